Source: an optimization exercise on an open RTL-to-GDS flow (aim: small area). Production flows keep margins and buffers that such runs may drop. The RTL was checked by simulation tests, not by an equivalence proof against the original design. Order is by start time. A run may have started before the one above it ended, and the first run may already hold edits. Some runs may be left out. An edit can pass the tests and still lose a function that they never use. Power figures rest on the tool's default switching activity, not on a simulated workload.

### flow/run.sh
#!/bin/bash
# synth_recipe.tcl (not shown) runs the flow's synth.tcl, then flattens the netlist and writes it again
# the make line also repeats each setting of config.mk as NAME=value (left out here)
make -C /OpenROAD-flow-scripts/flow DESIGN_CONFIG=/design/flow/config.mk WORK_HOME=/design/flow/orfs CLKGATE_MAP_FILE= SYNTH_SCRIPT=/design/flow/synth_recipe.tcl finish
### flow/config.mk
export PLATFORM = sky130hd
export DESIGN_NAME = top
export DESIGN_NICKNAME = top
export VERILOG_FILES = /design/flow/design.v
export SDC_FILE = /design/flow/constraint.sdc
export NUM_CORES = 4
export LEC_CHECK = 0
export CAP_MARGIN = 20
export CORE_MARGIN = 2
export CORE_UTILIZATION = 40
export SLEW_MARGIN = 20
### flow/constraint.sdc
create_clock -name core_clock -period 8.0 [get_ports {clk}]
set_input_delay 1.6000 -clock core_clock [delete_from_list [all_inputs] [get_ports {clk}]]
set_output_delay 1.6000 -clock core_clock [all_outputs]
set_load 0.01 [all_outputs]
### flow/design.v
module PC_Reg #(
    parameter DATA_LENGTH = 32
) (
    input logic clk,
    input logic rst,
    input logic [DATA_LENGTH-1:0] next_PC,
    output logic [DATA_LENGTH-1:0] PC
);
always_ff @(posedge clk)begin
    if (rst) PC <= 0;
    else PC <= next_PC;
end
endmodule
module adder #(
    parameter DATA_LENGTH = 32
) (
   input logic [DATA_LENGTH-1:0] in,
   input logic [DATA_LENGTH-1:0] N,
   output logic [DATA_LENGTH-1:0] out 
);
assign out = in + N;
endmodule
module mux_2 #(
    parameter WIDTH = 32
) (
    input logic [WIDTH-1:0] d_0,
    input logic [WIDTH-1:0] d_1,
    input logic s,
    output logic [WIDTH-1:0] dout
);
assign dout = s ? d_1 : d_0;
endmodule
module  top_fetch #(
    parameter WIDTH = 32
) (
    input logic clk,
    input logic rst,
    input logic PCsrc_E,
    input logic [WIDTH-1:0] PCTarget_E,
    input logic [WIDTH-1:0] imem_rdata,  
    output logic [WIDTH-1:0] instr_F,
    output logic [WIDTH-1:0] PC_F,
    output logic [WIDTH-1:0] PCPlus4_F
);
logic [WIDTH-1:0] next_PC;
adder add_inc(
    .in(PC_F),
    .N(32'd4),
    .out(PCPlus4_F)
);
mux_2 mux(
    .d_0(PCPlus4_F),
    .d_1(PCTarget_E),
    .s(PCsrc_E),
    .dout(next_PC)
);
PC_Reg PC_Reg(
    .clk(clk),
    .rst(rst),
    .next_PC(next_PC),
    .PC(PC_F)
);
assign instr_F = imem_rdata;
endmodule
module ALU_decoder #(
) (
    input logic [1:0] ALUOp,
    input logic [2:0] funct3,
    input logic funct7_bit,
    output logic [3:0] ALUControlD
);
always_comb begin
    case(ALUOp)
        2'b00: ALUControlD = 4'b0;
        2'b01: ALUControlD = {1'b0, funct3};
        default: begin
            case(funct3)
                3'b000: ALUControlD = {ALUOp == 2'b10 ? funct7_bit : 1'b0, 3'b000};  
                3'b001: ALUControlD = {funct7_bit, 3'b001};  
                3'b010: ALUControlD = {funct7_bit, 3'b101};  
                3'b011: ALUControlD = {funct7_bit, 3'b111};  
                3'b100: ALUControlD = {funct7_bit, 3'b100};  
                3'b101: ALUControlD = {funct7_bit, 3'b110};  
                3'b110: ALUControlD = {funct7_bit, 3'b011};  
                3'b111: ALUControlD = {funct7_bit, 3'b010};  
                default: ALUControlD = 4'b0;  
            endcase
        end
    endcase
end    
endmodule
module main_decoder #(
) (
    input logic [14:12] funct3,
    input logic [6:0] opcode,
    output logic RegWriteD,
    output logic [1:0] ResultSrcD,
    output logic ALUsrcD,
    output logic [2:0] ImmSrcD,
    output logic BranchD,
    output logic JumpD,
    output logic [1:0] ALUOp,
    output logic [2:0] R_size,
    output logic [2:0] DMem_size,
    output logic jalr_o, lui_o,
    output logic load_extend_s
);
typedef enum {UNDEFINED, R_type, addi, slli, L_type, lui, S_type, B_type, jal, jalr} Instr;
Instr instr;
always_comb begin
    case (opcode)
        7'b0110011: instr = R_type;
        7'b0010011: if (funct3 == 3'b000) instr = addi;
                    else instr = slli;  
        7'b0000011: instr = L_type;
        7'b0110111: instr = lui;
        7'b0100011: instr = S_type;
        7'b1100011: instr = B_type;
        7'b1101111: instr = jal;
        7'b1100111: instr = jalr;
        default: instr = UNDEFINED;
    endcase
end
always_comb begin
    RegWriteD = instr == R_type || instr == addi || instr == slli || instr == L_type || instr == lui || instr == jal || instr == jalr;
    case(instr)
        L_type: ResultSrcD = 2'b01;
        jal: ResultSrcD = 2'b10;
        jalr: ResultSrcD = 2'b10;
        default: ResultSrcD = 2'b00;
    endcase
    ALUsrcD = instr == addi || instr == slli || instr == L_type || instr == lui || instr == S_type;
    case(instr)
        lui: ImmSrcD = 3'b001;
        S_type: ImmSrcD = 3'b010;
        B_type: ImmSrcD = 3'b011;
        jal: ImmSrcD = 3'b100;
        default: ImmSrcD = 3'b000;  
    endcase
    BranchD = instr == B_type;
    JumpD = instr == jal || instr == jalr;
    case(instr)
        L_type: ALUOp = 2'b00;
        S_type: ALUOp = 2'b00;
        B_type: ALUOp = 2'b01;
        R_type: ALUOp = 2'b10;
        default: ALUOp = 2'b11;  
    endcase
    if(instr == L_type) begin
        case(funct3)
            3'b010: DMem_size = 3'b100;
            3'b001: DMem_size = 3'b010;
            3'b101: DMem_size = 3'b010;
            3'b000: DMem_size = 3'b001;
            3'b100: DMem_size = 3'b001;
            default: DMem_size = 3'b000;
        endcase
        R_size = 3'b000;
    end else if(instr == S_type) begin
        case(funct3)
            3'b010: R_size = 3'b100;
            3'b001: R_size = 3'b010;
            3'b000: R_size = 3'b001;
            default: R_size = 3'b000;
        endcase
        DMem_size = 3'b000;
    end else begin
        R_size = 3'b000;
        DMem_size = 3'b000;
    end
    jalr_o = instr == jalr;
    lui_o = instr == lui;
    load_extend_s = 1'b0;
    if(instr == L_type)
    case(funct3)
        3'b001: load_extend_s = 1'b1;
        3'b000: load_extend_s = 1'b1;
        default: load_extend_s = 1'b0;
    endcase
end
endmodule
module control_unit #(
) (
    input logic [6:0] opcode,
    input logic [2:0] funct3,
    input logic [6:0] funct7,
    output logic RegWriteD,
    output logic [1:0] ResultSrcD,
    output logic ALUsrcD,
    output logic [2:0] ImmSrcD,
    output logic BranchD,
    output logic JumpD,
    output logic [2:0] R_size,
    output logic [2:0] DMem_size,
    output logic [3:0] ALUControlD,
    output logic jalr, lui,
    output logic load_extend_s
);
logic [1:0] instr_type;        
main_decoder main_control (
    .funct3(funct3),
    .opcode(opcode),
    .RegWriteD(RegWriteD),
    .ResultSrcD(ResultSrcD),
    .ALUsrcD(ALUsrcD),
    .ImmSrcD(ImmSrcD),
    .BranchD(BranchD),
    .JumpD(JumpD),
    .R_size(R_size),
    .DMem_size(DMem_size),
    .ALUOp(instr_type),
    .jalr_o(jalr),
    .lui_o(lui),
    .load_extend_s(load_extend_s)
);
ALU_decoder alu_control (
    .ALUOp(instr_type),
    .funct3(funct3),
    .funct7_bit(funct7[5]),
    .ALUControlD(ALUControlD)
);
endmodule
module register #(
    parameter ADDRESS_WIDTH = 5,
    parameter DATA_WIDTH = 32
) (
    input logic clk, rst,
    input logic [4:0] rs1, rs2, rd,
    input logic WE3,
    input logic [DATA_WIDTH-1:0] WD3,
    output logic [DATA_WIDTH-1:0] RD1,
    output logic [DATA_WIDTH-1:0] RD2,
    output logic [DATA_WIDTH-1:0] a0
);
logic [DATA_WIDTH-1:0] reg_array [2**ADDRESS_WIDTH-1:0];
logic wr_en;
assign wr_en = WE3 && rd != 0;
always_comb begin
    RD1 = rs1 == 0 ? 0 : (wr_en && rd == rs1) ? WD3 : reg_array[rs1];
    RD2 = rs2 == 0 ? 0 : (wr_en && rd == rs2) ? WD3 : reg_array[rs2];
    a0 = reg_array[10];  
end
integer i;
always_ff @(posedge clk) begin
    for (i = 1; i < 2**ADDRESS_WIDTH; i = i + 1) begin
        if (rst)
            reg_array[i] <= 0;
        else if (wr_en && rd == i)  
            reg_array[i] <= WD3;
    end
end
endmodule
module sign_extend #(
    parameter data_width = 32,
              imm_width1 = 12,
              imm_width2 = 20,
              imm_width3 = 20
) (
    input logic [data_width-1:0] InstrD,
    input logic [2:0] ImmSrcD,
    output logic [data_width-1:0] ImmExtD
);
logic [imm_width1-1:0] imm_type_1;
logic [imm_width2-1:0] imm_type_lui;
logic [imm_width3-1:0] imm_type_jal;
always_comb begin
    imm_type_1 = {imm_width1{1'b0}};
    imm_type_lui = {imm_width2{1'b0}};
    imm_type_jal = {imm_width3{1'b0}};
    case(ImmSrcD)
        3'b000: imm_type_1 = InstrD[31:20];
        3'b001: imm_type_lui = InstrD[31:12];
        3'b010: imm_type_1 = {InstrD[31:25], InstrD[11:7]};
        3'b011: imm_type_1 = {InstrD[31], InstrD[7], InstrD[30:25], InstrD[11:8]};
        3'b100: imm_type_jal = {InstrD[31], InstrD[19:12], InstrD[20], InstrD[30:21]};
        default: ;
    endcase
    case(ImmSrcD)
        3'b000: ImmExtD = {{data_width - imm_width1{imm_type_1[11]}}, imm_type_1};
        3'b010: ImmExtD = {{data_width - imm_width1{imm_type_1[11]}}, imm_type_1};
        3'b011: ImmExtD = {{data_width - imm_width1{imm_type_1[11]}}, imm_type_1};
        3'b100: ImmExtD = {{data_width - imm_width3{imm_type_jal[19]}}, imm_type_jal};
        3'b001: ImmExtD = {imm_type_lui, {data_width - imm_width2{1'b0}}};
        default: ImmExtD = {data_width{1'b0}};
    endcase
end
endmodule
module top_decode #(
    parameter WIDTH = 32
) (
    input logic clk,
    input logic rst,
    input logic [WIDTH-1:0] instr_D,
    input logic regWrite_W,
    input logic [4:0] Rd_W,
    input logic [WIDTH-1:0] result_W,
    output logic regWrite_D,
    output logic [1:0] resultSrc_D,
    output logic jump_D,
    output logic branch_D,  
    output logic [3:0] ALUctrl_D,
    output logic ALUsrc_D,
    output logic [4:0] Rd_D,
    output logic [WIDTH-1:0] RD1_D, RD2_D, ImmExt_D, a0,
    output logic [2:0] R_size_D, DMem_size_D,
    output logic jalr, lui, load_extend_s
);
assign Rd_D = instr_D[11:7];
logic [2:0] ImmSrc_D;
register register (
    .clk(clk),
    .rst(rst),
    .rs1(instr_D[19:15]),
    .rs2(instr_D[24:20]),
    .rd(Rd_W),
    .WE3(regWrite_W),
    .WD3(result_W),
    .RD1(RD1_D),
    .RD2(RD2_D),
    .a0(a0)
);
control_unit control_unit(
    .opcode(instr_D[6:0]),
    .funct3(instr_D[14:12]),
    .funct7(instr_D[31:25]),
    .RegWriteD(regWrite_D),
    .ResultSrcD(resultSrc_D),
    .ALUsrcD(ALUsrc_D),
    .ImmSrcD(ImmSrc_D),
    .BranchD(branch_D),
    .JumpD(jump_D),
    .R_size(R_size_D),
    .DMem_size(DMem_size_D),
    .ALUControlD(ALUctrl_D),
    .jalr(jalr),
    .lui(lui),
    .load_extend_s(load_extend_s)
);
sign_extend SignExtend (
    .InstrD(instr_D),
    .ImmSrcD(ImmSrc_D),
    .ImmExtD(ImmExt_D)
);
endmodule
module alu #(
    parameter DATA_WIDTH = 32
) (
    input logic [DATA_WIDTH-1:0] ALUop1,
    input logic [DATA_WIDTH-1:0] ALUop2,
    input logic [3:0] ALUctrl,
    output logic [DATA_WIDTH-1:0] SUM,
    output logic EQ
);
logic [4:0] shamt;
assign shamt = ALUop2[4:0];
always_comb begin
        EQ = 1'b0;
        case (ALUctrl[2:0])
            3'b000: begin
                    SUM = ALUctrl[3] ? ALUop1 - ALUop2 : ALUop1 + ALUop2;  
                    EQ = (ALUop1 == ALUop2);  
            end
            3'b001: begin
                    SUM = ALUop1 << shamt;  
                    EQ = (ALUop1 != ALUop2);  
            end
            3'b010: SUM = ALUop1 & ALUop2;  
            3'b011: SUM = ALUop1 | ALUop2;  
            3'b101: begin
                SUM = {31'b0, signed'(ALUop1) < signed'(ALUop2)};  
                EQ = (signed'(ALUop1) >= signed'(ALUop2));  
            end
            3'b100: begin
                SUM = ALUop1 ^ ALUop2;
                EQ = (signed'(ALUop1) < signed'(ALUop2));  
            end
            3'b110: begin
                SUM = ALUctrl[3] ? DATA_WIDTH'(signed'(ALUop1) >>> shamt) : ALUop1 >> shamt;  
                EQ =  ALUop1 < ALUop2;  
            end
            3'b111: begin 
                SUM = {31'b0, ALUop1 < ALUop2};  
                EQ =  ALUop1 >=  ALUop2;  
            end
            default: begin
                SUM = ALUop1;
                EQ = (ALUop1 == ALUop2);
            end
        endcase
end
endmodule
module pc_src #(
) (
    input logic JumpE,
    input logic BranchE,
    input logic ZeroE,
    output logic PCSrcE
);
logic and_result;
always_comb begin
    and_result = BranchE & ZeroE;
    PCSrcE = and_result | JumpE;
end
endmodule
module top_execute #(
    parameter DATA_WIDTH = 32
) (
    input logic ALUsrc,
    input logic [3:0] ALUctrl,
    input logic [DATA_WIDTH-1:0] RD1, RD2,
    input logic [DATA_WIDTH-1:0] ImmOp,
    input logic [DATA_WIDTH-1:0] PC_E,
    input logic jump_E,
    input logic branch_E,
    input logic jalr,
    input logic lui,
    output logic [DATA_WIDTH-1:0] ALUout2,
    output logic PCsrc_E,
    output logic [DATA_WIDTH-1:0] PCTarget_E, writeData_E
);
logic EQ;
logic [DATA_WIDTH-1:0] ALUop2, ALUout1;
assign ALUop2 = ALUsrc ? ImmOp : RD2;
assign PCTarget_E = jalr ? ALUout1 : (PC_E + (ImmOp << 1));
assign writeData_E = RD2;
assign ALUout2 = lui ? ImmOp : ALUout1;
alu ALU(
.ALUop1(RD1),
.ALUop2(ALUop2),
.ALUctrl(ALUctrl),
.SUM(ALUout1),
.EQ(EQ)
);
pc_src pc_src(
    .JumpE(jump_E),
    .BranchE(branch_E),
    .ZeroE(EQ),
    .PCSrcE(PCsrc_E)
);
endmodule
module byte_extend #(
    parameter WORD_LENGTH = 32,
    parameter BYTE_LEN = 8
) (
    input logic [BYTE_LEN-1:0] din,
    input logic s,
    output logic [WORD_LENGTH-1:0] dout
);
logic sign;
always_comb begin
    sign = din[7];
    if(s) begin
        case (sign)
            1: dout = {{24{1'b1}},din};
            0: dout = {{24{1'b0}},din};
            default: dout = {{24{1'b0}},din};
        endcase
    end
    else begin
        dout = {{24{1'b0}},din};
    end    
end
endmodule
module half_extend #(
    parameter WORD_LENGTH = 32,
    parameter HALF_LEN = 16
) (
    input logic [HALF_LEN-1:0] din,
    input logic s,
    output logic [WORD_LENGTH-1:0] dout
);
logic sign;
always_comb begin
    sign = din[HALF_LEN-1];
    if(s) begin
        case (sign)
            1: dout = {{16{1'b1}},din};
            0: dout = {{16{1'b0}},din};
            default: dout = {{16{1'b0}},din};
        endcase
    end
    else begin
        dout = {{16{1'b0}},din};
    end    
end
endmodule
module half_byte_word #(
    parameter CPU_WORD = 32,
    parameter HALF_LEN = 16,
    parameter BYTE_LEN = 8
) (
    input logic lw,  
    input logic lb,  
    input logic lh,  
    input logic s,
    input [CPU_WORD-1:0] data,
    output logic [CPU_WORD-1:0] dout
);
    logic [CPU_WORD-1:0] he;
    logic [CPU_WORD-1:0] be;
    logic [HALF_LEN-1:0] h;
    logic [BYTE_LEN-1:0] b;
    assign h = data[HALF_LEN-1:0];
    assign b = data[BYTE_LEN-1:0];
    half_extend h_e(h,s,he);
    byte_extend s_e(b,s,be);
    always_comb begin
        if(lh)  begin
            dout = he;
        end
        else if(lb) begin
            dout = be;
        end
        else if(lw) begin
            dout = data;
        end
        else begin
            dout = {CPU_WORD{1'b0}};
        end
    end
endmodule
/*verilator lint_off MODDUP*/
module top_memory #(
    parameter WIDTH = 32
) (
    input logic clk,
    input logic sw,
    input logic sh,
    input logic sb,
    input logic lw,
    input logic lh,
    input logic lb,
    input logic s,
    input logic [WIDTH-1:0] ALUResult_M,
    input logic [WIDTH-1:0] writeData_M,
    output logic [WIDTH-1:0] readData_M,
    output logic [WIDTH-1:0] dmem_addr,
    output logic [WIDTH-1:0] dmem_wdata,
    output logic [3:0] dmem_we,
    output logic dmem_re,
    input logic [WIDTH-1:0] dmem_rdata
);
logic [WIDTH-1:0] dout;
assign dmem_addr = ALUResult_M;
assign dmem_wdata = writeData_M;
assign dmem_we = sb ? 4'b0001 : sh ? 4'b0011 : sw ? 4'b1111 : 4'b0000;
assign dmem_re = lw | lh | lb;
assign dout = dmem_rdata;
half_byte_word hbw(
    .lw(lw),
    .lh(lh),
    .lb(lb),
    .s(s),
    .data(dout),
    .dout(readData_M)
);
endmodule
module fetch_decode_reg #(
    parameter WIDTH = 32
) (
    input logic clk, rst,
    input logic [WIDTH-1:0] instr_F, PC_F, PCPlus4_F,
    output logic [WIDTH-1:0] instr_D, PC_D, PCPlus4_D
);
always_ff @(posedge clk) begin
    if (rst) begin
        instr_D <= 0;
        PC_D <= 0;
        PCPlus4_D <= 0;
    end else begin
        instr_D <= instr_F;
        PC_D <= PC_F;
        PCPlus4_D <= PCPlus4_F;
    end
end
endmodule
module decode_execute_reg #(
    parameter WIDTH = 32
) (
    input logic clk, rst,
    input logic regWrite_D, jump_D, ALUsrc_D, branch_D, jalr_D, lui_D, load_extend_s_D,
    input logic [1:0] resultSrc_D,
    input logic [2:0] R_size_D, DMem_size_D,
    input logic [3:0] ALUctrl_D,
    input logic [4:0] Rd_D,
    input logic [WIDTH-1:0] RD1_D, RD2_D, PC_D, ImmExt_D, PCPlus4_D,
    output logic regWrite_E, jump_E, ALUsrc_E, branch_E, jalr_E, lui_E, load_extend_s_E,
    output logic [1:0] resultSrc_E,
    output logic [2:0] R_size_E, DMem_size_E,
    output logic [3:0] ALUctrl_E,
    output logic [4:0] Rd_E,
    output logic [WIDTH-1:0] RD1_E, RD2_E, PC_E, ImmExt_E, PCPlus4_E
);
always_ff @(posedge clk) begin
    if (rst) begin
        regWrite_E <= 0;
        resultSrc_E <= 0;
        jump_E <= 0;
        branch_E <= 0;
        ALUctrl_E <= 0;
        ALUsrc_E <= 0;
        RD1_E <= 0;
        RD2_E <= 0;
        PC_E <= 0;
        Rd_E <= 0;
        ImmExt_E <= 0;
        PCPlus4_E <= 0;
        R_size_E <= 0;
        DMem_size_E <= 0;
        jalr_E <= 0;
        lui_E <= 0;
        load_extend_s_E <= 0;
    end else begin
        regWrite_E <= regWrite_D;
        resultSrc_E <= resultSrc_D;
        jump_E <= jump_D;
        branch_E <= branch_D;
        ALUctrl_E <= ALUctrl_D;
        ALUsrc_E <= ALUsrc_D;
        RD1_E <= RD1_D;
        RD2_E <= RD2_D;
        PC_E <= PC_D;
        Rd_E <= Rd_D;
        ImmExt_E <= ImmExt_D;
        PCPlus4_E <= PCPlus4_D;
        R_size_E <= R_size_D;
        DMem_size_E <= DMem_size_D;
        jalr_E <= jalr_D;
        lui_E <= lui_D;
        load_extend_s_E <= load_extend_s_D;
    end
end
endmodule
module execute_memory_reg #(
    parameter WIDTH = 32
) (
    input logic clk, rst,
    input logic regWrite_E, load_extend_s_E,
    input logic [1:0] resultSrc_E,
    input logic [2:0] R_size_E, DMem_size_E,
    input logic [4:0] Rd_E,
    input logic [WIDTH-1:0] ALUResult_E, writeData_E, PCPlus4_E,
    output logic regWrite_M, load_extend_s_M,
    output logic [1:0] resultSrc_M,
    output logic [2:0] R_size_M, DMem_size_M,
    output logic [4:0] Rd_M,
    output logic [WIDTH-1:0] ALUResult_M, writeData_M, PCPlus4_M
);
always_ff @(posedge clk) begin
    if (rst) begin
        regWrite_M <= 0;
        resultSrc_M <= 0;
        ALUResult_M <= 0;
        writeData_M <= 0;
        Rd_M <= 0;
        PCPlus4_M <= 0;
        R_size_M <= 0;
        DMem_size_M <= 0;
        load_extend_s_M <= 0;
    end else begin
        regWrite_M <= regWrite_E;
        resultSrc_M <= resultSrc_E;
        ALUResult_M <= ALUResult_E;
        writeData_M <= writeData_E;
        Rd_M <= Rd_E;
        PCPlus4_M <= PCPlus4_E;
        R_size_M <= R_size_E;
        DMem_size_M <= DMem_size_E;
        load_extend_s_M <= load_extend_s_E;
    end
end
endmodule
module memory_writeback_reg #(
    parameter WIDTH = 32
) (
    input logic clk, rst,
    input logic regWrite_M,
    input logic [1:0] resultSrc_M,
    input logic [4:0] Rd_M,
    input logic [WIDTH-1:0] ALUResult_M, readData_M, PCPlus4_M,
    output logic regWrite_W,
    output logic [1:0] resultSrc_W,
    output logic [4:0] Rd_W,
    output logic [WIDTH-1:0] ALUResult_W, readData_W, PCPlus4_W
);
always_ff @(posedge clk) begin
    if (rst) begin
        regWrite_W <= 0;
        resultSrc_W <= 0;
        Rd_W <= 0;
        ALUResult_W <= 0;
        readData_W <= 0;
        PCPlus4_W <= 0;
    end else begin
        regWrite_W <= regWrite_M;
        resultSrc_W <= resultSrc_M;
        Rd_W <= Rd_M;
        ALUResult_W <= ALUResult_M;
        readData_W <= readData_M;
        PCPlus4_W <= PCPlus4_M;
    end
end
endmodule
module top_writeback #(
    parameter WIDTH = 32
) (
    input logic [WIDTH-1:0] ALUResult_W, readData_W, PCPlus4_W,
    input logic [1:0] resultSrc_W,
    output logic [WIDTH-1:0] result_W
);
always_comb begin
    case (resultSrc_W)
        2'b00: result_W = ALUResult_W;
        2'b01: result_W = readData_W;
        2'b10: result_W = PCPlus4_W;
        default: result_W = 0;
    endcase
end
endmodule
module top #(
    parameter WIDTH = 32
) (
    input logic clk, rst,
    output logic [31:0] imem_addr,
    input logic [31:0] imem_rdata,
    output logic [31:0] dmem_addr,
    output logic [31:0] dmem_wdata,
    output logic [3:0] dmem_we,
    output logic dmem_re,
    input logic [31:0] dmem_rdata,
    output logic [31:0] a0
);
logic [WIDTH-1:0] instr_F, PC_F, PCPlus4_F;
logic [WIDTH-1:0] instr_D, PC_D, PCPlus4_D;
logic [WIDTH-1:0] RD1_D, RD2_D, ImmExt_D;
logic regWrite_D, jump_D, ALUsrc_D, branch_D, jalr_D, lui_D, load_extend_s_D;
logic [1:0] resultSrc_D;
logic [2:0] R_size_D, DMem_size_D;
logic [3:0] ALUctrl_D;
logic [4:0] Rd_D;
logic [WIDTH-1:0] RD1_E, RD2_E, ImmExt_E, PCPlus4_E, PC_E;
logic regWrite_E, jump_E, ALUsrc_E, PCsrc_E, branch_E, jalr_E, lui_E, load_extend_s_E;
logic [1:0] resultSrc_E;
logic [2:0] R_size_E, DMem_size_E;
logic [3:0] ALUctrl_E;
logic [4:0] Rd_E;
logic [WIDTH-1:0] ALUResult_E, writeData_E, PCTarget_E;
logic [WIDTH-1:0] ALUResult_M, writeData_M, PCPlus4_M;
logic regWrite_M, load_extend_s_M;
logic [1:0] resultSrc_M;
logic [2:0] R_size_M, DMem_size_M;
logic [4:0] Rd_M;
logic [WIDTH-1:0] readData_M;
logic [WIDTH-1:0] ALUResult_W, readData_W, PCPlus4_W;
logic regWrite_W;
logic [1:0] resultSrc_W;
logic [4:0] Rd_W;
logic [WIDTH-1:0] result_W;
top_fetch top_fetch(
    .clk(clk),
    .rst(rst),
    .PCsrc_E(PCsrc_E),  
    .PCTarget_E(PCTarget_E),  
    .imem_rdata(imem_rdata),
    .instr_F(instr_F),
    .PC_F(PC_F),
    .PCPlus4_F(PCPlus4_F)
);
assign imem_addr = PC_F;
fetch_decode_reg fetch_decode_reg(
    .clk(clk),
    .rst(rst),
    .instr_F(instr_F),
    .PC_F(PC_F),
    .PCPlus4_F(PCPlus4_F),
    .instr_D(instr_D),
    .PC_D(PC_D),
    .PCPlus4_D(PCPlus4_D)
);
top_decode top_decode(
    .clk(clk),
    .rst(rst),
    .instr_D(instr_D),
    .regWrite_W(regWrite_W),  
    .Rd_W(Rd_W),  
    .result_W(result_W),  
    .regWrite_D(regWrite_D),
    .resultSrc_D(resultSrc_D),
    .jump_D(jump_D),
    .branch_D(branch_D),
    .ALUctrl_D(ALUctrl_D),
    .ALUsrc_D(ALUsrc_D),
    .RD1_D(RD1_D),
    .RD2_D(RD2_D),
    .Rd_D(Rd_D),
    .ImmExt_D(ImmExt_D),
    .a0(a0),
    .R_size_D(R_size_D),
    .DMem_size_D(DMem_size_D),
    .jalr(jalr_D),
    .lui(lui_D),
    .load_extend_s(load_extend_s_D)
);
decode_execute_reg decode_execute_reg(
    .clk(clk),
    .rst(rst),
    .regWrite_D(regWrite_D),
    .jump_D(jump_D),
    .branch_D(branch_D),
    .jalr_D(jalr_D),
    .lui_D(lui_D),
    .load_extend_s_D(load_extend_s_D),
    .ALUsrc_D(ALUsrc_D),
    .resultSrc_D(resultSrc_D),
    .ALUctrl_D(ALUctrl_D),
    .Rd_D(Rd_D),
    .RD1_D(RD1_D),
    .RD2_D(RD2_D),
    .PC_D(PC_D),
    .ImmExt_D(ImmExt_D),
    .PCPlus4_D(PCPlus4_D),
    .R_size_D(R_size_D),
    .DMem_size_D(DMem_size_D),
    .regWrite_E(regWrite_E),
    .jump_E(jump_E),
    .branch_E(branch_E),
    .jalr_E(jalr_E),
    .lui_E(lui_E),
    .load_extend_s_E(load_extend_s_E),
    .ALUsrc_E(ALUsrc_E),
    .resultSrc_E(resultSrc_E),
    .ALUctrl_E(ALUctrl_E),
    .Rd_E(Rd_E),
    .RD1_E(RD1_E),
    .RD2_E(RD2_E),
    .PC_E(PC_E),
    .ImmExt_E(ImmExt_E),
    .PCPlus4_E(PCPlus4_E),
    .R_size_E(R_size_E),
    .DMem_size_E(DMem_size_E)
);
top_execute top_execute(
    .ALUctrl(ALUctrl_E),
    .ALUsrc(ALUsrc_E),
    .RD1(RD1_E),
    .RD2(RD2_E),
    .ImmOp(ImmExt_E),
    .PC_E(PC_E),
    .jump_E(jump_E),
    .branch_E(branch_E),
    .ALUout2(ALUResult_E),
    .PCsrc_E(PCsrc_E),
    .PCTarget_E(PCTarget_E),
    .writeData_E(writeData_E),
    .jalr(jalr_E),  
    .lui(lui_E)
);
execute_memory_reg execute_memory_reg(
    .clk(clk),
    .rst(rst),
    .regWrite_E(regWrite_E),
    .load_extend_s_E(load_extend_s_E),
    .resultSrc_E(resultSrc_E),
    .R_size_E(R_size_E),
    .DMem_size_E(DMem_size_E),
    .Rd_E(Rd_E),
    .ALUResult_E(ALUResult_E),
    .writeData_E(writeData_E),
    .PCPlus4_E(PCPlus4_E),
    .regWrite_M(regWrite_M),
    .load_extend_s_M(load_extend_s_M),
    .resultSrc_M(resultSrc_M),
    .R_size_M(R_size_M),
    .DMem_size_M(DMem_size_M),
    .Rd_M(Rd_M),
    .ALUResult_M(ALUResult_M),
    .writeData_M(writeData_M),
    .PCPlus4_M(PCPlus4_M)
);
top_memory top_memory(
    .clk(clk),
    .sw(R_size_M[2]),
    .sh(R_size_M[1]),
    .sb(R_size_M[0]),
    .lw(DMem_size_M[2]),
    .lh(DMem_size_M[1]),
    .lb(DMem_size_M[0]),
    .s(load_extend_s_M),
    .ALUResult_M(ALUResult_M),
    .writeData_M(writeData_M),
    .readData_M(readData_M),
    .dmem_addr(dmem_addr),
    .dmem_wdata(dmem_wdata),
    .dmem_we(dmem_we),
    .dmem_re(dmem_re),
    .dmem_rdata(dmem_rdata)
);
memory_writeback_reg memory_writeback_reg(
    .clk(clk),
    .rst(rst),
    .regWrite_M(regWrite_M),
    .resultSrc_M(resultSrc_M),
    .Rd_M(Rd_M),
    .ALUResult_M(ALUResult_M),
    .readData_M(readData_M),
    .PCPlus4_M(PCPlus4_M),
    .regWrite_W(regWrite_W),
    .resultSrc_W(resultSrc_W),
    .Rd_W(Rd_W),
    .ALUResult_W(ALUResult_W),
    .readData_W(readData_W),
    .PCPlus4_W(PCPlus4_W)
);
top_writeback top_writeback(
    .ALUResult_W(ALUResult_W),
    .readData_W(readData_W),
    .PCPlus4_W(PCPlus4_W),
    .resultSrc_W(resultSrc_W),
    .result_W(result_W)
);
endmodule
==> flow_metrics.py, run 1 <==
metrics = {
    "status": {
        "status": "finished clean",
    },
    "routing": {
        "drt_iter0_markers": 14500,
        "wl_per_cell_um": 35.2,
        "ant_nets": 0,
        "drt_first_pass_iters": 11,
        "wirelength_um": 371000,
        "drc": 0,
        "vias": 72800,
        "via_per_inst": 6.90,
    },
    "synth": {
        "async_flop_share_pct": 0,
        "ys_warn_count": 48,
        "yosysMostFrequentCell": "dfxtp_1",
        "synth_area_leaders": "dfxtp_1 42%, a211oi_1 11%, nor2_1 7.3%",
        "synth-seq-cells": 1515,
        "synth_ff_type": "dfxtp_1",
        "ys_seq_area_share_pct": 42.1,
        "syn_area_per_cell_sq_um": 8.72,
        "synth_nets": 8475,
        "synth_cell_types": 101,
        "synth_top_area_cell": "dfxtp_1",
        "synth-edff-count": 0,
        "syn_inst": 8274,
        "synth_top_cell_area_share_pct": 42.1,
        "synthTopCellsByCount": "1515 x dfxtp_1, 1400 x nor2_1, 1035 x a211oi_1",
        "synthesis.area_sq_um": 72100,
    },
    "power_and_ir_drop": {
        "clock_power_share_pct": 44.8,
        "p_total_mw": 17.5,
        "ir_drop_mv": 0.169,
        "p_leak_nw": 27.6,
        "switching_power_mw": 4.78,
        "pwr-share-seq_pct": 44.4,
        "power.density_nw_per_um2": 212,
        "intPower_mw": 12.7,
        "p_sw_share_pct": 27.4,
        "comb_power_share_pct": 10.7,
    },
    "clock_network": {
        "cts_buffers": 161,
        "cts_resized": 0,
        "postCtsHoldBufs": 0,
        "htreeDepth": 4,
        "clk_pin_slew_ns": 0.06,
        "cts_root_buf": "clkbuf_16",
        "postCtsSetupBuffers": 0,
        "clk_path_buf_depth": 3,
        "cts.sinks": 1515,
        "clkLatencyLatePin_ns": 0.84,
        "cts_tree": "yes",
    },
    "worst_setup_path": {
        "cp_top_family": "compound AO/OA/AOI/OAI gates",
        "cpPeakStageDelay_ns": 0.72,
        "timing.rr.end": "top_fetch.PC_Reg.PC[30]",
        "cp-startpoint": "decode_execute_reg.ALUsrc_E",
        "critPathLaunchType": "register",
        "rrSetupSlack_ns": 2.49,
        "worst_ep_arrival_time_ns": 6.19,
        "cp.buffers_inverters": 2,
        "path_depth": 14,
        "crit_top_cell": "buf_4",
        "cpMaxStageDelayCell": "a311oi_4",
        "regToRegStartpoint": "decode_execute_reg.ALUsrc_E",
        "worstPathRequired_ns": 8.68,
        "endpoint": "top_fetch.PC_Reg.PC[30]",
        "r2r_cells": 14,
        "worstPathCellList": "buf_4 > mux2i_1 > ha_1 > nor4_4 > nand2_1 > a211oi_2 > o31ai_2 > a21boi_2 > o21ai_1 > and2_1 > a311oi_4 > buf_4 > and4b_1 > or3_1",
        "endpoint_kind": "register",
        "critPathMaxFanout": 23,
        "critPathKind": "register to register",
    },
    "layout": {
        "drive_gt1_share_pct": 9.40,
        "fin_cells": 10600,
        "final_cell_area_sq_um": 82300,
        "multi_input_area_sq_um": 39100,
        "area_growth_pct": 14.1,
        "utilization_pct": 46.0,
        "register_area_sq_um": 30300,
        "fill_cells": 17300,
        "final_nets": 8255,
    },
    "floorplan": {
        "core_region_area_sq_um": 179000,
        "num_rows": 155,
        "dieHeight_um": 429,
        "die_x_um": 429,
        "initial_core_util_pct": 40.3,
        "boundaryPins": 199,
        "die_area_sq_um": 184000,
    },
    "timing": {
        "final-hold-violation-count": 0,
        "setup_slack_ns": 2.49,
        "fin_skew_ns": 0.0375,
        "fin_tns_setup_ns": 0,
        "hold_slack_ns": 0.430,
        "slew_violations": 0,
        "fin_crit_sh_pct": 68.9,
        "rsz0062_at_grt": "false",
        "slew_headroom_pct": 9.45,
        "fmax_mhz": 181,
        "setup_violations": 0,
        "worstMarginPinSlew_ns": 1.36,
        "period_needed_ns": 5.51,
    },
    "placed_design": {
        "dpl-instance-area_sq_um": 76700,
        "port_buffers": 198,
        "post-place-ws_ns": 2.61,
        "globalplace.congestion": 1.01,
        "placed_cells": 10200,
        "dp_hpwl_um": 233000,
    },
    "grt": {
        "grt_pass1_wl_um": 511000,
        "grt_use_total_pct": 38.4,
        "grt.overflow.total": 0,
        "grt_pass1_vias": 66200,
        "grt_max_degree": 203,
        "antenna_found_initial": 28,
    },
    "worst_hold_path": {
        "holdCritStartpoint": "fetch_decode_reg.PC_D[23]",
        "hp-class": "register to register",
    },
    "run": {
        "cap_violations": 0,
    },
}
[cells in the final DEF, fill, tap and decap left out, types with 211 or more instances in the layout]
cell type | Yosys | layout
a211oi_1 | 1035 | 1035
a21oi_1 | 288 | 256
a221oi_1 | 409 | 409
a22o_1 | 347 | 347
buf_4 | 8 | 225
dfxtp_1 | 1515 | 1512
mux2i_1 | 213 | 211
nand2_1 | 343 | 343
nor2_1 | 1400 | 1324
nor2b_1 | 302 | 298
[worst reg2reg max path: cells and delay by family (launching register included)]
| family | cells | cell delay, ns |
|---|---|---|
| AO/OA/AOI/OAI | 5 | 1.71 |
| adder cells (fa/ha/maj) | 1 | 0.38 |
| buffers and inverters | 2 | 0.85 |
| flip-flops | 1 | 0.65 |
| multiplexers | 1 | 0.42 |
| AND/OR/NAND/NOR | 5 | 1.38 |
[registers in the layout, summed over array words and instances, names as in the netlist, 30 cells and up]
register                          cells
decode_execute_reg.PC_E              32
execute_memory_reg.ALUResult_M       32
fetch_decode_reg.instr_D             32
fetch_decode_reg.PCPlus4_D           32
top_fetch.PC_Reg.PC                  32
decode_execute_reg.RD2_E             32
memory_writeback_reg.ALUResult_W     32
memory_writeback_reg.PCPlus4_W       32
execute_memory_reg.PCPlus4_M         32
fetch_decode_reg.PC_D                30
decode_execute_reg.ImmExt_E          32
top_decode.register.reg_array       992
execute_memory_reg.writeData_M       32
decode_execute_reg.PCPlus4_E         30
decode_execute_reg.RD1_E             32
memory_writeback_reg.readData_W      32
[metal layers]
| layer | global-route usage [%] | share of wire, % |
|---|---|---|
| met5 | 0 | 0.028 |
| met4 | 25.7 | 8.5 |
| met3 | 13.4 | 13 |
| met2 | 56.4 | 41 |
| met1 | 47.1 | 37 |
[how the worst min path moves through the flow]
stage                                                endpoint  slack [ns]  cells after the start
after floorplan              decode_execute_reg.PCPlus4_E[10]        0.41                      1
after global placement            decode_execute_reg.PC_E[17]        0.42                      1
after detailed placement          decode_execute_reg.PC_E[17]        0.42                      1
after CTS                 memory_writeback_reg.resultSrc_W[1]        0.44                      1
after global routing      memory_writeback_reg.resultSrc_W[1]        0.44                      1
final                             decode_execute_reg.PC_E[23]        0.43                      1
[power groups by stage]
stage / Clock (mW) / Combinational [mW] / Sequential [mW]
2_1_floorplan: 0 / 1.02 / 7.84
6_report: 7.83 / 1.87 / 7.76
3_5_place_dp: 0 / 1.76 / 7.93
4_1_cts: 7.83 / 1.77 / 7.76
3_3_place_gp: 0 / 1.78 / 7.93
5_1_grt: 8.14 / 1.91 / 7.76
[final cells by class]
cell class / count / area share, %
Antenna cell: 20 / 0.0608
Clock buffer: 233 / 5.73
Clock inverter: 57 / 0.891
Inverter: 155 / 0.707
Multi-Input combinational cell: 5787 / 47.5
Sequential cell: 1515 / 36.8
Tap cell: 2355 / 3.58
Timing Repair Buffer: 434 / 4.73
[cells by family after synthesis]
logic type / after synthesis / share of synthesized area (%)
compound gates: 2739 / 28.7
xor+xnor: 100 / 1.21
buf+inv: 972 / 5.30
mux: 308 / 4.70
flops: 1515 / 42.1
fa+ha+maj: 135 / 2.37
simple gates: 2505 / 15.6
==> run 2, diff against run 1 <==
==> flow/design.v (replaced) <==
module g_ha (input logic a, b, output logic s, co);
assign {co, s} = {1'b0, a} + {1'b0, b};
endmodule
module pc_inc (input logic [31:0] a, output logic [31:0] y);
logic [32:3] c;
assign y[1:0] = a[1:0];
g_inv u_2 (.a(a[2]), .y(y[2]));
assign c[3] = a[2];
for (genvar i = 3; i < 32; i++) begin : g_b
    g_ha u (.a(a[i]), .b(c[i]), .s(y[i]), .co(c[i+1]));
end
endmodule
module pc_tadd (input logic [31:0] a, input logic [12:1] b, input logic sign,
                output logic [31:0] y);
assign y[0] = a[0];
logic [13:2] c;
g_xor2 u_s1 (.a(a[1]), .b(b[1]), .y(y[1]));
g_and2 u_c1 (.a(a[1]), .b(b[1]), .y(c[2]));
for (genvar i = 2; i <= 12; i++) begin : g_lo
    logic p, g;
    if (i % 2 == 0) begin : g_even
        g_xor2  u_p (.a(a[i]), .b(b[i]), .y(p));
        g_and2  u_g (.a(a[i]), .b(b[i]), .y(g));
        g_a21oi u_c (.a1(p), .a2(c[i]), .b1(g), .y(c[i+1]));
    end else begin : g_odd
        g_xnor2 u_p (.a(a[i]), .b(b[i]), .y(p));
        g_nand2 u_g (.a(a[i]), .b(b[i]), .y(g));
        g_o21ai u_c (.a1(p), .a2(c[i]), .b1(g), .y(c[i+1]));
    end
    g_xor2 u_s (.a(p), .b(c[i]), .y(y[i]));
end
logic [32:13] d;
g_xor2 u_d13 (.a(c[13]), .b(sign), .y(d[13]));
for (genvar i = 13; i < 32; i++) begin : g_hi
    logic x;
    if (i % 2 == 1) begin : g_odd
        g_xnor2 u_x (.a(a[i]), .b(sign), .y(x));           
        g_nor2  u_d (.a(x), .b(d[i]), .y(d[i+1]));
        g_xnor2 u_y (.a(a[i]), .b(d[i]), .y(y[i]));
    end else begin : g_even
        g_xor2  u_x (.a(a[i]), .b(sign), .y(x));
        g_nand2 u_d (.a(x), .b(d[i]), .y(d[i+1]));
        g_xor2  u_y (.a(a[i]), .b(d[i]), .y(y[i]));
    end
end
endmodule
module g_ao222n (input logic a, b, c, d, e, f, output logic y);
assign y = ~((a & b) | (c & d) | (e & f));
endmodule
module g_ao22n (input logic a, b, c, d, output logic y);
assign y = ~((a & b) | (c & d));
endmodule
module g_nand2 (input logic a, b, output logic y);
assign y = ~(a & b);
endmodule
module g_nand3 (input logic a, b, c, output logic y);
assign y = ~(a & b & c);
endmodule
module g_nand4 (input logic a, b, c, d, output logic y);
assign y = ~(a & b & c & d);
endmodule
module g_or3 (input logic a, b, c, output logic y);
assign y = a | b | c;
endmodule
module rf_hold (input logic wd, en, q, hold, output logic d);
assign d = (wd & en) | (q & hold);
endmodule
module rf_read32 (input logic [31:0] s, x, output logic y);
logic [10:0] p;
for (genvar k = 0; k < 10; k++) begin : g_p
    g_ao222n u (.a(s[3*k]), .b(x[3*k]), .c(s[3*k+1]), .d(x[3*k+1]),
                .e(s[3*k+2]), .f(x[3*k+2]), .y(p[k]));
end
g_ao22n u_last (.a(s[30]), .b(x[30]), .c(s[31]), .d(x[31]), .y(p[10]));
logic [2:0] o;
g_nand4 u_o0 (.a(p[0]), .b(p[1]), .c(p[2]), .d(p[3]), .y(o[0]));
g_nand4 u_o1 (.a(p[4]), .b(p[5]), .c(p[6]), .d(p[7]), .y(o[1]));
g_nand3 u_o2 (.a(p[8]), .b(p[9]), .c(p[10]), .y(o[2]));
g_or3 u_y (.a(o[0]), .b(o[1]), .c(o[2]), .y(y));
endmodule
module rf_read31 (input logic [30:0] s, x, output logic y);
logic [10:0] p;
for (genvar k = 0; k < 10; k++) begin : g_p
    g_ao222n u (.a(s[3*k]), .b(x[3*k]), .c(s[3*k+1]), .d(x[3*k+1]),
                .e(s[3*k+2]), .f(x[3*k+2]), .y(p[k]));
end
g_nand2 u_last (.a(s[30]), .b(x[30]), .y(p[10]));
logic [2:0] o;
g_nand4 u_o0 (.a(p[0]), .b(p[1]), .c(p[2]), .d(p[3]), .y(o[0]));
g_nand4 u_o1 (.a(p[4]), .b(p[5]), .c(p[6]), .d(p[7]), .y(o[1]));
g_nand3 u_o2 (.a(p[8]), .b(p[9]), .c(p[10]), .y(o[2]));
g_or3 u_y (.a(o[0]), .b(o[1]), .c(o[2]), .y(y));
endmodule
module g_xor2 (input logic a, b, output logic y);
assign y = a ^ b;
endmodule
module g_xnor2 (input logic a, b, output logic y);
assign y = ~(a ^ b);
endmodule
module g_and2 (input logic a, b, output logic y);
assign y = a & b;
endmodule
module g_nor2 (input logic a, b, output logic y);
assign y = ~(a | b);
endmodule
module g_inv (input logic a, output logic y);
assign y = ~a;
endmodule
module g_a21oi (input logic a1, a2, b1, output logic y);
assign y = ~((a1 & a2) | b1);
endmodule
module g_o21ai (input logic a1, a2, b1, output logic y);
assign y = ~((a1 | a2) & b1);
endmodule
module g_a22oi (input logic a, b, c, d, output logic y);
assign y = ~((a & b) | (c & d));
endmodule
module g_o22ai (input logic a, b, c, d, output logic y);
assign y = ~((a | b) & (c | d));
endmodule
module g_ornot (input logic t, u, output logic y);
assign y = t | ~u;
endmodule
module g_mux2i (input logic s, d0, d1, output logic y);
assign y = ~(s ? d1 : d0);
endmodule
module g_mux2 (input logic s, d0, d1, output logic y);
assign y = s ? d1 : d0;
endmodule
module g_nor4 (input logic a, b, c, d, output logic y);
assign y = ~(a | b | c | d);
endmodule
module g_and4 (input logic a, b, c, d, output logic y);
assign y = a & b & c & d;
endmodule
module alu_core (
    input  logic [31:0] a, b,
    input  logic        sub,
    input  logic        ss, sxo, sao, ssr, ssl,
    input  logic        sh_left, fill,
    output logic [31:0] r,
    output logic        cout,
    output logic        eq
);
logic [31:0] bx;       
logic [31:0] pp;       
logic [31:0] gg;       
logic [31:0] s;
for (genvar i = 0; i < 32; i++) begin : g_pg
    g_xor2 u_bx (.a(b[i]), .b(sub), .y(bx[i]));
    if (i % 2 == 0) begin : g_even
        g_xor2  u_p (.a(a[i]), .b(bx[i]), .y(pp[i]));
        g_and2  u_g (.a(a[i]), .b(bx[i]), .y(gg[i]));
    end else begin : g_odd
        g_xnor2 u_p (.a(a[i]), .b(bx[i]), .y(pp[i]));
        g_nand2 u_g (.a(a[i]), .b(bx[i]), .y(gg[i]));
    end
end
logic [4:0] cb;        
assign cb[0] = sub;
logic [8:0] c0;
assign c0[0] = sub;
for (genvar i = 0; i < 8; i++) begin : g_b0
    if (i % 2 == 0) begin : g_even
        g_a21oi u_c (.a1(pp[i]), .a2(c0[i]), .b1(gg[i]), .y(c0[i+1]));
    end else begin : g_odd
        g_o21ai u_c (.a1(pp[i]), .a2(c0[i]), .b1(gg[i]), .y(c0[i+1]));
    end
    g_xor2 u_s (.a(pp[i]), .b(c0[i]), .y(s[i]));
end
assign cb[1] = c0[8];
for (genvar k = 1; k < 4; k++) begin : g_blk
    logic [8:1] z, o;      
    g_nand2 u_z1 (.a(a[8*k]), .b(bx[8*k]), .y(z[1]));
    g_nor2  u_o1 (.a(pp[8*k]), .b(gg[8*k]), .y(o[1]));
    g_xor2  u_s0 (.a(pp[8*k]), .b(cb[k]), .y(s[8*k]));
    for (genvar j = 1; j < 8; j++) begin : g_bit
        localparam int I = 8 * k + j;
        if (j < 7) begin : g_c
            if (j % 2 == 0) begin : g_even
                g_a21oi u_cz (.a1(pp[I]), .a2(z[j]), .b1(gg[I]), .y(z[j+1]));
                g_a21oi u_co (.a1(pp[I]), .a2(o[j]), .b1(gg[I]), .y(o[j+1]));
            end else begin : g_odd
                g_o21ai u_cz (.a1(pp[I]), .a2(z[j]), .b1(gg[I]), .y(z[j+1]));
                g_o21ai u_co (.a1(pp[I]), .a2(o[j]), .b1(gg[I]), .y(o[j+1]));
            end
        end else begin : g_last
            g_o21ai u_cz (.a1(pp[I]), .a2(z[j]), .b1(gg[I]), .y(z[j+1]));
            g_o21ai u_co (.a1(pp[I]), .a2(o[j]), .b1(gg[I]), .y(o[j+1]));
        end
        logic cn;    
        g_mux2i u_m (.s(cb[k]), .d0(z[j]), .d1(o[j]), .y(cn));
        g_xnor2 u_s (.a(pp[I]), .b(cn), .y(s[I]));
    end
    g_mux2 u_cb (.s(cb[k]), .d0(z[8]), .d1(o[8]), .y(cb[k+1]));
end
assign cout = cb[4];
logic [7:0] eqp;
for (genvar k = 0; k < 8; k++) begin : g_eq
    logic x0, x1;
    g_nor2 u_n0 (.a(pp[4*k+1]), .b(pp[4*k+3]), .y(x0));
    g_and2 u_n1 (.a(pp[4*k]), .b(pp[4*k+2]), .y(x1));
    g_and2 u_n2 (.a(x0), .b(x1), .y(eqp[k]));
end
logic eq0, eq1;
g_and4 u_eq0 (.a(eqp[0]), .b(eqp[1]), .c(eqp[2]), .d(eqp[3]), .y(eq0));
g_and4 u_eq1 (.a(eqp[4]), .b(eqp[5]), .c(eqp[6]), .d(eqp[7]), .y(eq1));
g_and2 u_eq (.a(eq0), .b(eq1), .y(eq));
logic [31:0] lv [0:5];
logic fill_n;
g_inv u_fn (.a(fill), .y(fill_n));
for (genvar k = 0; k < 32; k++) begin : g_rev
    g_mux2i u (.s(sh_left), .d0(a[k]), .d1(a[31-k]), .y(lv[0][k]));    
end
for (genvar l = 0; l < 5; l++) begin : g_lvl
    for (genvar k = 0; k < 32; k++) begin : g_bit
        if (k + (1 << l) < 32) begin : g_in
            g_mux2i u (.s(b[l]), .d0(lv[l][k]), .d1(lv[l][k + (1 << l)]), .y(lv[l+1][k]));
        end else begin : g_fill
            g_mux2i u (.s(b[l]), .d0(lv[l][k]), .d1(l % 2 == 0 ? fill_n : fill), .y(lv[l+1][k]));
        end
    end
end
logic sxo_n, sao_n;
g_inv u_i0 (.a(sxo), .y(sxo_n));
g_inv u_i1 (.a(sao), .y(sao_n));
for (genvar k = 0; k < 32; k++) begin : g_res
    if (k % 2 == 0) begin : g_even
        logic y1, y2;
        g_ao222n u1 (.a(s[k]), .b(ss), .c(pp[k]), .d(sxo), .e(gg[k]), .f(sao), .y(y1));
        g_a22oi  u2 (.a(lv[5][k]), .b(ssr), .c(lv[5][31-k]), .d(ssl), .y(y2));
        g_nand2  u3 (.a(y1), .b(y2), .y(r[k]));
    end else begin : g_odd
        logic t, u;
        g_o22ai  u1 (.a(pp[k]), .b(sxo_n), .c(gg[k]), .d(sao_n), .y(t));
        g_ao222n u2 (.a(s[k]), .b(ss), .c(lv[5][k]), .d(ssr), .e(lv[5][31-k]), .f(ssl), .y(u));
        g_ornot  u3 (.t(t), .u(u), .y(r[k]));
    end
end
endmodule
module top #(
    parameter WIDTH = 32
) (
    input logic clk, rst,
    output logic [31:0] imem_addr,
    input logic [31:0] imem_rdata,
    output logic [31:0] dmem_addr,
    output logic [31:0] dmem_wdata,
    output logic [3:0] dmem_we,
    output logic dmem_re,
    input logic [31:0] dmem_rdata,
    output logic [31:0] a0
);
logic [31:0] pc_F;
logic [31:0] instr_D, pc_D;
logic [31:0] instr_E, pc_E;
logic [31:0] res_M, sd_M;
logic [4:0]  rd_M;
logic        ld_M, st_M;
logic [2:0]  f3_M;
logic [31:0] wb_W;
logic [4:0]  rd_W;
logic [31:0] rf [1:31];
logic        taken_E;
logic [31:0] target_E;
assign imem_addr = pc_F;
logic [31:0] pc_inc4;
pc_inc u_inc (.a(pc_F), .y(pc_inc4));
always_ff @(posedge clk) begin
    if (rst) pc_F <= 32'd0;
    else     pc_F <= taken_E ? target_E : pc_inc4;
end
always_ff @(posedge clk) begin
    instr_D <= {imem_rdata[31:1], imem_rdata[0] & ~rst};
    pc_D    <= pc_F;
    instr_E <= {instr_D[31:1], instr_D[0] & ~rst};
    pc_E    <= pc_D;
    h1_E    <= h1_D;
    l1_E    <= l1_D;
    h2_E    <= h2_D;
    l2_E    <= l2_D;
end
logic [3:0] h1_D, h2_D, h1_E, h2_E;
logic [7:0] l1_D, l2_D, l1_E, l2_E;
logic       en1_D;
assign en1_D = !(instr_D[6:0] == 7'b0110111 || instr_D[6:0] == 7'b1101111);
always_comb begin
    for (int k = 0; k < 4; k++) begin
        h1_D[k] = instr_D[19:18] == k && en1_D;
        h2_D[k] = instr_D[24:23] == k;
    end
    for (int k = 0; k < 8; k++) begin
        l1_D[k] = instr_D[17:15] == k;
        l2_D[k] = instr_D[22:20] == k;
    end
end
logic [4:0] op, rs1, rs2, rd;
logic [2:0] f3;
logic       b30;
assign rs1 = {instr_E[19:18], |l1_E[7:4], l1_E[2] | l1_E[3] | l1_E[6] | l1_E[7],
              l1_E[1] | l1_E[3] | l1_E[5] | l1_E[7]};
assign rs2 = {h2_E[2] | h2_E[3], h2_E[1] | h2_E[3], |l2_E[7:4], l2_E[2] | l2_E[3] | l2_E[6] | l2_E[7],
              l2_E[1] | l2_E[3] | l2_E[5] | l2_E[7]};
logic [31:0] ins;
assign ins = {instr_E[31:25], rs2, rs1, instr_E[14:0]};
assign op  = instr_E[6:2];
assign rd  = instr_E[11:7];
assign f3  = instr_E[14:12];
assign b30 = instr_E[30];
logic v, is_r, is_i, is_ld, is_lui, is_st, is_br, is_jal, is_jalr;
assign v       = instr_E[1:0] == 2'b11;
assign is_r    = v && op == 5'b01100;
assign is_i    = v && op == 5'b00100;
assign is_ld   = v && op == 5'b00000;
assign is_lui  = v && op == 5'b01101;
assign is_st   = v && op == 5'b01000;
assign is_br   = v && op == 5'b11000;
assign is_jal  = v && op == 5'b11011;
assign is_jalr = v && op == 5'b11001;
logic [31:0] sel1, sel2;
always_comb begin
    sel1[0] = is_jal;
    sel2[0] = 1'b0;
    for (int i = 1; i < 32; i++) begin
        sel1[i] = h1_E[i / 8] && l1_E[i % 8];
        sel2[i] = h2_E[i / 8] && l2_E[i % 8];
    end
end
logic [31:0] rd1, rd2;
for (genvar b = 0; b < 32; b++) begin : g_rd
    logic [31:0] col;
    assign col[0] = pc_E[b];
    for (genvar i = 1; i < 32; i++) begin : g_col
        assign col[i] = rf[i][b];
    end
    rf_read32 u_rd1 (.s(sel1), .x(col), .y(rd1[b]));
    rf_read31 u_rd2 (.s(sel2[31:1]), .x(col[31:1]), .y(rd2[b]));
end
logic [31:0] imm_i, imm_s, imm_u, imm_j, imm_b;
assign imm_i = {{20{ins[31]}}, ins[31:20]};
assign imm_s = {{20{ins[31]}}, ins[31:25], ins[11:7]};
assign imm_u = {ins[31:12], 12'd0};
assign imm_j = {{12{ins[31]}}, ins[19:12], ins[20], ins[30:21], 1'b0};
assign imm_b = {{20{ins[31]}}, ins[7], ins[30:25], ins[11:8], 1'b0};
logic [31:0] opa, opb;
assign opa = rd1;
always_comb begin
    if (is_i || is_ld) opb = imm_i;
    else if (is_st)    opb = imm_s;
    else if (is_lui)   opb = imm_u;
    else if (is_jal)   opb = imm_j;
    else               opb = rd2;
end
logic       fmode;
logic [2:0] af3;
logic       sub;
assign fmode = is_r || is_i || is_jalr;
assign af3   = fmode ? f3 : 3'b000;
assign sub   = is_br || (fmode && f3[2:1] == 2'b01) || (is_r && f3 == 3'b000 && b30);
logic [31:0] alu, alu_r;
logic       cout, ltu, lts, eq;
logic       sel_sum, sel_xo, sel_ao, sel_sr, sel_sl;
assign sel_sum = af3 == 3'b000;
assign sel_xo  = af3 == 3'b100 || af3 == 3'b110;
assign sel_ao  = af3 == 3'b111 || af3 == 3'b110;
assign sel_sr  = af3 == 3'b101;
assign sel_sl  = af3 == 3'b001;
alu_core u_alu (
    .a(opa), .b(opb), .sub(sub),
    .ss(sel_sum), .sxo(sel_xo), .sao(sel_ao), .ssr(sel_sr), .ssl(sel_sl),
    .sh_left(sel_sl), .fill(sel_sr && b30 && opa[31]),
    .r(alu_r), .cout(cout), .eq(eq)
);
assign ltu = ~cout;
assign lts = (opa[31] ^ opb[31]) ? opa[31] : ltu;
assign alu = {alu_r[31:1], alu_r[0] | (af3 == 3'b010 && lts) | (af3 == 3'b011 && ltu)};
function automatic logic cond_f(input logic [2:0] f, input logic e, input logic c,
                                input logic a31, input logic b31);
    logic u, sl;
    u  = ~c;                           
    sl = (a31 ^ b31) ? a31 : u;        
    case (f)
        3'b000: cond_f = e;
        3'b001: cond_f = ~e;
        3'b100: cond_f = sl;
        3'b101: cond_f = ~sl;
        3'b110: cond_f = u;
        3'b111: cond_f = ~u;
        default: cond_f = 1'b0;
    endcase
endfunction
logic jump, tk0, tk1;
assign jump = is_jal || is_jalr;
assign tk0  = jump || (is_br && cond_f(f3, eq, 1'b0, opa[31], opb[31]));
assign tk1  = jump || (is_br && cond_f(f3, eq, 1'b1, opa[31], opb[31]));
g_mux2 u_taken (.s(cout), .d0(tk0), .d1(tk1), .y(taken_E));
logic [31:0] tadd;
pc_tadd u_tadd (.a(pc_E), .b(is_br ? imm_b[12:1] : 12'd2), .sign(is_br && instr_E[31]), .y(tadd));
assign target_E = jump ? alu : tadd;
always_ff @(posedge clk) begin
    res_M <= jump ? tadd : alu;
    sd_M  <= rd2;
    f3_M  <= f3;
    if (rst) begin
        rd_M <= 5'd0;
        ld_M <= 1'b0;
        st_M <= 1'b0;
    end else begin
        rd_M <= (is_r || is_i || is_ld || is_lui || jump) ? rd : 5'd0;
        ld_M <= is_ld;
        st_M <= is_st && f3[2] == 1'b0 && f3[1:0] != 2'b11;
    end
end
logic lw_M, lh_M, lb_M, sx_M;
assign dmem_re  = ld_M && !(f3_M[1] && f3_M[0]) && !(f3_M[2] && f3_M[1]);
assign lw_M     = dmem_re && f3_M[1];
assign lh_M     = dmem_re && f3_M[0];
assign lb_M     = dmem_re && !f3_M[1] && !f3_M[0];
assign sx_M     = !f3_M[2];
assign dmem_addr  = res_M;
assign dmem_wdata = sd_M;
assign dmem_we    = {st_M && f3_M[1], st_M && f3_M[1], st_M && (f3_M[1] || f3_M[0]), st_M};
logic [31:0] ld_val;
always_comb begin
    ld_val = 32'd0;
    if (lw_M) ld_val = dmem_rdata;
    else if (lh_M) ld_val = {{16{sx_M & dmem_rdata[15]}}, dmem_rdata[15:0]};
    else if (lb_M) ld_val = {{24{sx_M & dmem_rdata[7]}}, dmem_rdata[7:0]};
end
always_ff @(posedge clk) begin
    wb_W <= ld_M ? ld_val : res_M;
    if (rst) rd_W <= 5'd0;
    else     rd_W <= rd_M;
end
logic [31:1] wen, hold;
always_comb begin
    for (int i = 1; i < 32; i++) begin
        wen[i]  = !rst && rd_W == i;
        hold[i] = !rst && rd_W != i;
    end
end
for (genvar i = 1; i < 32; i++) begin : g_rf
    logic [31:0] d;
    for (genvar b = 0; b < 32; b++) begin : g_bit
        rf_hold u_h (.wd(wb_W[b]), .en(wen[i]), .q(rf[i][b]), .hold(hold[i]), .d(d[b]));
    end
    always_ff @(posedge clk) rf[i] <= d;
end
assign a0 = rf[10];
endmodule
==> flow/flow/run.sh (new file) <==
#!/bin/bash
# The standard layout (standard.sh, all steps), except that the
# input and output ports are buffered with sky130_fd_sc_hd__buf_1 cells
# instead of the default clkdlybuf4s50_1. The make output goes to
# standard.log here; ORFS's per-step logs are under orfs/logs.
set -euo pipefail
export BUFFER_PORTS_ARGS="-buffer_cell sky130_fd_sc_hd__buf_1"
bash standard.sh > standard.log 2>&1
==> flow/standard.sh (new file) <==
#!/bin/bash
# synth_recipe.tcl (not shown) runs the flow's synth.tcl, then flattens the netlist and writes it again
# the make line also repeats each setting of config.mk as NAME=value (left out here)
make -C /OpenROAD-flow-scripts/flow DESIGN_CONFIG=/design/flow/config.mk WORK_HOME=/design/flow/orfs CLKGATE_MAP_FILE= SYNTH_SCRIPT=/design/flow/synth_recipe.tcl "${@:-finish}"
==> flow/config.mk (replaced) <==
export PLATFORM = sky130hd
export DESIGN_NAME = top
export DESIGN_NICKNAME = top
export VERILOG_FILES = /design/flow/design.v
export SDC_FILE = /design/flow/constraint.sdc
export NUM_CORES = 4
export LEC_CHECK = 0
export CAP_MARGIN = 10
export CORE_MARGIN = 2
export CORE_UTILIZATION = 60
export CTS_CLUSTER_DIAMETER = 60
export CTS_CLUSTER_SIZE = 22
export SLEW_MARGIN = 10
export SYNTH_HIERARCHICAL = 1
removed: flow/run.sh
==> flow_metrics.py, run 2 <==
metrics = {
    "clock_network": {
        "cts.sinks": 1279,
        "postCtsHoldBufs": 0,
        "cts_tree": "yes",
        "clk_path_buf_depth": 3,
        "clk_pin_slew_ns": 0.08,
        "clkLatencyLatePin_ns": 0.73,
        "cts_resized": 0,
        "postCtsSetupBuffers": 0,
        "cts_root_buf": "clkbuf_16",
        "htreeDepth": 3,
        "cts_buffers": 89,
    },
    "layout": {
        "largest_reg_flops": 992,
        "area_growth_pct": 12.8,
        "regMostFlops": "rf",
        "final_common_cell": "dfxtp_1",
        "fin_cells": 6199,
        "final_nets": 5060,
        "layout_common_cells": "1278 x dfxtp_1, 992 x a22o_1, 672 x a222oi_1, 253 x mux2i_1, 197 x buf_1",
        "drive_gt1_share_pct": 10.2,
    },
    "synth": {
        "ys_seq_area_share_pct": 48.6,
        "async_flop_share_pct": 0,
        "synth_nets": 4681,
        "ys_warn_count": 11,
        "synth_top_cell_area_share_pct": 48.6,
        "synthTopCellsByCount": "1279 x dfxtp_1, 992 x a22o_1, 672 x a222oi_1",
        "synth_cell_types": 66,
        "syn_inst": 4585,
        "syn_area_per_cell_sq_um": 11.5,
        "synth_area_leaders": "dfxtp_1 49%, a22o_1 17%, a222oi_1 13%",
        "synth_top_area_cell": "dfxtp_1",
        "synth-seq-cells": 1279,
        "synth-edff-count": 0,
        "synthesis.area_sq_um": 52600,
        "synth_ff_type": "dfxtp_1",
        "yosysMostFrequentCell": "dfxtp_1",
    },
    "grt": {
        "grt_max_degree": 42,
        "grt_use_total_pct": 49.2,
        "grt_pass1_vias": 45500,
        "grt_pass1_wl_um": 329000,
        "grt.overflow.total": 0,
        "antenna_found_initial": 28,
    },
    "power_and_ir_drop": {
        "p_total_mw": 11.9,
        "power.density_nw_per_um2": 200,
        "p_leak_nw": 21.4,
        "ir_drop_mv": 0.297,
    },
    "timing": {
        "slew_headroom_pct": 11.6,
        "final-hold-violation-count": 0,
        "hold_slack_ns": 0.327,
        "rsz0062_at_grt": "false",
        "setup_violations": 0,
        "fin_crit_sh_pct": 90.2,
        "slew_violations": 0,
        "worstMarginPinSlew_ns": 1.32,
        "fmax_mhz": 139,
        "fin_tns_setup_ns": 0,
        "period_needed_ns": 7.21,
        "fin_skew_ns": 0.0402,
    },
    "worst_setup_path": {
        "rrSetupSlack_ns": 0.79,
        "cpPeakStageDelay_ns": 0.56,
        "cpMaxStageDelayCell": "or3_1",
        "critPathKind": "register to register",
        "worst_ep_arrival_time_ns": 7.84,
        "critPathLaunchType": "register",
        "worstPathRequired_ns": 8.63,
        "endpoint_kind": "register",
        "worstPathCellList": "nand4b_4 > or3_1 > inv_2 > a222oi_1 > nand4_1 > or3_1 > xor2_1 > a21oi_2 > o21ai_1 > a21oi_2 > o21ai_1 > a21oi_2 > o21ai_1 > a21oi_2 > o21ai_2 > buf_4 > mux2_4 > mux2_4 > mux2_4 > mux2_4 > buf_4 > nor2_1 > a211oi_1",
        "critPathMaxFanout": 35,
    },
    "routing": {
        "vias": 50900,
        "drc": 0,
        "wirelength_um": 233000,
        "drt_iter0_markers": 14800,
        "wl_per_cell_um": 37.6,
        "drt_first_pass_iters": 22,
        "ant_nets": 0,
        "via_per_inst": 8.22,
    },
    "floorplan": {
        "dieHeight_um": 300,
        "die_area_sq_um": 90100,
        "die_x_um": 300,
        "num_rows": 108,
        "initial_core_util_pct": 60.6,
        "core_region_area_sq_um": 86900,
        "boundaryPins": 199,
    },
    "worst_hold_path": {
        "hp-class": "register to register",
    },
    "placed_design": {
        "globalplace.congestion": 1.04,
        "dp_hpwl_um": 154000,
        "port_buffers": 198,
        "placed_cells": 6028,
    },
    "run": {
        "cap_violations": 0,
    },
    "status": {
        "status": "finished clean",
    },
}
==> run 2: cell count changes after synthesis, sizes merged, moves of 110 or more <==
cell    before   now
a21oi      290   100
a222oi      64   672
nor2      1400   126
a221oi     411     0
and2        16   126
clkbuf     700    36
inv        154    24
nor2b      302    18
a211oi    1037    32
nand2      343   140
dfxtp     1515  1279
a22o       347   992
==> run 2: worst max-delay path, delay by kind of cell (launching register included) <==
| family | cells | cell delay [ns] |
|---|---|---|
| compound gates | 10 | 2.05 |
| simple gates | 5 | 1.52 |
| flops | 1 | 0.55 |
| xor+xnor | 1 | 0.38 |
| buf+inv | 3 | 0.90 |
| mux | 4 | 1.70 |
==> run 2: cell families (layout without fill, tap and decap cells) <==
family                   count (synthesis)  after routing  share of synthesized area, %
other                                    0             13                             0
AND/OR/NAND/NOR                        761            761                          7.79
buffers and inverters                  115            561                          1.18
flip-flops                            1279           1279                          48.6
adder cells (fa/ha/maj)                 30             30                         0.713
multiplexers                           290            290                          5.63
AO/OA/AOI/OAI                         1952           1952                          33.4
XOR/XNOR                               158            158                          2.63
==> run 2: per-layer routing <==
metal / vias up / wire length, um / share of wire (%) / GRT usage [%]
met5: - / 142 / 0.061 / 0.370
met4: 22 / 21000 / 9.0 / 34.0
met3: 1078 / 37200 / 16 / 13.9
met2: 5120 / 91700 / 39 / 67.6
met1: 24100 / 83300 / 36 / 66.6
li1: 20600 / - / - / -
==> run 2: final timing paths <==
kind               from  endpoint  cells past startpoint
max          instr_E[4]  pc_F[20]                     23
min            pc_D[22]  pc_E[22]                      0
max reg2reg  instr_E[4]  pc_F[20]                     23
min reg2reg    pc_D[22]  pc_E[22]                      0
==> run 2: per-module statistics from Yosys, one instance, submodules excluded, a selection <==
module	flops+latches	cells inside	area, sq um	times used
rf_hold	0	1	8.76	992
g_xnor2	0	1	8.76	61
g_mux2	0	1	15.0	4
g_ornot	0	1	6.26	16
g_o22ai	0	1	6.26	16
g_and2	0	1	6.26	40
g_a21oi	0	1	8.76	28
g_o21ai	0	1	5.00	33
g_nor2	0	1	3.75	20
g_nand4	0	1	6.26	128
g_nand3	0	1	5.00	64
==> run 2: area by class of cell <==
type	instances	area (sq um)
antenna	13	32.5
clock buffer	97	2300
clock inverter	61	871
fill	6620	27500
inverter	24	90.1
multi-input combinational	3191	26900
sequential	1279	25600
tap	1155	1450
timing repair buffer	379	2110
==> run 2: through the flow <==
| stage | instance area (sq um) | utilization [%] | setup WS [ns] |
|---|---|---|---|
| 3_3_place_gp | 56200 | 64.6 | 1.21 |
| 3_5_place_dp | 56200 | 64.6 | 0.981 |
| 2_1_floorplan | 52600 | - | 0.0622 |
| 5_1_grt | 59300 | 68.3 | 0.115 |
| 4_1_cts | 59300 | 68.3 | 0.936 |
| 6_report | 59400 | 68.3 | 0.786 |
==> run 2: report_power, final <==
| part | leakage, nW | internal [mW] | total (mW) | switching (mW) |
|---|---|---|---|---|
| combinational | 9.53 | 0.0671 | 0.375 | 0.308 |
| clock | 1.54 | 2.45 | 5.06 | 2.61 |
| sequential | 10.3 | 6.39 | 6.44 | 0.0449 |
==> run 3, diff against run 2 <==
==> flow/run.sh (new file) <==
#!/bin/bash
# synth_recipe.tcl (not shown) runs the flow's synth.tcl, then flattens the netlist and writes it again
# the make line also repeats each setting of config.mk as NAME=value (left out here)
make -C /OpenROAD-flow-scripts/flow DESIGN_CONFIG=/design/flow/config.mk WORK_HOME=/design/flow/orfs CLKGATE_MAP_FILE= SYNTH_SCRIPT=/design/flow/synth_recipe.tcl finish
removed: flow/flow/run.sh
removed: flow/standard.sh
==> flow_metrics.py, run 3 <==
metrics = {
    "worst_setup_path": {
        "critPathKind": "register to register",
        "timing.rr.end": "pc_F[0]",
        "rrSetupSlack_ns": 0.70,
        "worstPathRequired_ns": 8.56,
        "critPathMaxFanout": 65,
        "regToRegStartpoint": "h2_E[3]",
        "cp-startpoint": "h2_E[3]",
        "endpoint": "pc_F[0]",
        "worst_ep_arrival_time_ns": 7.86,
        "critPathLaunchType": "register",
        "r2r_cells": 24,
        "endpoint_kind": "register",
    },
    "routing": {
        "ant_nets": 0,
        "wirelength_um": 232000,
        "via_per_inst": 8.22,
        "vias": 50800,
        "drt_iter0_markers": 13800,
        "wl_per_cell_um": 37.6,
        "drc": 0,
        "drt_first_pass_iters": 20,
    },
    "clock_network": {
        "cts.sinks": 1279,
        "postCtsHoldBufs": 0,
        "clk_path_buf_depth": 3,
        "cts_tree": "yes",
        "cts_resized": 0,
        "cts_root_buf": "clkbuf_16",
        "htreeDepth": 3,
        "clkLatencyLatePin_ns": 0.71,
        "cts_buffers": 88,
        "clk_pin_slew_ns": 0.09,
        "postCtsSetupBuffers": 0,
    },
    "floorplan": {
        "num_rows": 108,
        "die_area_sq_um": 90100,
        "boundaryPins": 199,
        "core_region_area_sq_um": 86900,
        "dieHeight_um": 300,
        "die_x_um": 300,
        "initial_core_util_pct": 60.6,
    },
    "layout": {
        "fill_cells": 6566,
        "layout_common_cells": "1279 x dfxtp_1, 992 x a22o_1, 672 x a222oi_1, 253 x mux2i_1, 197 x clkdlybuf4s50_1",
        "largest_reg_flops": 992,
        "regMostFlops": "rf",
        "final_cell_area_sq_um": 60300,
        "final_common_cell": "dfxtp_1",
        "area_growth_pct": 14.6,
        "final_nets": 5053,
        "drive_gt1_share_pct": 9.96,
    },
    "synth": {
        "ys_seq_area_share_pct": 48.6,
        "ys_warn_count": 11,
        "synth_nets": 4681,
        "syn_area_per_cell_sq_um": 11.5,
        "synth_top_area_cell": "dfxtp_1",
        "yosys.area_share.xor_xnor_pct": 2.63,
        "synth_mux_area_share_pct": 5.63,
        "synth_top_cell_area_share_pct": 48.6,
        "synth_ff_type": "dfxtp_1",
        "synth_compound_area_share_pct": 33.4,
        "synth_cell_types": 66,
        "synthAdderAreaFrac_pct": 0.713,
        "syn_inst": 4585,
        "synth_top_family_by_area": "compound AO/OA/AOI/OAI gates",
        "synth-seq-cells": 1279,
        "async_flop_share_pct": 0,
        "synth_area_leaders": "dfxtp_1 49%, a22o_1 17%, a222oi_1 13%",
        "synthTopCellsByCount": "1279 x dfxtp_1, 992 x a22o_1, 672 x a222oi_1",
        "synthesis.area_sq_um": 52600,
        "synth-edff-count": 0,
        "yosysMostFrequentCell": "dfxtp_1",
        "yosys.area_share.simple_pct": 7.79,
    },
    "grt": {
        "grt.overflow.total": 0,
        "antenna_found_initial": 16,
        "grt_pass1_vias": 46400,
        "grt_use_total_pct": 49.6,
        "grt_pass1_wl_um": 331000,
        "grt_max_degree": 66,
    },
    "power_and_ir_drop": {
        "p_leak_nw": 21.7,
        "ir_drop_mv": 0.244,
        "p_total_mw": 11.7,
        "power.density_nw_per_um2": 193,
    },
    "timing": {
        "setup_violations": 0,
        "fin_crit_sh_pct": 91.3,
        "final-hold-violation-count": 0,
        "period_needed_ns": 7.30,
        "rsz0062_at_grt": "false",
        "slew_headroom_pct": 15.9,
        "fmax_mhz": 137,
        "worstMarginPinSlew_ns": 1.26,
        "slew_violations": 0,
        "fin_skew_ns": 0.0287,
        "fin_tns_setup_ns": 0,
    },
    "placed_design": {
        "dpl-instance-area_sq_um": 57300,
        "port_buffers": 198,
        "dp_hpwl_um": 153000,
        "globalplace.congestion": 1.06,
    },
    "run": {
        "cap_violations": 0,
    },
    "worst_hold_path": {
        "hp-class": "register to register",
    },
    "status": {
        "status": "finished clean",
    },
}
-- run 3: changes by cell type in the layout (fill, tap and decap cells not counted), moves of 2 or more --
cell and delta:
diode_2 -5, clkinv_8 -3, a21oi_2 +4, clkdlybuf4s50_1 +197, a21oi_4 -4, inv_6 +4, clkinv_2 -3, buf_1 -197
inv_16 -2, clkinv_4 +4, buf_4 -5, bufinv_16 -4
-- run 3: how the worst min path moves through the flow --
stage | slack (ns) | from | depth (start not counted) | endpoint
after global routing | 0.31 | instr_D[29] | 0 | instr_E[29]
after floorplan | 0.31 | instr_D[10] | 0 | instr_E[10]
after CTS | 0.30 | instr_D[29] | 0 | instr_E[29]
final | 0.32 | instr_D[29] | 0 | instr_E[29]
after global placement | 0.31 | pc_D[30] | 0 | pc_E[30]
after detailed placement | 0.31 | instr_D[27] | 0 | instr_E[27]
-- run 3: cell families (layout without fill, tap and decap cells) --
logic type	after synthesis	count (layout)
flops	1279	1279
simple gates	761	761
mux	290	290
other cells	0	8
buf+inv	115	550
xor+xnor	158	158
compound gates	1952	1952
fa+ha+maj	30	30
-- run 3: critical path, stage by stage (launching register included) --
cell       delay, ns
dfxtp_1         0.48
and2_1          0.71
a222oi_1        0.26
nand3_1         0.20
or3_1           0.32
or3b_1          0.44
a21oi_4         0.17
xor2_1          0.22
xor2_1          0.34
a21oi_2         0.12
o21ai_1         0.27
a21oi_2         0.10
o21ai_1         0.25
a21oi_2         0.11
o21ai_1         0.25
a21oi_2         0.11
o21ai_2         0.14
buf_4           0.22
mux2_4          0.41
mux2_4          0.41
mux2_4          0.37
mux2_4          0.68
inv_1           0.08
a2111oi_0       0.36
nor3_1          0.10
-- run 3: stage by stage --
step                      hold WS [ns]  setup slack (ns)  std cells  utilization (%)
final                            0.315             0.698       6183             69.4
after CTS                        0.304             0.957       6175             69.4
after detailed placement         0.312             0.990       6022             66.0
after floorplan                  0.310            0.0622       4585                -
after global routing             0.309            0.0629       6176             69.4
after global placement           0.310              1.13       6022             66.0
-- run 3: modules after synthesis, one instance, submodules excluded, a selection --
module,flops+latches,cells inside,copies in the design,area [sq um]
g_inv,0,1,4,3.75
pc_inc,0,2,1,15.0
g_xnor2,0,1,61,8.76
rf_hold,0,1,992,8.76
g_o21ai,0,1,33,5.00
g_a22oi,0,1,16,12.5
g_nand3,0,1,64,5.00
g_or3,0,1,64,6.26
g_ao222n,0,1,672,10.0
g_and4,0,1,2,8.76
g_and2,0,1,40,6.26
-- run 3: cell type report --
cell class / instances / area, sq um / area share [%]
multi-input cells: 3191 / 26900 / 44.6
flip-flops and latches: 1279 / 25600 / 42.4
repair buffers: 373 / 3290 / 5.46
clock buffers: 97 / 2310 / 3.83
well taps: 1155 / 1450 / 2.40
clock inverters: 56 / 678 / 1.12
inverters: 24 / 90.1 / 0.149
diodes: 8 / 20.0 / 0.0332
-- run 3: metal layers --
layer | wire, um | vias up | GRT usage, %
met1 | 81600 | 24000 | 65.3
met3 | 36000 | 1193 | 14.8
li1 | - | 20500 | -
met2 | 92100 | 5053 | 69.2
met5 | 115 | - | 0.317
met4 | 22600 | 12 | 34.8
-- run 3: power by group --
group / internal (mW) / total (mW) / leakage (nW) / switching [mW]
Combinational: 0.0901 / 0.392 / 9.97 / 0.302
Clock: 2.30 / 4.84 / 1.45 / 2.54
Sequential: 6.39 / 6.44 / 10.3 / 0.0485
Total: 8.78 / 11.7 / 21.7 / 2.89
==> run 4, diff against run 3 <==
--- a/flow/design.v
+++ b/flow/design.v
@@ -1,9 +1,8 @@
 module g_ha (input logic a, b, output logic s, co);
 assign {co, s} = {1'b0, a} + {1'b0, b};
 endmodule
-module pc_inc (input logic [31:0] a, output logic [31:0] y);
+module pc_inc (input logic [31:0] a, output logic [31:2] y);
 logic [32:3] c;
-assign y[1:0] = a[1:0];
 g_inv u_2 (.a(a[2]), .y(y[2]));
 assign c[3] = a[2];
 for (genvar i = 3; i < 32; i++) begin : g_b
@@ -11,8 +10,7 @@
 end
 endmodule
 module pc_tadd (input logic [31:0] a, input logic [12:1] b, input logic sign,
-                output logic [31:0] y);
-assign y[0] = a[0];
+                output logic [31:1] y);
 logic [13:2] c;
 g_xor2 u_s1 (.a(a[1]), .b(b[1]), .y(y[1]));
 g_and2 u_c1 (.a(a[1]), .b(b[1]), .y(c[2]));
@@ -21,7 +19,7 @@
     if (i % 2 == 0) begin : g_even
         g_xor2  u_p (.a(a[i]), .b(b[i]), .y(p));
         g_and2  u_g (.a(a[i]), .b(b[i]), .y(g));
-        g_a21oi u_c (.a1(p), .a2(c[i]), .b1(g), .y(c[i+1]));
+        g_o22ai u_c (.a(a[i]), .b(b[i]), .c(c[i]), .d(g), .y(c[i+1]));
     end else begin : g_odd
         g_xnor2 u_p (.a(a[i]), .b(b[i]), .y(p));
         g_nand2 u_g (.a(a[i]), .b(b[i]), .y(g));
@@ -71,7 +69,7 @@
     g_ao222n u (.a(s[3*k]), .b(x[3*k]), .c(s[3*k+1]), .d(x[3*k+1]),
                 .e(s[3*k+2]), .f(x[3*k+2]), .y(p[k]));
 end
-g_ao22n u_last (.a(s[30]), .b(x[30]), .c(s[31]), .d(x[31]), .y(p[10]));
+g_ao222n u_last (.a(s[30]), .b(x[30]), .c(s[31]), .d(x[31]), .e(s[31]), .f(x[31]), .y(p[10]));
 logic [2:0] o;
 g_nand4 u_o0 (.a(p[0]), .b(p[1]), .c(p[2]), .d(p[3]), .y(o[0]));
 g_nand4 u_o1 (.a(p[4]), .b(p[5]), .c(p[6]), .d(p[7]), .y(o[1]));
@@ -162,7 +160,7 @@
 assign c0[0] = sub;
 for (genvar i = 0; i < 8; i++) begin : g_b0
     if (i % 2 == 0) begin : g_even
-        g_a21oi u_c (.a1(pp[i]), .a2(c0[i]), .b1(gg[i]), .y(c0[i+1]));
+        g_o22ai u_c (.a(a[i]), .b(bx[i]), .c(c0[i]), .d(gg[i]), .y(c0[i+1]));
     end else begin : g_odd
         g_o21ai u_c (.a1(pp[i]), .a2(c0[i]), .b1(gg[i]), .y(c0[i+1]));
     end
@@ -178,8 +176,8 @@
         localparam int I = 8 * k + j;
         if (j < 7) begin : g_c
             if (j % 2 == 0) begin : g_even
-                g_a21oi u_cz (.a1(pp[I]), .a2(z[j]), .b1(gg[I]), .y(z[j+1]));
-                g_a21oi u_co (.a1(pp[I]), .a2(o[j]), .b1(gg[I]), .y(o[j+1]));
+                g_o22ai u_cz (.a(a[I]), .b(bx[I]), .c(z[j]), .d(gg[I]), .y(z[j+1]));
+                g_o22ai u_co (.a(a[I]), .b(bx[I]), .c(o[j]), .d(gg[I]), .y(o[j+1]));
             end else begin : g_odd
                 g_o21ai u_cz (.a1(pp[I]), .a2(z[j]), .b1(gg[I]), .y(z[j+1]));
                 g_o21ai u_co (.a1(pp[I]), .a2(o[j]), .b1(gg[I]), .y(o[j+1]));
@@ -228,7 +226,7 @@
     if (k % 2 == 0) begin : g_even
         logic y1, y2;
         g_ao222n u1 (.a(s[k]), .b(ss), .c(pp[k]), .d(sxo), .e(gg[k]), .f(sao), .y(y1));
-        g_a22oi  u2 (.a(lv[5][k]), .b(ssr), .c(lv[5][31-k]), .d(ssl), .y(y2));
+        g_ao222n u2 (.a(lv[5][k]), .b(ssr), .c(lv[5][31-k]), .d(ssl), .e(lv[5][31-k]), .f(ssl), .y(y2));
         g_nand2  u3 (.a(y1), .b(y2), .y(r[k]));
     end else begin : g_odd
         logic t, u;
@@ -265,13 +263,14 @@
 logic [31:0] target_E;
 assign imem_addr = pc_F;
 logic [31:0] pc_inc4;
-pc_inc u_inc (.a(pc_F), .y(pc_inc4));
+assign pc_inc4[1:0] = pc_F[1:0];
+pc_inc u_inc (.a(pc_F), .y(pc_inc4[31:2]));
 always_ff @(posedge clk) begin
     if (rst) pc_F <= 32'd0;
     else     pc_F <= taken_E ? target_E : pc_inc4;
 end
 always_ff @(posedge clk) begin
-    instr_D <= {imem_rdata[31:1], imem_rdata[0] & ~rst};
+    instr_D <= {imem_rdata[31:1], imem_rdata[1] & imem_rdata[0] & ~rst};
     pc_D    <= pc_F;
     instr_E <= {instr_D[31:1], instr_D[0] & ~rst};
     pc_E    <= pc_D;
@@ -283,7 +282,7 @@
 logic [3:0] h1_D, h2_D, h1_E, h2_E;
 logic [7:0] l1_D, l2_D, l1_E, l2_E;
 logic       en1_D;
-assign en1_D = !(instr_D[6:0] == 7'b0110111 || instr_D[6:0] == 7'b1101111);
+assign en1_D = !(instr_D[0] && (instr_D[6:2] == 5'b01101 || instr_D[6:2] == 5'b11011));
 always_comb begin
     for (int k = 0; k < 4; k++) begin
         h1_D[k] = instr_D[19:18] == k && en1_D;
@@ -308,7 +307,7 @@
 assign f3  = instr_E[14:12];
 assign b30 = instr_E[30];
 logic v, is_r, is_i, is_ld, is_lui, is_st, is_br, is_jal, is_jalr;
-assign v       = instr_E[1:0] == 2'b11;
+assign v       = instr_E[0];
 assign is_r    = v && op == 5'b01100;
 assign is_i    = v && op == 5'b00100;
 assign is_ld   = v && op == 5'b00000;
@@ -395,7 +394,8 @@
 assign tk1  = jump || (is_br && cond_f(f3, eq, 1'b1, opa[31], opb[31]));
 g_mux2 u_taken (.s(cout), .d0(tk0), .d1(tk1), .y(taken_E));
 logic [31:0] tadd;
-pc_tadd u_tadd (.a(pc_E), .b(is_br ? imm_b[12:1] : 12'd2), .sign(is_br && instr_E[31]), .y(tadd));
+assign tadd[0] = pc_E[0];
+pc_tadd u_tadd (.a(pc_E), .b(is_br ? imm_b[12:1] : 12'd2), .sign(is_br && instr_E[31]), .y(tadd[31:1]));
 assign target_E = jump ? alu : tadd;
 always_ff @(posedge clk) begin
     res_M <= jump ? tadd : alu;
==> flow/flow/run.sh (new file) <==
#!/bin/bash
# The standard layout (standard.sh, all steps), except that the
# input and output ports are buffered with sky130_fd_sc_hd__buf_1 cells
# instead of the default clkdlybuf4s50_1. The make output goes to
# standard.log here; ORFS's per-step logs are under orfs/logs.
set -euo pipefail
export BUFFER_PORTS_ARGS="-buffer_cell sky130_fd_sc_hd__buf_1"
bash standard.sh > standard.log 2>&1
==> flow/standard.sh (new file) <==
#!/bin/bash
# synth_recipe.tcl (not shown) runs the flow's synth.tcl, then flattens the netlist and writes it again
# the make line also repeats each setting of config.mk as NAME=value (left out here)
make -C /OpenROAD-flow-scripts/flow DESIGN_CONFIG=/design/flow/config.mk WORK_HOME=/design/flow/orfs CLKGATE_MAP_FILE= SYNTH_SCRIPT=/design/flow/synth_recipe.tcl "${@:-finish}"
--- a/flow/config.mk
+++ b/flow/config.mk
@@ -8,7 +8,7 @@
 export CAP_MARGIN = 10
 export CORE_MARGIN = 2
 export CORE_UTILIZATION = 60
-export CTS_CLUSTER_DIAMETER = 60
-export CTS_CLUSTER_SIZE = 22
+export CTS_CLUSTER_DIAMETER = 70
+export CTS_CLUSTER_SIZE = 28
 export SLEW_MARGIN = 10
 export SYNTH_HIERARCHICAL = 1
removed: flow/run.sh
==> flow_metrics.py, run 4 <==
metrics = {
    "timing": {
        "fin_skew_ns": 0.0583,
        "final-hold-violation-count": 0,
        "rsz0062_at_grt": "false",
        "slew_violations": 1,
        "slew_headroom_pct": -1.95,
        "worstMarginPinSlew_ns": 1.53,
        "setup_violations": 0,
        "fin_tns_setup_ns": 0,
        "fin_crit_sh_pct": 95.7,
        "period_needed_ns": 7.66,
        "fmax_mhz": 131,
        "hold_slack_ns": 0.332,
    },
    "synth": {
        "synthTopCellsByCount": "1277 x dfxtp_1, 1001 x a22o_1, 720 x a222oi_1",
        "syn_area_per_cell_sq_um": 11.3,
        "async_flop_share_pct": 0,
        "synth-seq-cells": 1277,
        "synth_top_area_cell": "dfxtp_1",
        "syn_inst": 4621,
        "synth_cell_types": 61,
        "synth_ff_type": "dfxtp_1",
        "ys_warn_count": 11,
        "synth_top_cell_area_share_pct": 48.8,
        "synth_area_leaders": "dfxtp_1 49%, a22o_1 17%, a222oi_1 14%",
        "yosysMostFrequentCell": "dfxtp_1",
        "ys_seq_area_share_pct": 48.8,
        "synth-edff-count": 0,
        "synth_nets": 4717,
        "synthesis.area_sq_um": 52300,
    },
    "worst_setup_path": {
        "critPathMaxFanout": 65,
        "rrSetupSlack_ns": 0.34,
        "worstPathRequired_ns": 8.65,
        "cp.buffers_inverters": 0,
        "cpPeakStageDelay_ns": 1.36,
        "critPathKind": "register to register",
        "worst_ep_arrival_time_ns": 8.30,
        "r2r_cells": 21,
        "worstPathCellList": "and2_1 > a222oi_1 > nand4_1 > or3_1 > mux2i_1 > nor2_1 > xor2_1 > xnor2_1 > o21ai_1 > o22ai_1 > o21ai_1 > o22ai_1 > o21ai_1 > o22ai_1 > o21ai_1 > mux2_4 > mux2_4 > mux2_4 > mux2_4 > nor2_1 > a311oi_1",
        "endpoint_kind": "register",
        "cpMaxStageDelayCell": "a222oi_1",
        "cp_top_family": "compound AO/OA/AOI/OAI gates",
        "regToRegStartpoint": "h2_E[1]",
        "timing.rr.end": "pc_F[9]",
        "critPathLaunchType": "register",
    },
    "grt": {
        "grt_max_degree": 81,
        "grt.overflow.total": 0,
        "antenna_found_initial": 36,
        "grt_use_total_pct": 55.6,
        "gr-max-usage-layer": "met2",
        "grt_pass1_vias": 46700,
        "grtUsageMet2_pct": 74.0,
        "grt_pass1_wl_um": 361000,
        "grt_util_met1_pct": 68.3,
        "use_met3_pct": 28.2,
    },
    "status": {
        "status": "complete, but fails checks",
        "so.violations": "slew limit",
    },
    "floorplan": {
        "num_rows": 108,
        "boundaryPins": 199,
        "core_region_area_sq_um": 86600,
        "die_x_um": 299,
        "initial_core_util_pct": 60.4,
        "dieHeight_um": 299,
        "die_area_sq_um": 89600,
    },
    "power_and_ir_drop": {
        "p_leak_nw": 20.7,
        "power.density_nw_per_um2": 183,
        "ir_drop_mv": 0.223,
    },
    "routing": {
        "drc": 0,
        "drt_first_pass_iters": 19,
        "drt_iter0_markers": 15500,
        "wl_per_cell_um": 42.4,
        "wirelength_um": 262000,
        "vias": 53300,
        "ant_nets": 0,
        "via_per_inst": 8.63,
    },
    "layout": {
        "final_common_cell": "dfxtp_1",
        "layout_common_cells": "1276 x dfxtp_1, 1001 x a22o_1, 720 x a222oi_1, 222 x mux2i_1, 197 x buf_1",
        "final_cell_area_sq_um": 57900,
        "regMostFlops": "rf",
        "largest_reg_flops": 992,
        "final_nets": 5065,
        "drive_gt1_share_pct": 7.88,
        "area_growth_pct": 10.6,
    },
    "clock_network": {
        "cts_resized": 0,
        "cts_tree": "yes",
        "postCtsHoldBufs": 0,
        "clkLatencyLatePin_ns": 0.75,
        "cts_buffers": 60,
        "htreeDepth": 2,
        "cts_root_buf": "clkbuf_16",
        "cts.sinks": 1277,
        "clk_path_buf_depth": 3,
        "postCtsSetupBuffers": 0,
        "clk_pin_slew_ns": 0.11,
    },
    "worst_hold_path": {
        "holdCritStartpoint": "pc_D[31]",
        "whs_path_depth": 0,
        "min_to": "pc_E[31]",
        "hp-class": "register to register",
    },
    "placed_design": {
        "port_buffers": 198,
        "dpl-instance-area_sq_um": 55800,
        "dp_hpwl_um": 178000,
        "globalplace.congestion": 1.09,
    },
    "run": {
        "cap_violations": 0,
    },
}
## run 4: final cells by class
class                      count  area (sq um)
sequential                  1277         25600
timing repair buffer         383          2140
antenna                       26          65.1
multi-input combinational   3240         26700
clock buffer                  67          1590
tap                         1155          1450
inverter                       7          26.3
clock inverter                25           380
fill                        6874         28700
## run 4: per-stage QoR
stage	power (mW)	setup slack, ns	std cells	utilization [%]
finish	10.6	0.343	6180	66.8
CTS	10.5	0.919	6151	66.7
detailed placement	6.89	0.952	6059	64.4
global placement	6.89	1.04	6059	64.4
global route	10.8	0.210	6157	66.7
floorplan	6.70	0.210	4621	-
## run 4: modules after synthesis (local to each module, per instance), a selection
module    flops+latches  times used
g_nand4               0         128
g_ornot               0          16
rf_hold               0         992
g_ao222n              0         720
g_and4                0           2
g_mux2                0           4
g_or3                 0          64
g_nand2               0          81
g_o21ai               0          33
g_xor2                0          96
g_inv                 0           4
g_nor2                0          20
g_xnor2               0          61
## run 4: routing by layer
metal | part of all wire (%) | up-vias
met2 | 38 | 5687
met1 | 34 | 25400
met4 | 10 | 22
met3 | 18 | 1428
li1 | - | 20800
met5 | 0.11 | -
## run 4: logic make-up (layout without fill, tap and decap cells)
kind of cell,after synthesis,count (layout),share of synthesized area [%]
adder cells (fa/ha/maj),30,30,0.717
other,0,26,0
AND/OR/NAND/NOR,839,839,8.37
multiplexers,257,257,5.03
AO/OA/AOI/OAI,1957,1957,33.3
flip-flops,1277,1277,48.8
buffers and inverters,104,482,1.12
XOR/XNOR,157,157,2.63
## run 4: worst max-delay path by stage
stage,slack (ns),endpoint,start,cells past startpoint
3_5_place_dp,0.95,pc_F[9],l2_E[7],20
2_1_floorplan,0.21,pc_F[14],h2_E[3],22
4_1_cts,0.92,pc_F[9],l2_E[7],20
6_report,0.34,pc_F[9],h2_E[1],21
5_1_grt,0.21,pc_F[31],instr_E[5],38
3_3_place_gp,1.04,pc_F[0],l2_E[7],20
## run 4: where the power goes
part / internal, mW / switching [mW] / leakage [nW]
clock network: 1.56 / 2.27 / 0.955
registers: 6.38 / 0.0531 / 10.3
logic: 0.0597 / 0.281 / 9.47
## run 4: worst reg2reg max path, cell delays in order (launching register included)
cell and delay, ns:
dfxtp_1 0.43, and2_1 0.57, a222oi_1 1.36, nand4_1 0.48, or3_1 0.55, mux2i_1 0.14
nor2_1 0.06, xor2_1 0.19, xnor2_1 0.43, o21ai_1 0.16, o22ai_1 0.19, o21ai_1 0.12
o22ai_1 0.20, o21ai_1 0.12, o22ai_1 0.18, o21ai_1 0.09, mux2_4 0.38, mux2_4 0.43
mux2_4 0.34, mux2_4 0.67, nor2_1 0.18, a311oi_1 0.29

-- port drivers added, routing unchanged --
The results above use ideal ports. As a check the final layouts listed here were re-extracted and re-timed, cells and wires unchanged.
Step 1 sets driving cells, clkbuf_16 on the clock port and buf_2 on the other inputs (assumed; they add their load-dependent delay and slew).
Step 2 adds t to the input delays and takes it off the output delays; t is the mean of the earliest and latest rising clock arrival at the registers after step 1. Input paths then give back, and output paths get back, about the clock's delay inside the block.
a / b / c = no drivers / after step 1 / after step 2; a / b = the first two.
| run | shift t [ns] | setup WS [ns] | hold WS [ns] | pins driven straight from the clock port |
|---|---|---|---|---|
| run 1 | 0.899 | 2.489 / 2.489 / 2.489 | 0.430 / 0.430 / 0.430 | 1 |
| run 2 | 0.791 | 0.786 / 0.786 / 0.786 | 0.327 / 0.327 / 0.327 | 1 |
| run 3 | 0.778 | 0.698 / 0.698 / 0.698 | 0.315 / 0.315 / 0.315 | 1 |
| run 4 | 0.801 | 0.343 / 0.343 / 0.343 | 0.332 / 0.332 / 0.332 | 1 |
